This design comes from an exercise in tuning for small area on the open sky130 flow, not from production work.
Only simulation tests tie the RTL to the original design; equivalence was not proved.
Runs are listed by start time; runs that overlapped did not see each other's results, and the first one shown may already differ from the original design.
Some runs may be left out. An edit can pass the tests and still lose a function that they never use.
In runs 2 to 12 the design's own scripts or RTL, not TritonCTS, make the clock network.
The clock port is modelled as an ideal driver, which makes a skipped or thinned clock tree look cheaper than it is; a real chip needs a root buffer or a tree.

[flow/design.v]
module mastermind(
    input clk,
    input rst,
    input enterA,
    input enterB,
    input [2:0] letterIn,            
    output reg [7:0] LEDX,
    output reg [6:0] SSD3,
    output reg [6:0] SSD2,
    output reg [6:0] SSD1,
    output reg [6:0] SSD0 
);
    parameter [4:0] START = 5'd0;
    parameter [4:0] SHOW_SCORE = 5'd1;
    parameter [4:0] SHOW_ACTIVE_PLAYER = 5'd2;
    parameter [4:0] CODE_MAKER_INPUT_1 = 5'd3;
    parameter [4:0] CODE_MAKER_INPUT_2 = 5'd4;
    parameter [4:0] CODE_MAKER_INPUT_3 = 5'd5;
    parameter [4:0] CODE_MAKER_INPUT_4 = 5'd6;
    parameter [4:0] SHOW_BREAKER_LIVES = 5'd7;
    parameter [4:0] CODE_BREAKER_INPUT_1 = 5'd8;
    parameter [4:0] CODE_BREAKER_INPUT_2 = 5'd9;
    parameter [4:0] CODE_BREAKER_INPUT_3 = 5'd10;
    parameter [4:0] CODE_BREAKER_INPUT_4 = 5'd11;
    parameter [4:0] CHECK_CODE = 5'd12;
    parameter [4:0] SHOW_CORRECT = 5'd13;
    parameter [4:0] WAIT_NEXT = 5'd14;
    parameter [4:0] END_ROUND = 5'd15;
    parameter [4:0] SHOW_ACTIVE_BREAKER = 5'd16;
    reg [4:0] cState;
    reg [4:0] nState;
    reg [2:0] code [3:0];
    reg [2:0] guess [3:0];
    reg [3:0] scoreA;
    reg [3:0] scoreB;
    reg [2:0] lives;         
    reg codeMaker;
    reg [7:0] waitCounter;
    always @(posedge clk or negedge rst) 
    begin
        if (!rst) begin
            cState <= START;
            scoreA <= 4'd0;
            scoreB <= 4'd0;
            lives <= 3'd3;
            codeMaker <= 1'b0;
            waitCounter <= 8'd0;
            code[0] <= 3'b000; code[1] <= 3'b000; code[2] <= 3'b000; code[3] <= 3'b000;
            guess[0] <= 3'b000; guess[1] <= 3'b000; guess[2] <= 3'b000; guess[3] <= 3'b000;
        end
        else 
            begin
            cState <= nState;
            if (cState == CODE_MAKER_INPUT_1 && ((codeMaker == 0 && enterA) || (codeMaker == 1 && enterB)) && letterIn != 3'b000)
                code[3] <= letterIn;
            if (cState == CODE_MAKER_INPUT_2 && ((codeMaker == 0 && enterA) || (codeMaker == 1 && enterB)) && letterIn != 3'b000)
                code[2] <= letterIn;
            if (cState == CODE_MAKER_INPUT_3 && ((codeMaker == 0 && enterA) || (codeMaker == 1 && enterB)) && letterIn != 3'b000)
                code[1] <= letterIn;
            if (cState == CODE_MAKER_INPUT_4 && ((codeMaker == 0 && enterA) || (codeMaker == 1 && enterB)) && letterIn != 3'b000)
                code[0] <= letterIn;
            if (cState == CODE_BREAKER_INPUT_1 && ((codeMaker == 1 && enterA) || (codeMaker == 0 && enterB)) && letterIn != 3'b000)
                guess[3] <= letterIn;
            if (cState == CODE_BREAKER_INPUT_2 && ((codeMaker == 1 && enterA) || (codeMaker == 0 && enterB)) && letterIn != 3'b000)
                guess[2] <= letterIn;
            if (cState == CODE_BREAKER_INPUT_3 && ((codeMaker == 1 && enterA) || (codeMaker == 0 && enterB)) && letterIn != 3'b000)
                guess[1] <= letterIn;
            if (cState == CODE_BREAKER_INPUT_4 && ((codeMaker== 1 && enterA) || (codeMaker == 0 && enterB)) && letterIn != 3'b000)
                guess[0] <= letterIn;
            if (cState == CHECK_CODE && nState == END_ROUND)
                begin
                    if(codeMaker == 1'b0)
                        scoreB <= scoreB + 1;
                    else
                        scoreA <= scoreA + 1;
                end
            if (cState == WAIT_NEXT && ((codeMaker == 1 && enterA) || (codeMaker == 0 && enterB))) 
            begin
                if(lives > 3'd1)
                    lives <= lives - 1;
                else 
                    begin
                    if(codeMaker == 1'b0)
                        scoreA <= scoreA + 1;
                    else
                        scoreB <= scoreB + 1;
                end
            end
            if (cState == END_ROUND && waitCounter >= 8'd100) begin
                if (scoreA != 4'd2 && scoreB != 4'd2) begin
                    lives <= 3'd3;
                    if (codeMaker == 1'b0)
                        codeMaker <= 1'b1;
                    else
                        codeMaker <= 1'b0;
                end
            end
            if (cState == START && (enterA || enterB)) 
            begin
                scoreA <= 4'd0;
                scoreB <= 4'd0;
                lives <= 3'd3;
                if (enterA)
                    codeMaker <= 1'b0;
                else
                    codeMaker <= 1'b1;
            end
            if (cState != nState) begin
                waitCounter <= 8'd0;
            end
            else if (cState == SHOW_SCORE || 
                cState == SHOW_ACTIVE_PLAYER || 
                cState == SHOW_BREAKER_LIVES || 
                cState == SHOW_CORRECT || 
                cState == END_ROUND ||
                cState == SHOW_ACTIVE_BREAKER) begin
                waitCounter <= waitCounter + 1;
            end
            else begin
                waitCounter <= 8'd0;
            end
        end
    end
    always @(*) begin
        nState = cState;
        case(cState)
            START: begin
                if (enterA || enterB) 
                    nState = SHOW_SCORE;
            end
            SHOW_SCORE: begin
                if (waitCounter >=8'd100) 
                    nState = SHOW_ACTIVE_PLAYER;
            end
            SHOW_ACTIVE_PLAYER: begin
                if (waitCounter >= 8'd100) 
                    nState = CODE_MAKER_INPUT_1;
            end
            CODE_MAKER_INPUT_1: begin
                if (((codeMaker == 0 && enterA) || (codeMaker == 1 && enterB)) && letterIn != 3'b000)
                    nState = CODE_MAKER_INPUT_2;
            end
            CODE_MAKER_INPUT_2: begin
                if (((codeMaker == 0 && enterA) || (codeMaker == 1 && enterB)) && letterIn != 3'b000)
                    nState = CODE_MAKER_INPUT_3;
            end
            CODE_MAKER_INPUT_3: begin
                if (((codeMaker == 0 && enterA) || (codeMaker == 1 && enterB)) && letterIn != 3'b000) 
                    nState = CODE_MAKER_INPUT_4;
            end
            CODE_MAKER_INPUT_4: begin
                if (((codeMaker == 0 && enterA) || (codeMaker == 1 && enterB)) && letterIn != 3'b000) 
                    nState = SHOW_ACTIVE_BREAKER;
            end
            SHOW_ACTIVE_BREAKER: begin
                if (waitCounter >= 8'd100)
                    nState = SHOW_BREAKER_LIVES;
            end
            SHOW_BREAKER_LIVES: begin
                if (waitCounter >= 8'd100) 
                    nState = CODE_BREAKER_INPUT_1;
            end
            CODE_BREAKER_INPUT_1: begin
                if (((codeMaker == 1 && enterA) || (codeMaker == 0 && enterB)) && letterIn != 3'b000) 
                    nState=CODE_BREAKER_INPUT_2;
            end
            CODE_BREAKER_INPUT_2: begin
                if (((codeMaker == 1 && enterA) || (codeMaker == 0 && enterB)) && letterIn != 3'b000) 
                    nState=CODE_BREAKER_INPUT_3;
            end
            CODE_BREAKER_INPUT_3: begin
                if (((codeMaker == 1 && enterA) || (codeMaker == 0 && enterB)) && letterIn != 3'b000) 
                    nState=CODE_BREAKER_INPUT_4;
            end
            CODE_BREAKER_INPUT_4: begin
                if (((codeMaker == 1 && enterA) || (codeMaker == 0 && enterB)) && letterIn != 3'b000) 
                    nState=CHECK_CODE;
            end
            CHECK_CODE: begin
                if (code[0] == guess[0] && code[1] == guess[1] && code[2] == guess[2] && code[3] == guess[3]) begin
                    if ((codeMaker==0 && enterB) || (codeMaker == 1 && enterA)) begin
                        nState = END_ROUND;
                    end
                    else begin
                        nState = CHECK_CODE;
                    end
                end
                else begin
                    nState = WAIT_NEXT;
                end
            end
            WAIT_NEXT:
                if ((codeMaker == 1 && enterA) || (codeMaker == 0 && enterB))
                    if (lives == 3'd1)
                        nState = SHOW_CORRECT;
                    else
                        nState = SHOW_BREAKER_LIVES;
            SHOW_CORRECT: 
                if (waitCounter >= 8'd100) 
                    nState = END_ROUND;
            END_ROUND:
                if (waitCounter >= 8'd100)
                    if ((scoreA == 4'd2) || (scoreB == 4'd2))
                        nState = START;
                    else
                        nState = SHOW_ACTIVE_PLAYER;
            default: nState = START;
        endcase
    end
    always @(*) begin
        SSD3 = 7'b1111111;
        SSD2 = 7'b1111111;
        SSD1 = 7'b1111111;
        SSD0 = 7'b1111111;
        LEDX = 8'b00000000;
        case (cState)
            START: begin
                SSD2 = 7'b0001000;  
                SSD1 = 7'b0111111;  
                SSD0 = 7'b0000011;  
            end
            SHOW_SCORE: begin
                SSD1 = 7'b0111111;  
                if (scoreA == 0) SSD2 = 7'b1000000;
                else if (scoreA == 1) SSD2 = 7'b1111001;
                else SSD2 = 7'b0100100;
                if (scoreB == 0) SSD0 = 7'b1000000;
                else if (scoreB == 1) SSD0 = 7'b1111001;
                else SSD0 = 7'b0100100;
            end
            SHOW_ACTIVE_PLAYER: begin
                SSD2 = 7'b0001100;  
                SSD1 = 7'b0111111;  
                if (codeMaker == 0) SSD0 = 7'b0001000;  
                else SSD0 = 7'b0000011;  
            end
            SHOW_ACTIVE_BREAKER: begin
                SSD2 = 7'b0001100;  
                SSD1 = 7'b0111111;  
                if (codeMaker == 0) SSD0 = 7'b0000011;  
                else SSD0 = 7'b0001000;  
            end
            CODE_MAKER_INPUT_1: begin
                if (letterIn == 3'b001) 
                    SSD3 = 7'b0001000;
                else if (letterIn == 3'b010) 
                    SSD3 = 7'b1000110;
                else if (letterIn == 3'b011) 
                    SSD3 = 7'b0000110;
                else if (letterIn == 3'b100) 
                    SSD3 = 7'b0001110;
                else if (letterIn == 3'b101) 
                    SSD3 = 7'b0001001;
                else if (letterIn == 3'b110) 
                    SSD3 = 7'b1000111;
                else if (letterIn == 3'b111) 
                    SSD3 = 7'b1000001;
            end
            CODE_MAKER_INPUT_2: begin
                SSD3 = 7'b0111111;
                if (letterIn == 3'b001) 
                    SSD2 = 7'b0001000;
                else if (letterIn == 3'b010) 
                    SSD2 = 7'b1000110;
                else if (letterIn == 3'b011) 
                    SSD2 = 7'b0000110;
                else if (letterIn == 3'b100) 
                    SSD2 = 7'b0001110;
                else if (letterIn == 3'b101) 
                    SSD2 = 7'b0001001;
                else if (letterIn == 3'b110) 
                    SSD2 = 7'b1000111;
                else if (letterIn == 3'b111) 
                    SSD2 = 7'b1000001;
            end
            CODE_MAKER_INPUT_3: begin
                SSD3 = 7'b0111111;
                SSD2 = 7'b0111111;
                if (letterIn == 3'b001) 
                    SSD1 = 7'b0001000;
                else if (letterIn == 3'b010) 
                    SSD1 = 7'b1000110;
                else if (letterIn == 3'b011) 
                    SSD1 = 7'b0000110;
                else if (letterIn == 3'b100) 
                    SSD1 = 7'b0001110;
                else if (letterIn == 3'b101) 
                    SSD1 = 7'b0001001;
                else if (letterIn == 3'b110) 
                    SSD1 = 7'b1000111;
                else if (letterIn == 3'b111) 
                    SSD1 = 7'b1000001;
            end
            CODE_MAKER_INPUT_4: begin
                SSD3 = 7'b0111111;
                SSD2 = 7'b0111111;
                SSD1 = 7'b0111111;
                if (letterIn == 3'b001) 
                    SSD0 = 7'b0001000;
                else if (letterIn == 3'b010) 
                    SSD0 = 7'b1000110;
                else if (letterIn == 3'b011) 
                    SSD0 = 7'b0000110;
                else if (letterIn == 3'b100) 
                    SSD0 = 7'b0001110;
                else if (letterIn == 3'b101) 
                    SSD0 = 7'b0001001;
                else if (letterIn == 3'b110) 
                    SSD0 = 7'b1000111;
                else if (letterIn == 3'b111) 
                    SSD0 = 7'b1000001;
            end
            SHOW_BREAKER_LIVES: begin
                if (waitCounter<8'd100) begin
                    SSD2 = 7'b1000111;  
                    SSD1 = 7'b0111111;  
                    if (lives == 3) SSD0 = 7'b0110000;
                    else if (lives == 2) SSD0 = 7'b0100100;
                    else SSD0 = 7'b1111001;
                end
            end
            CODE_BREAKER_INPUT_1: begin
                if (letterIn == 3'b001) 
                    SSD3 = 7'b0001000;
                else if (letterIn == 3'b010) 
                    SSD3 = 7'b1000110;
                else if (letterIn == 3'b011) 
                    SSD3 = 7'b0000110;
                else if (letterIn == 3'b100) 
                    SSD3 = 7'b0001110;
                else if (letterIn == 3'b101) 
                    SSD3 = 7'b0001001;
                else if (letterIn == 3'b110) 
                    SSD3 = 7'b1000111;
                else if (letterIn == 3'b111) 
                    SSD3 = 7'b1000001;
            end
            CODE_BREAKER_INPUT_2: begin
                case (guess[3])
                    3'b001: SSD3 = 7'b0001000;
                    3'b010: SSD3 = 7'b1000110;
                    3'b011: SSD3 = 7'b0000110;
                    3'b100: SSD3 = 7'b0001110;
                    3'b101: SSD3 = 7'b0001001;
                    3'b110: SSD3 = 7'b1000111;
                    3'b111: SSD3 = 7'b1000001;
                endcase
                if (letterIn == 3'b001) 
                    SSD2 = 7'b0001000;
                else if (letterIn == 3'b010) 
                    SSD2 = 7'b1000110;
                else if (letterIn == 3'b011) 
                    SSD2 = 7'b0000110;
                else if (letterIn == 3'b100) 
                    SSD2 = 7'b0001110;
                else if (letterIn == 3'b101) 
                    SSD2 = 7'b0001001;
                else if (letterIn == 3'b110) 
                    SSD2 = 7'b1000111;
                else if (letterIn == 3'b111) 
                    SSD2 = 7'b1000001;
            end
            CODE_BREAKER_INPUT_3: begin
                case (guess[3])
                    3'b001: SSD3 = 7'b0001000;
                    3'b010: SSD3 = 7'b1000110;
                    3'b011: SSD3 = 7'b0000110;
                    3'b100: SSD3 = 7'b0001110;
                    3'b101: SSD3 = 7'b0001001;
                    3'b110: SSD3 = 7'b1000111;
                    3'b111: SSD3 = 7'b1000001;
                endcase
                case (guess[2])
                    3'b001: SSD2 = 7'b0001000;
                    3'b010: SSD2 = 7'b1000110;
                    3'b011: SSD2 = 7'b0000110;
                    3'b100: SSD2 = 7'b0001110;
                    3'b101: SSD2 = 7'b0001001;
                    3'b110: SSD2 = 7'b1000111;
                    3'b111: SSD2 = 7'b1000001;
                endcase
                if (letterIn == 3'b001) 
                    SSD1 = 7'b0001000;
                else if (letterIn == 3'b010) 
                    SSD1 = 7'b1000110;
                else if (letterIn == 3'b011) 
                    SSD1 = 7'b0000110;
                else if (letterIn == 3'b100) 
                    SSD1 = 7'b0001110;
                else if (letterIn == 3'b101) 
                    SSD1 = 7'b0001001;
                else if (letterIn == 3'b110) 
                    SSD1 = 7'b1000111;
                else if (letterIn == 3'b111) 
                    SSD1 = 7'b1000001;
            end
            CODE_BREAKER_INPUT_4: begin
                case (guess[3])
                    3'b001: SSD3 = 7'b0001000;
                    3'b010: SSD3 = 7'b1000110;
                    3'b011: SSD3 = 7'b0000110;
                    3'b100: SSD3 = 7'b0001110;
                    3'b101: SSD3 = 7'b0001001;
                    3'b110: SSD3 = 7'b1000111;
                    3'b111: SSD3 = 7'b1000001;
                endcase
                case (guess[2])
                    3'b001: SSD2 = 7'b0001000;
                    3'b010: SSD2 = 7'b1000110;
                    3'b011: SSD2 = 7'b0000110;
                    3'b100: SSD2 = 7'b0001110;
                    3'b101: SSD2 = 7'b0001001;
                    3'b110: SSD2 = 7'b1000111;
                    3'b111: SSD2 = 7'b1000001;
                endcase
                case (guess[1])
                    3'b001: SSD1 = 7'b0001000;
                    3'b010: SSD1 = 7'b1000110;
                    3'b011: SSD1 = 7'b0000110;
                    3'b100: SSD1 = 7'b0001110;
                    3'b101: SSD1 = 7'b0001001;
                    3'b110: SSD1 = 7'b1000111;
                    3'b111: SSD1 = 7'b1000001;
                endcase
                if (letterIn == 3'b001) 
                    SSD0 = 7'b0001000;
                else if (letterIn == 3'b010) 
                    SSD0 = 7'b1000110;
                else if (letterIn == 3'b011) 
                    SSD0 = 7'b0000110;
                else if (letterIn == 3'b100) 
                    SSD0 = 7'b0001110;
                else if (letterIn == 3'b101) 
                    SSD0 = 7'b0001001;
                else if (letterIn == 3'b110) 
                    SSD0 = 7'b1000111;
                else if (letterIn == 3'b111) 
                    SSD0 = 7'b1000001;
            end
            CHECK_CODE,
            WAIT_NEXT: begin
                if (guess[3] == code[3]) begin
                    LEDX[7:6] = 2'b11;
                end
                else if (guess[3] == code[2] || guess[3] == code[1] || guess[3] == code[0]) begin
                    LEDX[7:6] = 2'b01;
                end
                else begin
                    LEDX[7:6] = 2'b00;
                end
                if (guess[2] == code[2]) begin
                    LEDX[5:4] = 2'b11;
                end
                else if (guess[2] == code[3] || guess[2] == code[1] || guess[2] == code[0]) begin
                    LEDX[5:4] = 2'b01;
                end
                else begin
                    LEDX[5:4] = 2'b00;
                end
                if (guess[1] == code[1]) begin
                    LEDX[3:2] = 2'b11;
                end
                else if (guess[1] == code[3] || guess[1] == code[2] || guess[1] == code[0]) begin
                    LEDX[3:2] = 2'b01;
                end
                else begin
                    LEDX[3:2] = 2'b00;
                end
                if (guess[0] == code[0]) begin
                    LEDX[1:0] = 2'b11;
                end
                else if (guess[0] == code[3] || guess[0] == code[2] || guess[0] == code[1]) begin
                    LEDX[1:0] = 2'b01;
                end
                else begin
                    LEDX[1:0] = 2'b00;
                end
            end
            SHOW_CORRECT: begin
                if (code[3] == 3'b001) 
                    SSD3 = 7'b0001000;
                else if (code[3] == 3'b010) 
                    SSD3 = 7'b1000110;
                else if (code[3] == 3'b011) 
                    SSD3 = 7'b0000110;
                else if (code[3] == 3'b100) 
                    SSD3 = 7'b0001110;
                else if (code[3] == 3'b101) 
                    SSD3 = 7'b0001001;
                else if (code[3] == 3'b110) 
                    SSD3 = 7'b1000111;
                else 
                    SSD3 = 7'b1000001;
                if (code[2] == 3'b001) 
                    SSD2 = 7'b0001000;
                else if (code[2] == 3'b010) 
                    SSD2 = 7'b1000110;
                else if (code[2] == 3'b011) 
                    SSD2 = 7'b0000110;
                else if (code[2] == 3'b100) 
                    SSD2 = 7'b0001110;
                else if (code[2] == 3'b101) 
                    SSD2 = 7'b0001001;
                else if (code[2] == 3'b110) 
                    SSD2 = 7'b1000111;
                else SSD2 = 7'b1000001;
                if (code[1] == 3'b001) 
                    SSD1 = 7'b0001000;
                else if (code[1] == 3'b010) 
                    SSD1 = 7'b1000110;
                else if (code[1] == 3'b011) 
                    SSD1 = 7'b0000110;
                else if (code[1] == 3'b100) 
                    SSD1 = 7'b0001110;
                else if (code[1] == 3'b101) 
                    SSD1 = 7'b0001001;
                else if (code[1] == 3'b110) 
                    SSD1 = 7'b1000111;
                else 
                    SSD1 = 7'b1000001;
                if (code[0] == 3'b001) SSD0 = 7'b0001000;
                else if (code[0] == 3'b010) SSD0 = 7'b1000110;
                else if (code[0] == 3'b011) SSD0 = 7'b0000110;
                else if (code[0] == 3'b100) SSD0 = 7'b0001110;
                else if (code[0] == 3'b101) SSD0 = 7'b0001001;
                else if (code[0] == 3'b110) SSD0 = 7'b1000111;
                else SSD0 = 7'b1000001;
            end
            END_ROUND: begin
                if (waitCounter<8'd100) begin
                    SSD1 = 7'b0111111;  
                    if (scoreA == 0) SSD2 = 7'b1000000;
                    else if (scoreA == 1) SSD2 = 7'b1111001;
                    else SSD2 = 7'b0100100;
                    if (scoreB == 0) 
                        SSD0 = 7'b1000000;
                    else if (scoreB == 1) 
                        SSD0 = 7'b1111001;
                    else 
                        SSD0 = 7'b0100100;
                end
                if ((scoreA == 4'd2) || (scoreB == 4'd2)) 
                begin
                    if (waitCounter[3])
                        LEDX = 8'b11111111;
                    else
                        LEDX = 8'b00000000;
                end
                else begin
                    LEDX = 8'b00000000;
                end
            end
        endcase
    end
endmodule
[flow/run.sh]
#!/bin/bash
# synth_recipe.tcl (not shown) runs the flow's synth.tcl, then flattens the netlist and writes it again
# the make line also repeats each setting of config.mk as NAME=value (left out here)
make -C /OpenROAD-flow-scripts/flow DESIGN_CONFIG=/design/flow/config.mk WORK_HOME=/design/flow/orfs CLKGATE_MAP_FILE= SYNTH_SCRIPT=/design/flow/synth_recipe.tcl finish
[flow/config.mk]
export PLATFORM = sky130hd
export DESIGN_NAME = mastermind
export DESIGN_NICKNAME = mastermind
export VERILOG_FILES = /design/flow/design.v
export SDC_FILE = /design/flow/constraint.sdc
export NUM_CORES = 4
export LEC_CHECK = 0
export CAP_MARGIN = 20
export CORE_MARGIN = 2
export CORE_UTILIZATION = 40
export SLEW_MARGIN = 20
[flow/constraint.sdc]
create_clock -name core_clock -period 10.0 [get_ports {clk}]
set_input_delay 2.0000 -clock core_clock [delete_from_list [all_inputs] [get_ports {clk}]]
set_output_delay 2.0000 -clock core_clock [all_outputs]
set_load 0.01 [all_outputs]
==> results.cfg, run 1 <==
[detailed_routing]
route.detailed.drc = 0
ant_nets = 0
routed_wl_um = 15100
routed.top_layer = met4
vias = 4638
drt-vias-per-instance = 6.17
dr_wl_met2_um = 6990
wl_met3_um = 1060
routedWlPerCell_um = 20.1
met1Wirelength_um = 6280
drt_first_pass_iters = 8
drt_iter0_drc = 641

[synthesis]
avgSynthCellArea_um2 = 7.70
ys_types = 65
synth_top_area_share_pct = 25.1
synth_edf_count = 0
synth_seq_area_share_pct = 26.2
netlist_area_um2 = 4690
post-synth-top-count-cell = nor2_1
yosysTopAreaCell = dfrtp_1
synth_seq_cells = 49
yosys-top-cells-area = dfrtp_1 (25%), xnor2_1 (8.2%), nor2_1 (5.4%)
yosys_warnings = 3
synth_nets = 631
synthFlopType = dfrtp_1
synthCells = 610
ys_top_cells_by_count = nor2_1 (67), nand2_1 (53), dfrtp_1 (47)
synthArstFlopShare_pct = 100

[sta]
worstMarginPinSlew_ps = 1080
finalClockSkew_ps = 4.62
fin_crit_sh_pct = 68.7
slew_violations = 0
period_minus_slack_ps = 6870
final.setup.tns_ps = 0
slew-limit-headroom_pct = 27.7
rsz0062_at_grt = no
clock.fmax_mhz = 146
setup_violations = 0
hold_violations = 0

[die]
start_util_pct = 41.1
die_area_um2 = 12600
rows = 39
core_area_um2 = 11400
ioPinCount = 43
die_w_um = 112
die_h_um = 112

[clock_tree]
cts_resized = 0
cts-root-buf = clkbuf_16
cts_tree = yes
htreeDepth = 2
post-cts-setup-buffers = 0
cts_buffer_depth = 2
path_clk_slew_ps = 60
clock-sinks = 49
clock_latency_ps = 290
cts_made_buffers = 5
hold_buffers = 0

[flow_run]
maxCapViolCount = 0

[layout]
diodes = 0
nets = 629
utilization_pct = 45.8
fin_cells = 752
layout-drive-gt1-share_pct = 6.73
area_growth_pct = 11.5
fillers = 1152

[min_path]
min_path_cells = 1
min_from = waitCounter[0]
hold_path_class = reg2reg

[run_status]
status = no timing/DRC/antenna violations

[setup_path]
reg2reg_from = cState[3]
critical_path.startpoint = letterIn[1]
reg2reg_slack_ps = 6520
cp_slowest_cell = a21boi_0
cp.arrival_ps = 4870
crit_path_end_kind = output port
worst-setup-path-type = in2out
critPathLaunchType = primary input
critical_path.max_stage_delay_ps = 970
cpMostUsedCell = clkdlybuf4s50_1
worst-path-max-fanout = 17
cp_cell_sequence = clkdlybuf4s50_1 > a21boi_0 > o2111ai_1 > a211o_1 > clkdlybuf4s50_1
rr_worst_depth = 7
critPathRequiredTime_ps = 8000

[grt]
antenna_found_initial = 0
grt_max_degree = 50
grt_first_pass_wirelength_um = 23600
gr-total-overflow = 0
grt_pass1_vias = 4292
grt.total_usage_pct = 23.5

[place]
place_inst = 744
io_buffers = 42
globalplace.congestion = 1.02
hpwl_um = 11200
==> path summary, 6_finish.rpt <==
kind	end
max in group asynchronous	waitCounter[6]
hold / removal	waitCounter[0]
setup / recovery	SSD2[2]
min in group asynchronous	code[3][0]
hold reg to reg	waitCounter[0]
setup reg to reg	waitCounter[5]
==> kinds of logic (layout without fill, tap and decap cells) <==
logic type                 after synthesis  in the layout  synth area share, %
adders and majority gates               14             14                 3.73
and+or+nand+nor                        218            218                 22.0
AOI/OAI and AO/OA                      157            157                 22.5
other                                    1              1               0.0799
DFF                                     49             49                 26.2
buffers and inverters                   76             75                 6.48
muxes                                   30             30                 6.93
xor gates and xnor gates                65             65                 12.1
==> worst max-delay path: cells and delay by family <==
family / cells / cell delay, ps
AO/OA/AOI/OAI: 3 / 1630
buffers and inverters: 2 / 1220
==> placed cells by master, fill, tap and decap left out, types with 3 or more instances in the layout <==
cell type and count:
o21bai_1 3, a211o_1 7, nor4_1 7, o22ai_1 5
and3_1 6, o21ai_0 35, o221ai_1 4, o21ai_1 4
o31ai_1 3, nand2b_1 10, o211ai_1 12, clkbuf_16 5
nor2b_1 3, ha_1 14, o2111ai_1 8, a211oi_1 6
mux2i_1 10, o41ai_1 3, mux2_2 20, a2111oi_0 3
clkdlybuf4s50_1 41, or3_1 8, dfrtp_1 47, inv_1 20
xor2_1 21, nor2_1 67, nand2_1 53, nand3_1 25
nand4_1 4, a21oi_1 31, o21a_1 3, nor3_1 19
xnor2_1 44, buf_4 4, a21boi_0 4, a31oi_1 9
==> metrics by stage <==
stage          setup WS [ps]  hold WS, ps  cell area, um2
5_1_grt                 3090          517            5230
3_5_place_dp            3210          495            5090
3_3_place_gp            3240          475            5090
6_report                3130          498            5230
2_1_floorplan           4770          455            4690
4_1_cts                 3210          504            5230
==> metal layers <==
| layer | GRT usage [%] | vias up |
|---|---|---|
| met3 | 3.51 | 57 |
| met1 | 29.9 | 2181 |
| li1 | - | 2155 |
| met4 | 12.8 | 0 |
| met2 | 38.5 | 245 |
| met5 | 0 | - |
==> final cells by class <==
cell class                      count  area [um2]  share of cell area, %
Multi-Input combinational cell    485        3160                   60.4
Sequential cell                    49        1230                   23.5
Timing Repair Buffer               46         445                   8.51
Tap cell                          143         179                   3.42
Clock buffer                        7         133                   2.53
Inverter                           21        78.8                   1.51
Clock inverter                      1        7.51                  0.143
==> sequential cells by signal, indices dropped and copies added, names as in the netlist <==
register,flops
guess,12
codeMaker,1
cState,5
scoreB,4
lives,3
code,12
scoreA,4
waitCounter,8
Power of run 1 is not shown: the default activity estimate is doubtful for this run.
==> run 2, diff against run 1 <==
==> flow/design.v (replaced) <==
module mastermind(
    input clk,
    input rst,
    input enterA,
    input enterB,
    input [2:0] letterIn,
    output [7:0] LEDX,
    output [6:0] SSD3,
    output [6:0] SSD2,
    output [6:0] SSD1,
    output [6:0] SSD0
);
    localparam [4:0] START = 5'b00000, SS = 5'b00001, SAP = 5'b00010, SBL = 5'b00011,
                     ER = 5'b00101, SAB = 5'b00110,
                     CHK = 5'b01000, WN = 5'b01001, SC = 5'b01100,
                     MI1 = 5'b10000, BI1 = 5'b11000;
    reg [4:0] s, ns;
    reg cm;                     
    reg [2:0] c3, c2, c1, c0;   
    reg [2:0] g3, g2, g1;       
    reg [2:0] xm, pm;           
    reg a1, a0, b1, b0;         
    reg l1, l0;                 
    wire E  = s[4];             
    wire Bk = s[4] & s[3];      
    wire Mk = s[4] & ~s[3];     
    wire I  = ~s[4] & ~s[3];    
    wire X  = ~s[4] & s[3];     
    wire [1:0] p = s[1:0];
    wire SCs = X & s[2];
    wire FB  = X & ~s[2];       
    wire [6:0] cnt = {g1[2], g2, g3};
    wire tc = cnt[6] & cnt[5] & cnt[2];           
    wire disp = (I & (s[2] | s[1] | s[0])) | SCs;
    wire pA = enterA, pB = enterB;
    wire rp = (s[3] ^ cm) ? pB : pA;              
    wire bp = cm ? pA : pB;                       
    wire lnz = |letterIn;
    wire allm = xm[2] & xm[1] & xm[0] & g1[1];
    wire go = a1 | b1;
    wire last = ~l0;
    wire e3 = letterIn == c3;
    wire e2 = letterIn == c2;
    wire e1 = letterIn == c1;
    wire e0 = letterIn == c0;
    wire pres = e3 | e2 | e1 | e0;
    always @(*) begin
        ns = s;
        if (E) begin
            if (rp & lnz) begin
                if (p == 2'd3) ns = s[3] ? CHK : SAB;
                else ns = {s[4:2], p + 2'd1};
            end
        end else if (I) begin
            case (s[2:0])
                3'b000: if (pA | pB) ns = SS;
                3'b001: if (tc) ns = SAP;
                3'b010: if (tc) ns = MI1;
                3'b110: if (tc) ns = SBL;
                3'b011: if (tc) ns = BI1;
                3'b101: if (tc) ns = go ? START : SAP;
                default: ns = START;
            endcase
        end else begin
            case (s[2:0])
                3'b000: if (!allm) ns = WN; else if (bp) ns = ER;
                3'b001: if (bp) ns = last ? SC : SBL;
                3'b100: if (tc) ns = ER;
                default: ns = START;
            endcase
        end
    end
    always @(posedge clk or negedge rst)
        if (!rst) s <= START;
        else s <= ns;
    wire [6:0] cnt_n = tc ? 7'd0 : cnt + 7'd1;
    always @(posedge clk) begin
        if (s == START) cm <= ~pA;
        else if (s == ER && tc && !go) cm <= ~cm;
        if (Mk && p == 2'd0) c3 <= letterIn;
        if (Mk && p == 2'd1) c2 <= letterIn;
        if (Mk && p == 2'd2) c1 <= letterIn;
        if (Mk && p == 2'd3) c0 <= letterIn;
        if (disp) {g1[2], g2, g3} <= cnt_n;
        else if (Bk) begin
            if (p == 2'd0) g3 <= letterIn;
            if (p == 2'd1) g2 <= letterIn;
            if (p == 2'd2) g1[2] <= letterIn[2];
        end
        else {g1[2], g2, g3} <= 7'd0;
        if (Bk && p == 2'd2) g1[1:0] <= letterIn[1:0];
        if (Bk && p == 2'd3 && rp && lnz) g1[1:0] <= {e0, pres};
        if (Bk && p == 2'd0) begin xm[2] <= e3; pm[2] <= pres; end
        if (Bk && p == 2'd1) begin xm[1] <= e2; pm[1] <= pres; end
        if (Bk && p == 2'd2) begin xm[0] <= e1; pm[0] <= pres; end
        if (s == START) begin a1 <= 1'b0; a0 <= 1'b0; b1 <= 1'b0; b0 <= 1'b0; end
        else if ((s == CHK && allm && bp && !cm) || (s == WN && bp && last && cm)) begin
            b1 <= b0; b0 <= 1'b1;
        end
        else if ((s == CHK && allm && bp && cm) || (s == WN && bp && last && !cm)) begin
            a1 <= a0; a0 <= 1'b1;
        end
        if (Bk || s == SBL || FB) begin
            if (s == WN && bp) begin l1 <= 1'b0; l0 <= l1; end
        end
        else begin l1 <= 1'b1; l0 <= 1'b1; end
    end
    function [6:0] let7;
        input [2:0] l;
        case (l)
            3'd1: let7 = 7'b0001000;  
            3'd2: let7 = 7'b1000110;  
            3'd3: let7 = 7'b0000110;  
            3'd4: let7 = 7'b0001110;  
            3'd5: let7 = 7'b0001001;  
            3'd6: let7 = 7'b1000111;  
            3'd7: let7 = 7'b1000001;  
            default: let7 = 7'b1111111;
        endcase
    endfunction
    function [6:0] dig7;
        input one, two;
        dig7 = two ? 7'b0100100 : one ? 7'b1111001 : 7'b1000000;
    endfunction
    wire blankI = tc & s[0] & (s[1] | s[2]);      
    wire [2:0] src3 = ({3{E & p == 2'd0}} & letterIn) | ({3{Bk & p != 2'd0}} & g3) | ({3{SCs}} & c3);
    wire [2:0] src2 = ({3{E & p == 2'd1}} & letterIn) | ({3{Bk & p[1]}} & g2) | ({3{SCs}} & c2);
    wire [2:0] src1 = ({3{E & p == 2'd2}} & letterIn) | ({3{Bk & p == 2'd3}} & g1) | ({3{SCs}} & c1);
    wire [2:0] src0 = ({3{E & p == 2'd3}} & letterIn) | ({3{SCs}} & c0);
    wire [6:0] l3 = let7(src3), l2 = let7(src2), l1d = let7(src1), l0d = let7(src0);
    reg [6:0] i2, i0;
    always @(*) begin
        case (s[2:0])
            3'b000:  begin i2 = 7'b0001000; i0 = 7'b0000011; end              
            3'b010:  begin i2 = 7'b0001100; i0 = cm ? 7'b0000011 : 7'b0001000; end   
            3'b110:  begin i2 = 7'b0001100; i0 = cm ? 7'b0001000 : 7'b0000011; end   
            3'b011:  begin i2 = 7'b1000111;                                   
                           i0 = l1 ? 7'b0110000 : l0 ? 7'b0100100 : 7'b1111001; end
            default: begin i2 = dig7(a0, a1); i0 = dig7(b0, b1); end          
        endcase
    end
    wire dash3 = Mk & p != 2'd0;
    wire dash2 = Mk & p[1];
    wire dash1 = (Mk & p == 2'd3) | (I & ~blankI);
    assign SSD3 = {l3[6] & ~dash3, l3[5:0]};
    assign SSD2 = (I & ~blankI) ? i2 : {l2[6] & ~dash2, l2[5:0]};
    assign SSD1 = {l1d[6] & ~dash1, l1d[5:0]};
    assign SSD0 = (I & ~blankI) ? i0 : l0d;
    wire blink = I & s[0] & ~s[1] & go & cnt[3];
    assign LEDX = ({8{FB}} & {xm[2], pm[2], xm[1], pm[1], xm[0], pm[0], g1[1], g1[0]}) | {8{blink}};
endmodule
==> flow/flow/run.sh (new file) <==
#!/bin/bash
# Own layout flow: the standard flow (standard.sh) with
#  - synthesis through flow/synth.tcl (the same registers; a deeper, area-oriented ABC
#    script maps the logic),
#  - port buffers made with the smallest buffer cell (sky130_fd_sc_hd__buf_1),
#  - a flat clock tree: the clock port drives four clock buffers, each at the centre of
#    a cluster of registers (flow/pre_cts.tcl), instead of TritonCTS's H-tree.
# make's output (every tool's) goes to make.log here; ORFS's per-step logs are in orfs/logs/.
set -euo pipefail
HERE=$(pwd)
bash standard.sh SYNTH_SCRIPT=$HERE/flow/synth.tcl \
  "BUFFER_PORTS_ARGS=-buffer_cell sky130_fd_sc_hd__buf_1" \
  PRE_CTS_TCL=$HERE/flow/pre_cts.tcl CLK_BUF_CELL=sky130_fd_sc_hd__clkbuf_4 CLK_CLUSTERS=4 \
  finish > $HERE/make.log 2>&1
==> flow/flow/abc.script (new file) <==
strash; &get -n; &deepsyn -T 60; &put; &get -n; &dch -f; &nf -R 1000; &put
==> flow/flow/pre_cts.tcl (new file) <==
# Clock tree: the design has few registers, so the clock port drives a few clock
# buffers directly (at most CLK_CLUSTERS, each at the centre of a cluster of
# registers) and TritonCTS, which builds a deeper H-tree, is skipped.
set cts_cell $::env(CLK_BUF_CELL)
set k $::env(CLK_CLUSTERS)
set blk [ord::get_db_block]
set dbu [$blk getDefUnits]
set clk_net [$blk findNet clk]
set pts {}
foreach it [$clk_net getITerms] {
  set bb [[$it getInst] getBBox]
  lappend pts [list [expr {([$bb xMin] + [$bb xMax]) / 2.0 / $dbu}] \
                    [expr {([$bb yMin] + [$bb yMax]) / 2.0 / $dbu}] \
                    "[[$it getInst] getName]/[[$it getMTerm] getName]"]
}
# k-means, seeded along the x then y extent
set sorted [lsort -real -index 0 $pts]
set n [llength $sorted]
set cents {}
for {set c 0} {$c < $k} {incr c} {
  set p [lindex $sorted [expr {int(($c + 0.5) * $n / $k)}]]
  lappend cents [list [lindex $p 0] [lindex $p 1]]
}
for {set iter 0} {$iter < 50} {incr iter} {
  set sums {}
  for {set c 0} {$c < $k} {incr c} { lappend sums [list 0.0 0.0 0] }
  set assign {}
  foreach p $pts {
    set best 0; set bd 1e30
    for {set c 0} {$c < $k} {incr c} {
      set d [expr {abs([lindex $p 0] - [lindex $cents $c 0]) + abs([lindex $p 1] - [lindex $cents $c 1])}]
      if {$d < $bd} { set bd $d; set best $c }
    }
    lappend assign $best
    set s [lindex $sums $best]
    lset sums $best [list [expr {[lindex $s 0] + [lindex $p 0]}] [expr {[lindex $s 1] + [lindex $p 1]}] [expr {[lindex $s 2] + 1}]]
  }
  for {set c 0} {$c < $k} {incr c} {
    set s [lindex $sums $c]
    if {[lindex $s 2] > 0} { lset cents $c [list [expr {[lindex $s 0] / [lindex $s 2]}] [expr {[lindex $s 1] / [lindex $s 2]}]] }
  }
}
for {set c 0} {$c < $k} {incr c} {
  set loads {}
  foreach p $pts a $assign { if {$a == $c} { lappend loads [get_pins [lindex $p 2]] } }
  if {[llength $loads] == 0} continue
  puts "clock buffer $c: $cts_cell, [llength $loads] registers, at [lindex $cents $c]"
  insert_buffer -buffer_cell $cts_cell -net clk -load_pins $loads -location [lindex $cents $c] \
    -buffer_name clkbuf_leaf_$c -net_name clk_leaf_$c
}
foreach it [$clk_net getITerms] {
  set cnet [[[$it getInst] findITerm X] getNet]
  $cnet setSigType CLOCK
  puts "[[$it getInst] getName] drives [expr {[llength [$cnet getITerms]] - 1}] pins"
}
rename clock_tree_synthesis __orfs_clock_tree_synthesis
proc clock_tree_synthesis {args} { puts "clock_tree_synthesis skipped: clock buffers inserted before" }
==> flow/flow/synth.tcl (new file) <==
# The standard flow's synthesis (synth_recipe.tcl) with one change: the combinational logic is
# mapped by ABC with the script in abc.script (deeper, area-oriented) instead of
# ORFS's abc_speed/abc_area script. Registers are mapped exactly as in the standard
# synthesis (dfflibmap runs before abc and abc never touches flip-flops).
set my_abc_script [file join [file dirname [file normalize [info script]]] abc.script]
proc synth {args} { yosys synth -nofsm -noshare {*}$args }
proc abc {args} {
  global my_abc_script
  set i [lsearch -exact $args -script]
  if { $i >= 0 } { lset args [expr {$i + 1}] $my_abc_script }
  puts "custom abc: $args"
  yosys abc {*}$args
}
source $::env(SCRIPTS_DIR)/synth.tcl
# left out here: clear keep_hierarchy, flatten, clean up, hide names made inside functions, write 1_2_yosys.v
==> flow/standard.sh (new file) <==
#!/bin/bash
# synth_recipe.tcl (not shown) runs the flow's synth.tcl, then flattens the netlist and writes it again
# the make line also repeats each setting of config.mk as NAME=value (left out here)
make -C /OpenROAD-flow-scripts/flow DESIGN_CONFIG=/design/flow/config.mk WORK_HOME=/design/flow/orfs CLKGATE_MAP_FILE= SYNTH_SCRIPT=/design/flow/synth_recipe.tcl "${@:-finish}"
--- a/flow/config.mk
+++ b/flow/config.mk
@@ -7,5 +7,5 @@
 export LEC_CHECK = 0
 export CAP_MARGIN = 20
 export CORE_MARGIN = 2
-export CORE_UTILIZATION = 40
+export CORE_UTILIZATION = 60
 export SLEW_MARGIN = 20
removed: flow/run.sh
==> run 2 against run 1 <==
  * Core utilization is 24 points higher
  * Maximum frequency is 23% higher
  * Global-route usage is 3.1 points higher
  * Sequential share of layout area is 15 points higher
  * Wire length is 56% lower
  * Clock skew is 24 ps higher
  * Register-to-register slack better by 600 ps
  * Die area is 61% lower
  * Sequential cell count is 10 lower
  * Setup slack better by 1300 ps
  * Critical path depth is 2 higher
  * Via count is 46% lower
==> results.cfg, run 2 <==
[synthesis]
synth_seq_cells = 39
synth_nets = 308
synth_edf_count = 28
yosys_warnings = 1
ys_types = 43
yosysTopAreaCell = edfxtp_1
ys_top_cells_by_count = nand2_1 (37), nor2_1 (33), edfxtp_1 (28)
post-synth-top-count-cell = nand2_1
synth_top_area_share_pct = 32.2
synth_seq_area_share_pct = 41.6
synthCells = 295
netlist_area_um2 = 2610
synthArstFlopShare_pct = 12.8
yosys-top-cells-area = edfxtp_1 (32%), nand2_1 (5.3%), dfrtp_1 (4.8%)
avgSynthCellArea_um2 = 8.85
synthFlopType = edfxtp_1

[sta]
worstMarginPinSlew_ps = 908
rsz0062_at_grt = no
finalClockSkew_ps = 28.6
period_minus_slack_ps = 5600
setup_violations = 0
fin_crit_sh_pct = 56.0
slew_violations = 0
final.setup.tns_ps = 0
slew-limit-headroom_pct = 39.5
clock.fmax_mhz = 179
hold_violations = 0

[min_path]
min_to = l1
min_path_cells = 2
hold_path_class = reg2reg
min_from = l1

[place]
globalplace.congestion = 0.943
hpwl_um = 5000
place_inst = 385
io_buffers = 42

[layout]
final_cell_mix = buf_1 (42), nand2_1 (37), nor2_1 (33), edfxtp_1 (28), o21ai_0 (25)
nets = 354
fin_cells = 389
utilization_pct = 69.7
regMostFlops = s
layout-drive-gt1-share_pct = 1.77
layout_commonest_cell = buf_1
diodes = 0
largest_register_ffs = 5
area_growth_pct = 9.01

[die]
die_w_um = 70.0
rows = 23
die_h_um = 70.0
core_area_um2 = 4090
ioPinCount = 43
die_area_um2 = 4900
start_util_pct = 63.9

[grt]
grt_max_degree = 30
grt_pass1_vias = 2285
grt_first_pass_wirelength_um = 10900
grt.total_usage_pct = 26.6
antenna_found_initial = 0
gr-total-overflow = 0

[setup_path]
critPathLaunchType = primary input
worst-path-max-fanout = 16
worst-setup-path-type = in2out
cp.arrival_ps = 3600
rr_worst_depth = 8
reg2reg_from = s[4]
critPathRequiredTime_ps = 8000
crit_path_end_kind = output port
reg2reg_slack_ps = 7120
rr_endpoint = a1

[run_status]
status = no timing/DRC/antenna violations

[clock_tree]
hold_buffers = 0
post-cts-setup-buffers = 0
cts_resized = 0
clock_latency_ps = 180
path_clk_slew_ps = 80

[flow_run]
maxCapViolCount = 0

[detailed_routing]
route.detailed.drc = 0
vias = 2496
drt-vias-per-instance = 6.42
routedWlPerCell_um = 17.1
drt_iter0_drc = 289
ant_nets = 0
routed_wl_um = 6670
drt_first_pass_iters = 4
[run 2: per-layer routing]
metal / global-route usage (%) / vias up / wire length [um]
li1: - / 1209 / -
met1: 39.1 / 1164 / 2980
met2: 44.2 / 115 / 3110
met3: 2.02 / 8 / 487
met4: 4.06 / 0 / 89
met5: 0 / - / 0
[run 2: cells by family after synthesis]
group                      Yosys count  synth area share, %
and+or+nand+nor                    125                 22.9
AOI/OAI and AO/OA                   94                 24.0
DFF                                 39                 41.6
xor gates and xnor gates            14                 4.70
buffers and inverters               13                 2.44
adders and majority gates            6                 2.87
muxes                                4                 1.58
[run 2: worst max-delay path, stage by stage]
cell and delay (ps):
buf_1 340, a32o_1 390, a21oi_1 220, clkinv_1 150, nor3_1 220, nand2b_1 140, buf_1 140
[run 2: final cells by class, without the clock buffers]
| type | instances | area (um2) |
|---|---|---|
| multi-input cells | 243 | 1460 |
| fillers | 363 | 1240 |
| flip-flops and latches | 39 | 1090 |
| repair buffers | 44 | 173 |
| well taps | 50 | 62.6 |
| inverters | 9 | 33.8 |
[run 2: how the worst max path moves through the flow]
stage                     depth (start not counted)      end  slack (ps)        start
final                                             7  SSD1[0]        4400  letterIn[1]
after detailed placement                          7  SSD1[0]        4420  letterIn[1]
after global routing                              7  SSD1[0]        4230  letterIn[1]
after CTS                                         7  SSD1[0]        4420  letterIn[1]
after floorplan                                   5  SSD1[0]        4770  letterIn[1]
after global placement                            7  SSD1[0]        4510  letterIn[1]
[run 2: stage by stage]
stage | setup WS [ps] | hold WS [ps] | area, um2
finish | 4400 | 515 | 2850
global route | 4230 | 563 | 2850
CTS | 4420 | 502 | 2850
detailed placement | 4420 | 501 | 2820
global placement | 4510 | 498 | 2820
floorplan | 4770 | 462 | 2610
Power of run 2 is not shown: the default activity estimate is doubtful for this run.
==> run 3, diff against run 2 <==
--- a/flow/design.v
+++ b/flow/design.v
@@ -19,7 +19,7 @@
     reg [2:0] c3, c2, c1, c0;   
     reg [2:0] g3, g2, g1;       
     reg [2:0] xm, pm;           
-    reg a1, a0, b1, b0;         
+    reg sa, sb;                 
     reg l1, l0;                 
     wire E  = s[4];             
     wire Bk = s[4] & s[3];      
@@ -37,8 +37,9 @@
     wire bp = cm ? pA : pB;                       
     wire lnz = |letterIn;
     wire allm = xm[2] & xm[1] & xm[0] & g1[1];
-    wire go = a1 | b1;
+    wire go = l1 | l0;                            
     wire last = ~l0;
+    wire winA = cm ^ s[0];                        
     wire e3 = letterIn == c3;
     wire e2 = letterIn == c2;
     wire e1 = letterIn == c1;
@@ -93,59 +94,63 @@
         if (Bk && p == 2'd0) begin xm[2] <= e3; pm[2] <= pres; end
         if (Bk && p == 2'd1) begin xm[1] <= e2; pm[1] <= pres; end
         if (Bk && p == 2'd2) begin xm[0] <= e1; pm[0] <= pres; end
-        if (s == START) begin a1 <= 1'b0; a0 <= 1'b0; b1 <= 1'b0; b0 <= 1'b0; end
-        else if ((s == CHK && allm && bp && !cm) || (s == WN && bp && last && cm)) begin
-            b1 <= b0; b0 <= 1'b1;
+        if ((s == CHK && allm && bp) || (s == WN && bp && last)) begin
+            l1 <= winA & sa;  sa <= sa | winA;
+            l0 <= ~winA & sb; sb <= sb | ~winA;
         end
-        else if ((s == CHK && allm && bp && cm) || (s == WN && bp && last && !cm)) begin
-            a1 <= a0; a0 <= 1'b1;
-        end
-        if (Bk || s == SBL || FB) begin
-            if (s == WN && bp) begin l1 <= 1'b0; l0 <= l1; end
-        end
-        else begin l1 <= 1'b1; l0 <= 1'b1; end
+        else if (s == WN && bp) begin l1 <= 1'b0; l0 <= l1; end
+        else if (s == START) begin sa <= 1'b0; sb <= 1'b0; l1 <= 1'b0; l0 <= 1'b0; end
+        else if (s == SAP || s == SAB || Mk) begin l1 <= 1'b1; l0 <= 1'b1; end
     end
     function [6:0] let7;
         input [2:0] l;
-        case (l)
-            3'd1: let7 = 7'b0001000;  
-            3'd2: let7 = 7'b1000110;  
-            3'd3: let7 = 7'b0000110;  
-            3'd4: let7 = 7'b0001110;  
-            3'd5: let7 = 7'b0001001;  
-            3'd6: let7 = 7'b1000111;  
-            3'd7: let7 = 7'b1000001;  
-            default: let7 = 7'b1111111;
-        endcase
+        reg z;
+        begin
+            z = ~(l[2] | l[1] | l[0]);
+            let7[6] = z | (l[1] & ~l[0]) | (l[2] & l[1]);
+            let7[5] = z;
+            let7[4] = z;
+            let7[3] = ~l[1];
+            let7[2] = ~l[0] | (~l[2] & l[1]);
+            let7[1] = ~l[0] | (~l[2] & l[1]);
+            let7[0] = z | (l[2] & (l[1] | l[0]));
+        end
     endfunction
-    function [6:0] dig7;
-        input one, two;
-        dig7 = two ? 7'b0100100 : one ? 7'b1111001 : 7'b1000000;
-    endfunction
-    wire blankI = tc & s[0] & (s[1] | s[2]);      
-    wire [2:0] src3 = ({3{E & p == 2'd0}} & letterIn) | ({3{Bk & p != 2'd0}} & g3) | ({3{SCs}} & c3);
-    wire [2:0] src2 = ({3{E & p == 2'd1}} & letterIn) | ({3{Bk & p[1]}} & g2) | ({3{SCs}} & c2);
-    wire [2:0] src1 = ({3{E & p == 2'd2}} & letterIn) | ({3{Bk & p == 2'd3}} & g1) | ({3{SCs}} & c1);
-    wire [2:0] src0 = ({3{E & p == 2'd3}} & letterIn) | ({3{SCs}} & c0);
+    wire info = I & ~(tc & s[0] & (s[1] | s[2]));    
+    wire p0 = p == 2'd0, p1 = p == 2'd1, p2 = p == 2'd2, p3 = p == 2'd3;
+    wire [2:0] src3 = ({3{E & p0}} & letterIn) | ({3{Bk & ~p0}} & g3) | ({3{SCs}} & c3);
+    wire [2:0] src2 = ({3{E & p1}} & letterIn) | ({3{Bk & p[1]}} & g2) | ({3{SCs}} & c2);
+    wire [2:0] src1 = ({3{E & p2}} & letterIn) | ({3{Bk & p3}} & g1) | ({3{SCs}} & c1);
+    wire [2:0] src0 = ({3{E & p3}} & letterIn) | ({3{SCs}} & c0);
     wire [6:0] l3 = let7(src3), l2 = let7(src2), l1d = let7(src1), l0d = let7(src0);
-    reg [6:0] i2, i0;
+    wire iSc = s[0] & ~s[1];                 
+    wire iP  = s[1] & ~s[0];                 
+    wire iL  = s[1] & s[0];                  
+    wire iSt = ~s[2] & ~s[1] & ~s[0];        
+    wire one_a = sa & ~l1;
+    wire [6:0] i2 = {iSc ? ~l1 : iL,
+                     iSc & sa,
+                     iSc & one_a,
+                     iSc ? one_a : ~iL,
+                     iSc ? l1 : ~iSt,
+                     iL,
+                     iSc ? one_a : iL};
+    wire showA0 = iP & (cm ^ ~s[2]);         
+    wire one_b = sb & ~l0;
+    reg [6:0] i0;
     always @(*) begin
-        case (s[2:0])
-            3'b000:  begin i2 = 7'b0001000; i0 = 7'b0000011; end              
-            3'b010:  begin i2 = 7'b0001100; i0 = cm ? 7'b0000011 : 7'b0001000; end   
-            3'b110:  begin i2 = 7'b0001100; i0 = cm ? 7'b0001000 : 7'b0000011; end   
-            3'b011:  begin i2 = 7'b1000111;                                   
-                           i0 = l1 ? 7'b0110000 : l0 ? 7'b0100100 : 7'b1111001; end
-            default: begin i2 = dig7(a0, a1); i0 = dig7(b0, b1); end          
-        endcase
+        if (iSc)       i0 = {~l0, sb, one_b, one_b, l0, 1'b0, one_b};
+        else if (iL)   i0 = {~l0, 1'b1, l1 | ~l0, ~l0, l0 & ~l1, 1'b0, ~l0};
+        else if (showA0) i0 = 7'b0001000;
+        else           i0 = 7'b0000011;
     end
-    wire dash3 = Mk & p != 2'd0;
+    wire dash3 = Mk & ~p0;
     wire dash2 = Mk & p[1];
-    wire dash1 = (Mk & p == 2'd3) | (I & ~blankI);
+    wire dash1 = (Mk & p3) | info;
     assign SSD3 = {l3[6] & ~dash3, l3[5:0]};
-    assign SSD2 = (I & ~blankI) ? i2 : {l2[6] & ~dash2, l2[5:0]};
+    assign SSD2 = info ? i2 : {l2[6] & ~dash2, l2[5:0]};
     assign SSD1 = {l1d[6] & ~dash1, l1d[5:0]};
-    assign SSD0 = (I & ~blankI) ? i0 : l0d;
-    wire blink = I & s[0] & ~s[1] & go & cnt[3];
+    assign SSD0 = info ? i0 : l0d;
+    wire blink = I & s[2] & s[0] & go & cnt[3];    
     assign LEDX = ({8{FB}} & {xm[2], pm[2], xm[1], pm[1], xm[0], pm[0], g1[1], g1[0]}) | {8{blink}};
 endmodule
==> flow/flow/run.sh (replaced) <==
#!/bin/bash
# Own layout flow: the standard flow (standard.sh) with
#  - synthesis through flow/synth.tcl: the same registers as the standard synthesis;
#    the logic is mapped by a deeper, area-oriented ABC script (flow/abc.script), and
#    adders are left to ABC (no ADDER_MAP_FILE),
#  - port buffers made with the smallest buffer cell (sky130_fd_sc_hd__buf_1),
#  - a flat clock tree: the clock port drives three clock buffers, each at the centre
#    of a cluster of registers (flow/pre_cts.tcl), instead of TritonCTS's H-tree.
# make's output (every tool's) goes to make.log here; ORFS's per-step logs are in orfs/logs/.
set -euo pipefail
HERE=$(pwd)
bash standard.sh SYNTH_SCRIPT=$HERE/flow/synth.tcl ADDER_MAP_FILE= \
  "BUFFER_PORTS_ARGS=-buffer_cell sky130_fd_sc_hd__buf_1" \
  PRE_CTS_TCL=$HERE/flow/pre_cts.tcl CLK_BUF_CELL=sky130_fd_sc_hd__clkbuf_8 CLK_CLUSTERS=3 \
  finish > $HERE/make.log 2>&1
--- a/flow/config.mk
+++ b/flow/config.mk
@@ -7,5 +7,5 @@
 export LEC_CHECK = 0
 export CAP_MARGIN = 20
 export CORE_MARGIN = 2
-export CORE_UTILIZATION = 60
+export CORE_UTILIZATION = 70
 export SLEW_MARGIN = 20
==> run 3 against run 2 <==
  * Final cell count decreased by 6.9%
  * Maximum frequency is 11% lower
  * Final area fell by 6.8%
  * Critical endpoint is now SSD2[0]
  * Core utilization up 9.9 points
  * Critical path type unchanged
  * Area after synthesis down 7.0%
  * First-iteration DRC count is 30% lower
  * Highest routed layer unchanged
  * Synthesized cell count is 6.8% lower
  * Sequential cell count decreased by 2
  * Register-to-register slack worse by 80 ps
==> results.cfg, run 3 <==
[sta]
worstMarginPinSlew_ps = 788
rsz0062_at_grt = no
final.setup.tns_ps = 0
finalClockSkew_ps = 28.5
period_minus_slack_ps = 6280
slew_violations = 0
setup_violations = 0
slew-limit-headroom_pct = 47.2
hold_violations = 0
clock.fmax_mhz = 159
fin_crit_sh_pct = 62.8

[die]
core_area_um2 = 3340
rows = 21
die_h_um = 62.9
ioPinCount = 43
start_util_pct = 72.7
die_area_um2 = 3950
die_w_um = 62.9

[flow_run]
maxCapViolCount = 0

[synthesis]
ys_top_cells_by_count = nor2_1 (37), nand2_1 (36), edfxtp_1 (32)
yosys_warnings = 1
synthArstFlopShare_pct = 13.5
synth_edf_count = 32
synth_seq_area_share_pct = 44.7
yosysTopAreaCell = edfxtp_1
synthFlopType = edfxtp_1
yosys-top-cells-area = edfxtp_1 (40%), nor2_1 (5.7%), nand2_1 (5.6%)
synthCells = 275
netlist_area_um2 = 2430
synth_nets = 282
avgSynthCellArea_um2 = 8.83
post-synth-top-count-cell = nor2_1
ys_types = 39
synth_top_area_share_pct = 39.6
synth_seq_cells = 37

[layout]
fillers = 247
utilization_pct = 79.5
nets = 325
final_cell_mix = buf_1 (42), nor2_1 (37), nand2_1 (36), edfxtp_1 (32), o21ai_0 (27)
layout-drive-gt1-share_pct = 0.949
largest_register_ffs = 5
regMostFlops = s
area_growth_pct = 9.33
layout_commonest_cell = buf_1
diodes = 0

[grt]
grt_pass1_vias = 2122
grt_max_degree = 18
antenna_found_initial = 0
gr-total-overflow = 0
grt_first_pass_wirelength_um = 9850
grt.total_usage_pct = 30.7

[clock_tree]
path_clk_slew_ps = 90
post-cts-setup-buffers = 0
clock_latency_ps = 150
hold_buffers = 0
cts_resized = 0

[place]
globalplace.congestion = 0.911
io_buffers = 42
hpwl_um = 4480

[run_status]
status = no timing/DRC/antenna violations

[min_path]
hold_path_class = reg2reg

[detailed_routing]
routedWlPerCell_um = 16.1
drt-vias-per-instance = 6.32
routed_wl_um = 5830
drt_first_pass_iters = 5
vias = 2289
drt_iter0_drc = 201
route.detailed.drc = 0
ant_nets = 0

[setup_path]
worst-setup-path-type = in2out
crit_path_end_kind = output port
critPathLaunchType = primary input
critPathRequiredTime_ps = 8000
worst-path-max-fanout = 12
cp.arrival_ps = 4280
==> run 3: final timing paths <==
path	start	endpoint	slack, ps	cells after the start
hold reg to reg	sa	sa	670	2
max in group asynchronous	rst	s[0]	8140	1
setup / recovery	letterIn[1]	SSD2[0]	3720	9
min in group asynchronous	rst	s[1]	1670	1
hold / removal	sa	sa	670	2
setup reg to reg	s[0]	s[1]	7040	10
==> run 3: area by class of cell, without the clock buffers <==
class	count	area, um2	share of cell area [%]
multi-input combinational	223	1270	47.9
sequential	37	1090	40.9
timing repair buffer	42	158	5.94
tap	46	57.6	2.17
inverter	11	41.3	1.56
==> run 3: through the flow <==
stage | setup slack, ps | cells | hold WS (ps) | area [um2]
2_1_floorplan | 4550 | 275 | 563 | 2430
3_3_place_gp | 3880 | 359 | 644 | 2610
3_5_place_dp | 3760 | 359 | 657 | 2610
4_1_cts | 3770 | 362 | 657 | 2650
5_1_grt | 3420 | 362 | 708 | 2650
6_report | 3720 | 362 | 670 | 2650
==> run 3: cells by family (layout without fill, tap and decap cells) <==
group | after synthesis | count (layout) | synth area share, %
buf+inv | 15 | 56 | 2.94
mux | 5 | 5 | 2.16
xor+xnor | 16 | 16 | 5.77
flops | 37 | 37 | 44.7
compound gates | 84 | 84 | 21.9
simple gates | 118 | 118 | 22.5
==> run 3: metal layers <==
layer,track usage [%],share of wire (%)
met5,0,0
met4,6.67,2.2
met1,44.6,42
met2,49.7,47
met3,3.96,8.6
==> run 3: worst max-delay path, cell delays in order <==
cell      delay (ps)
buf_1            440
nand2_1          220
o21ai_0          550
clkinv_1         120
o21ai_0          180
nand2_1           90
o21a_1           130
o311ai_0         350
buf_1            190
Power of run 3 is not shown: the default activity estimate is doubtful for this run.
==> run 4, diff against run 3 <==
==> flow/design.v (replaced) <==
module mastermind(
    input clk,
    input rst,
    input enterA,
    input enterB,
    input [2:0] letterIn,
    output [7:0] LEDX,
    output [6:0] SSD3,
    output [6:0] SSD2,
    output [6:0] SSD1,
    output [6:0] SSD0
);
    localparam [3:0] START = 4'b0000, SS = 4'b0001, SAP = 4'b0010, SBL = 4'b0011,
                     ER = 4'b0101, SAB = 4'b0110,
                     MI = 4'b1000, BI = 4'b1100, SC = 4'b1001, CHK = 4'b1110, WN = 4'b1111;
    reg [3:0] s, ns;
    reg cm;                     
    reg [2:0] c3, c2, c1, c0;   
    reg [2:0] g3, g2, g1;       
    reg [2:0] xm, pm;           
    reg sa, sb;                 
    reg l1, l0;                 
    wire I   = ~s[3];                       
    wire E   = s[3] & ~s[1] & ~s[0];        
    wire Bk  = E & s[2];
    wire Mk  = E & ~s[2];
    wire SCs = s[3] & ~s[1] & s[0];
    wire FB  = s[3] & s[1];                 
    wire [6:0] cnt = {g1[2], g2, g3};
    wire tc = cnt[6] & cnt[5] & cnt[2];           
    wire disp = (I & (s[2] | s[1] | s[0])) | SCs;
    wire nz3 = |g3, nz2 = |g2, nz1 = |g1;
    wire q0 = ~nz3, q1 = nz3 & ~nz2, q2 = nz2 & ~nz1, q3 = nz1;    
    wire pA = enterA, pB = enterB;
    wire rp = (s[2] ^ cm) ? pB : pA;              
    wire bp = cm ? pA : pB;                       
    wire lnz = |letterIn;
    wire allm = xm[2] & xm[1] & xm[0] & g1[1];
    wire go = l1 | l0;                            
    wire last = ~l0;
    wire winA = cm ^ s[0];                        
    wire e3 = letterIn == c3;
    wire e2 = letterIn == c2;
    wire e1 = letterIn == c1;
    wire e0 = letterIn == c0;
    wire pres = e3 | e2 | e1 | e0;
    always @(*) begin
        ns = s;
        case (s)
            START: if (pA | pB) ns = SS;
            SS:    if (tc) ns = SAP;
            SAP:   if (tc) ns = MI;
            SAB:   if (tc) ns = SBL;
            SBL:   if (tc) ns = BI;
            ER:    if (tc) ns = go ? START : SAP;
            MI:    if (rp & lnz & q3) ns = SAB;
            BI:    if (rp & lnz & q3) ns = CHK;
            CHK:   if (!allm) ns = WN; else if (bp) ns = ER;
            WN:    if (bp) ns = last ? SC : SBL;
            SC:    if (tc) ns = ER;
            default: ns = START;
        endcase
    end
    always @(posedge clk or negedge rst)
        if (!rst) s <= START;
        else s <= ns;
    wire [6:0] cnt_n = tc ? 7'd0 : cnt + 7'd1;
    wire [2:0] lin = letterIn & {3{rp}};          
    always @(posedge clk) begin
        if (s == START) cm <= ~pA;
        else if (s == ER && tc && !go) cm <= ~cm;
        if (Mk && q0) c3 <= letterIn;
        if (Mk && q1) c2 <= letterIn;
        if (Mk && q2) c1 <= letterIn;
        if (Mk && q3) c0 <= letterIn;
        if (disp) {g1[2], g2, g3} <= cnt_n;
        else if (E) begin
            if (q0) g3 <= lin;
            if (q1) g2 <= lin;
            if (q2) g1[2] <= lin[2];
            if (q3 && rp && lnz) {g1[2], g2, g3} <= 7'd0;
        end
        else {g1[2], g2, g3} <= 7'd0;
        if (disp) g1[1:0] <= 2'd0;
        else if (E && q2) g1[1:0] <= lin[1:0];
        else if (Bk && q3 && rp && lnz) g1[1:0] <= {e0, pres};
        if (Bk && q0) begin xm[2] <= e3; pm[2] <= pres; end
        if (Bk && q1) begin xm[1] <= e2; pm[1] <= pres; end
        if (Bk && q2) begin xm[0] <= e1; pm[0] <= pres; end
        if ((s == CHK && allm && bp) || (s == WN && bp && last)) begin
            l1 <= winA & sa;  sa <= sa | winA;
            l0 <= ~winA & sb; sb <= sb | ~winA;
        end
        else if (s == WN && bp) begin l1 <= 1'b0; l0 <= l1; end
        else if (s == START) begin sa <= 1'b0; sb <= 1'b0; l1 <= 1'b0; l0 <= 1'b0; end
        else if (s == SAP || s == SAB || Mk) begin l1 <= 1'b1; l0 <= 1'b1; end
    end
    function [6:0] let7;
        input [2:0] l;
        reg z;
        begin
            z = ~(l[2] | l[1] | l[0]);
            let7[6] = z | (l[1] & ~l[0]) | (l[2] & l[1]);
            let7[5] = z;
            let7[4] = z;
            let7[3] = ~l[1];
            let7[2] = ~l[0] | (~l[2] & l[1]);
            let7[1] = ~l[0] | (~l[2] & l[1]);
            let7[0] = z | (l[2] & (l[1] | l[0]));
        end
    endfunction
    wire info = I & ~(tc & s[0] & (s[1] | s[2]));    
    wire [2:0] src3 = ({3{E & q0}} & letterIn) | ({3{Bk & nz3}} & g3) | ({3{SCs}} & c3);
    wire [2:0] src2 = ({3{E & q1}} & letterIn) | ({3{Bk & nz2}} & g2) | ({3{SCs}} & c2);
    wire [2:0] src1 = ({3{E & q2}} & letterIn) | ({3{Bk & nz1}} & g1) | ({3{SCs}} & c1);
    wire [2:0] src0 = ({3{E & q3}} & letterIn) | ({3{SCs}} & c0);
    wire [6:0] l3 = let7(src3), l2 = let7(src2), l1d = let7(src1), l0d = let7(src0);
    wire iSc = s[0] & ~s[1];                 
    wire iP  = s[1] & ~s[0];                 
    wire iL  = s[1] & s[0];                  
    wire iSt = ~s[2] & ~s[1] & ~s[0];        
    wire one_a = sa & ~l1;
    wire [6:0] i2 = {iSc ? ~l1 : iL,
                     iSc & sa,
                     iSc & one_a,
                     iSc ? one_a : ~iL,
                     iSc ? l1 : ~iSt,
                     iL,
                     iSc ? one_a : iL};
    wire showA0 = iP & (cm ^ ~s[2]);         
    wire one_b = sb & ~l0;
    reg [6:0] i0;
    always @(*) begin
        if (iSc)         i0 = {~l0, sb, one_b, one_b, l0, 1'b0, one_b};
        else if (iL)     i0 = {~l0, 1'b1, l1 | ~l0, ~l0, l0 & ~l1, 1'b0, ~l0};
        else if (showA0) i0 = 7'b0001000;
        else             i0 = 7'b0000011;
    end
    wire dash3 = Mk & nz3;
    wire dash2 = Mk & nz2;
    wire dash1 = (Mk & nz1) | info;
    assign SSD3 = {l3[6] & ~dash3, l3[5:0]};
    assign SSD2 = info ? i2 : {l2[6] & ~dash2, l2[5:0]};
    assign SSD1 = {l1d[6] & ~dash1, l1d[5:0]};
    assign SSD0 = info ? i0 : l0d;
    wire blink = I & s[2] & s[0] & go & cnt[3];    
    assign LEDX = ({8{FB}} & {xm[2], pm[2], xm[1], pm[1], xm[0], pm[0], g1[1], g1[0]}) | {8{blink}};
endmodule
==> flow/flow/abc.script (replaced) <==
strash; &get -n; &deepsyn -T 60; &put; &get -n; &dch -f; &nf -R 1000 -E 100 -C 32 -F 10; &put
==> run 4 against run 3 <==
  * Still clean
  * Final area decreased by 4.5%
  * Area after synthesis decreased by 5.1%
  * Critical path depth decreased by 1
  * Critical path type unchanged
  * Critical endpoint unchanged
==> results.cfg, run 4 <==
[run_status]
status = no timing/DRC/antenna violations

[min_path]
hold_path_class = reg2reg
min_path_cells = 2

[sta]
slew_violations = 0
finalClockSkew_ps = 9.42
rsz0062_at_grt = no
worstMarginPinSlew_ps = 887
slew-limit-headroom_pct = 40.7
clock.fmax_mhz = 166
period_minus_slack_ps = 6020
final.setup.tns_ps = 0
fin_crit_sh_pct = 60.2
hold_violations = 0
setup_violations = 0

[synthesis]
synthFlopType = edfxtp_1
avgSynthCellArea_um2 = 9.29
synth_nets = 255
post-synth-top-count-cell = edfxtp_1
yosys-top-cells-area = edfxtp_1 (39%), xor2_1 (5.3%), dfrtp_1 (4.3%)
ys_types = 42
synth_top_area_share_pct = 39.1
synthArstFlopShare_pct = 11.1
yosys_warnings = 1
ys_top_cells_by_count = edfxtp_1 (30), nor2_1 (26), nand2_1 (24)
synth_seq_cells = 36
synth_edf_count = 30
netlist_area_um2 = 2300
yosysTopAreaCell = edfxtp_1
synthCells = 248
synth_seq_area_share_pct = 45.2

[layout]
utilization_pct = 81.7
diodes = 0
final_cell_mix = buf_1 (42), edfxtp_1 (30), nor2_1 (26), nand2_1 (24), a21oi_1 (19)
regMostFlops = s
fin_cells = 334
nets = 299
area_growth_pct = 10.0
largest_register_ffs = 4
layout-drive-gt1-share_pct = 1.38
layout_commonest_cell = buf_1

[setup_path]
cp_slowest_cell = a222oi_1
critical_path.max_stage_delay_ps = 750
critPathLaunchType = primary input
rr_worst_depth = 7
worst-setup-path-type = in2out
cp.arrival_ps = 4020
critPathRequiredTime_ps = 8000
crit_path_end_kind = output port
cp_cell_sequence = buf_1 > a222oi_1 > a21oi_1 > o32ai_1 > a21oi_1 > nor2_1 > nand2_1 > buf_1
worst-path-max-fanout = 14

[detailed_routing]
drt_iter0_drc = 293
vias = 2220
drt-vias-per-instance = 6.65
drt_first_pass_iters = 5
routedWlPerCell_um = 17.1
routed_wl_um = 5700
route.detailed.drc = 0
ant_nets = 0

[flow_run]
maxCapViolCount = 0

[clock_tree]
path_clk_slew_ps = 80
post-cts-setup-buffers = 0
cts_resized = 0
hold_buffers = 0
clock_latency_ps = 140

[grt]
grt_pass1_vias = 1843
antenna_found_initial = 0
gr-total-overflow = 0
grt.total_usage_pct = 29.6
grt_max_degree = 23
grt_first_pass_wirelength_um = 8470

[die]
rows = 20
die_area_um2 = 3770
core_area_um2 = 3100
die_w_um = 61.4
ioPinCount = 43
start_util_pct = 74.2
die_h_um = 61.4

[place]
place_inst = 331
hpwl_um = 4190
io_buffers = 42
globalplace.congestion = 0.947
[run 4: cell count changes after synthesis, moves of 5 or more]
| cell | change |
|---|---|
| a222oi_1 | +8 |
| nor3_1 | +8 |
| o21a_1 | +6 |
| nor2_1 | -11 |
| o21ai_0 | -14 |
| xnor2_1 | -5 |
| nand2b_1 | -6 |
| nand2_1 | -12 |
| nor2b_1 | -5 |
[run 4: final timing paths]
| kind | startpoint | slack (ps) | to |
|---|---|---|---|
| max | letterIn[2] | 3980 | SSD2[0] |
| min | g1[0] | 590 | g1[0] |
| max reg2reg | s[1] | 6880 | s[3] |
| min reg2reg | g1[0] | 590 | g1[0] |
| max in group asynchronous | rst | 8130 | s[3] |
| min in group asynchronous | rst | 1680 | s[1] |
[run 4: layer usage]
| layer | global-route usage, % | share of wire [%] |
|---|---|---|
| met5 | 0 | 0 |
| met1 | 41.3 | 42 |
| met4 | 5.17 | 1.9 |
| met2 | 51.2 | 48 |
| met3 | 3.15 | 8.5 |
[run 4: kinds of logic (layout without fill, tap and decap cells)]
group | after synthesis | count (layout) | synth area share (%)
muxes | 3 | 3 | 1.30
and+or+nand+nor | 101 | 101 | 20.9
buffers and inverters | 12 | 54 | 2.61
AOI/OAI and AO/OA | 81 | 81 | 24.3
DFF | 36 | 36 | 45.2
xor gates and xnor gates | 15 | 15 | 5.70
[run 4: critical path: cells and delay by family]
kind                   cells  cell delay [ps]
buffers and inverters      2              400
and+or+nand+nor            2              170
AOI/OAI and AO/OA          4             1440
[run 4: cell type report, without the clock buffers]
type	count	area [um2]
inverters	8	30.0
well taps	44	55.1
flip-flops and latches	36	1040
multi-input cells	200	1200
fillers	227	568
repair buffers	43	165
[run 4: stage by stage]
step	setup WS (ps)	hold slack, ps	instance area [um2]
floorplan	4530	479	2300
global placement	4150	552	2490
detailed placement	4020	558	2490
CTS	4020	557	2530
global route	3750	628	2530
finish	3980	590	2530
Power of run 4 is not shown: the default activity estimate is doubtful for this run.
==> run 5, diff against run 4 <==
--- a/flow/design.v
+++ b/flow/design.v
@@ -10,9 +10,8 @@
     output [6:0] SSD1,
     output [6:0] SSD0
 );
-    localparam [3:0] START = 4'b0000, SS = 4'b0001, SAP = 4'b0010, SBL = 4'b0011,
-                     ER = 4'b0101, SAB = 4'b0110,
-                     MI = 4'b1000, BI = 4'b1100, SC = 4'b1001, CHK = 4'b1110, WN = 4'b1111;
+    localparam [3:0] START = 4'd0, SS = 4'd1, SAP = 4'd2, SBL = 4'd14, ER = 4'd13, SAB = 4'd15,
+                     MI = 4'd11, BI = 4'd10, SC = 4'd6, CHK = 4'd3, WN = 4'd12;
     reg [3:0] s, ns;
     reg cm;                     
     reg [2:0] c3, c2, c1, c0;   
@@ -20,25 +19,27 @@
     reg [2:0] xm, pm;           
     reg sa, sb;                 
     reg l1, l0;                 
-    wire I   = ~s[3];                       
-    wire E   = s[3] & ~s[1] & ~s[0];        
-    wire Bk  = E & s[2];
-    wire Mk  = E & ~s[2];
-    wire SCs = s[3] & ~s[1] & s[0];
-    wire FB  = s[3] & s[1];                 
+    wire I   = (~s[0] & ~s[2] & ~s[3]) | (s[0] & ~s[1]) | (s[1] & s[2] & s[3]);    
+    wire E   = (~s[2] & s[3]);    
+    wire Bk  = (~s[0] & ~s[2] & s[3]);
+    wire Mk  = (s[0] & ~s[2] & s[3]);
+    wire SCs = (s[2] & ~s[3]);
+    wire FB  = (~s[0] & ~s[1] & s[2]) | (s[0] & s[1] & ~s[3]);    
     wire [6:0] cnt = {g1[2], g2, g3};
     wire tc = cnt[6] & cnt[5] & cnt[2];           
-    wire disp = (I & (s[2] | s[1] | s[0])) | SCs;
+    wire disp = (~s[0] & s[1] & ~s[3]) | (s[0] & ~s[1]) | (s[1] & s[2]);
     wire nz3 = |g3, nz2 = |g2, nz1 = |g1;
     wire q0 = ~nz3, q1 = nz3 & ~nz2, q2 = nz2 & ~nz1, q3 = nz1;    
+    wire bE = (~s[0]);
+    wire sSTART = (~s[0] & ~s[1] & ~s[2]), sERg = (s[0] & ~s[1] & s[2]), sCHK = (s[0] & s[1] & ~s[3]), sWNg = (~s[0] & ~s[1] & s[2]), lset = (~s[0] & s[1] & ~s[2] & ~s[3]) | (s[0] & s[1] & s[3]);
     wire pA = enterA, pB = enterB;
-    wire rp = (s[2] ^ cm) ? pB : pA;              
+    wire rp = (bE ^ cm) ? pB : pA;              
     wire bp = cm ? pA : pB;                       
     wire lnz = |letterIn;
     wire allm = xm[2] & xm[1] & xm[0] & g1[1];
     wire go = l1 | l0;                            
     wire last = ~l0;
-    wire winA = cm ^ s[0];                        
+    wire winA = cm ^ ((~s[0]));                        
     wire e3 = letterIn == c3;
     wire e2 = letterIn == c2;
     wire e1 = letterIn == c1;
@@ -67,8 +68,8 @@
     wire [6:0] cnt_n = tc ? 7'd0 : cnt + 7'd1;
     wire [2:0] lin = letterIn & {3{rp}};          
     always @(posedge clk) begin
-        if (s == START) cm <= ~pA;
-        else if (s == ER && tc && !go) cm <= ~cm;
+        if (sSTART) cm <= ~pA;
+        else if (sERg && tc && !go) cm <= ~cm;
         if (Mk && q0) c3 <= letterIn;
         if (Mk && q1) c2 <= letterIn;
         if (Mk && q2) c1 <= letterIn;
@@ -87,13 +88,13 @@
         if (Bk && q0) begin xm[2] <= e3; pm[2] <= pres; end
         if (Bk && q1) begin xm[1] <= e2; pm[1] <= pres; end
         if (Bk && q2) begin xm[0] <= e1; pm[0] <= pres; end
-        if ((s == CHK && allm && bp) || (s == WN && bp && last)) begin
+        if ((sCHK && allm && bp) || (sWNg && bp && last)) begin
             l1 <= winA & sa;  sa <= sa | winA;
             l0 <= ~winA & sb; sb <= sb | ~winA;
         end
-        else if (s == WN && bp) begin l1 <= 1'b0; l0 <= l1; end
-        else if (s == START) begin sa <= 1'b0; sb <= 1'b0; l1 <= 1'b0; l0 <= 1'b0; end
-        else if (s == SAP || s == SAB || Mk) begin l1 <= 1'b1; l0 <= 1'b1; end
+        else if (sWNg && bp) begin l1 <= 1'b0; l0 <= l1; end
+        else if (sSTART) begin sa <= 1'b0; sb <= 1'b0; l1 <= 1'b0; l0 <= 1'b0; end
+        else if (lset) begin l1 <= 1'b1; l0 <= 1'b1; end
     end
     function [6:0] let7;
         input [2:0] l;
@@ -109,16 +110,16 @@
             let7[0] = z | (l[2] & (l[1] | l[0]));
         end
     endfunction
-    wire info = I & ~(tc & s[0] & (s[1] | s[2]));    
+    wire info = I & ~(tc & ((~s[0] & s[2]) | (~s[1] & s[2])));    
     wire [2:0] src3 = ({3{E & q0}} & letterIn) | ({3{Bk & nz3}} & g3) | ({3{SCs}} & c3);
     wire [2:0] src2 = ({3{E & q1}} & letterIn) | ({3{Bk & nz2}} & g2) | ({3{SCs}} & c2);
     wire [2:0] src1 = ({3{E & q2}} & letterIn) | ({3{Bk & nz1}} & g1) | ({3{SCs}} & c1);
     wire [2:0] src0 = ({3{E & q3}} & letterIn) | ({3{SCs}} & c0);
     wire [6:0] l3 = let7(src3), l2 = let7(src2), l1d = let7(src1), l0d = let7(src0);
-    wire iSc = s[0] & ~s[1];                 
-    wire iP  = s[1] & ~s[0];                 
-    wire iL  = s[1] & s[0];                  
-    wire iSt = ~s[2] & ~s[1] & ~s[0];        
+    wire iSc = (s[0] & ~s[1]);    
+    wire iP  = (s[0] & s[1]) | (s[1] & ~s[2]);    
+    wire iL  = (~s[0] & s[2]);    
+    wire iSt = (~s[0] & ~s[1]);    
     wire one_a = sa & ~l1;
     wire [6:0] i2 = {iSc ? ~l1 : iL,
                      iSc & sa,
@@ -127,7 +128,7 @@
                      iSc ? l1 : ~iSt,
                      iL,
                      iSc ? one_a : iL};
-    wire showA0 = iP & (cm ^ ~s[2]);         
+    wire showA0 = iP & (cm ^ ~((s[0])));    
     wire one_b = sb & ~l0;
     reg [6:0] i0;
     always @(*) begin
@@ -143,6 +144,6 @@
     assign SSD2 = info ? i2 : {l2[6] & ~dash2, l2[5:0]};
     assign SSD1 = {l1d[6] & ~dash1, l1d[5:0]};
     assign SSD0 = info ? i0 : l0d;
-    wire blink = I & s[2] & s[0] & go & cnt[3];    
+    wire blink = I & ((~s[1] & s[2])) & go & cnt[3];    
     assign LEDX = ({8{FB}} & {xm[2], pm[2], xm[1], pm[1], xm[0], pm[0], g1[1], g1[0]}) | {8{blink}};
 endmodule
==> run 5 against run 4 <==
  * Critical path depth is the same
  * Sequential share of layout area shrank 0.66 points
  * Hold slack lost 4.7 ps
  * First-iteration DRC count grew 11%
  * Sequential cell count is the same
  * Final area grew 1.6%
  * Critical path type unchanged
  * Die area grew 1.9%
==> results.cfg, run 5 <==
[detailed_routing]
drt_first_pass_iters = 6
routed_wl_um = 5800
drt-vias-per-instance = 6.39
routedWlPerCell_um = 16.2
drt_iter0_drc = 325
vias = 2286
ant_nets = 0
route.detailed.drc = 0

[layout]
layout-drive-gt1-share_pct = 0.962
layout_commonest_cell = nand2_1
regMostFlops = s
largest_register_ffs = 4
area_growth_pct = 9.64
diodes = 0
final_cell_mix = nand2_1 (52), buf_1 (42), edfxtp_1 (30), nor2_1 (28), o21ai_0 (23)
nets = 321

[synthesis]
synth_seq_area_share_pct = 44.3
synthArstFlopShare_pct = 11.1
synth_top_area_share_pct = 38.3
synth_edf_count = 30
synthCells = 271
synth_seq_cells = 36
yosys-top-cells-area = edfxtp_1 (38%), nand2_1 (8.3%), o21ai_0 (4.9%)
synth_nets = 278
post-synth-top-count-cell = nand2_1
netlist_area_um2 = 2350
yosysTopAreaCell = edfxtp_1
synthFlopType = edfxtp_1
avgSynthCellArea_um2 = 8.67
ys_types = 44
ys_top_cells_by_count = nand2_1 (52), edfxtp_1 (30), nor2_1 (28)
yosys_warnings = 1

[die]
rows = 21
ioPinCount = 43
die_h_um = 61.9
die_w_um = 61.9
die_area_um2 = 3840
core_area_um2 = 3280
start_util_pct = 71.5

[setup_path]
rr_worst_depth = 12
cp.arrival_ps = 3800
critPathRequiredTime_ps = 8000
crit_path_end_kind = output port
reg2reg_slack_ps = 6430
worst-setup-path-type = in2out
worst-path-max-fanout = 13
rr_endpoint = s[1]
critPathLaunchType = primary input
reg2reg_from = s[0]
critical_path.startpoint = letterIn[1]
crit_end = SSD2[0]

[place]
io_buffers = 42
globalplace.congestion = 0.878
hpwl_um = 4390
dp_worst_setup_slack_ps = 4250

[run_status]
status = no timing/DRC/antenna violations

[clock_tree]
post-cts-setup-buffers = 0
clock_latency_ps = 140
path_clk_slew_ps = 80
hold_buffers = 0
cts_resized = 0

[grt]
grt_pass1_vias = 1835
grt_first_pass_wirelength_um = 8850
gr-total-overflow = 0
grt_max_degree = 17
antenna_found_initial = 0
grt.total_usage_pct = 30.6

[sta]
period_minus_slack_ps = 5800
slew_violations = 0
fin_ws_ps = 4200
finalClockSkew_ps = 14.9
hold_violations = 0
final.setup.tns_ps = 0
rsz0062_at_grt = no
slew-limit-headroom_pct = 39.9
clock.fmax_mhz = 172
fin_crit_sh_pct = 58.0
setup_violations = 0
worstMarginPinSlew_ps = 890

[min_path]
min_path_cells = 2
hold_path_class = reg2reg

[flow_run]
maxCapViolCount = 0
[run 5: cell count changes in the layout (fill, tap and decap cells not counted), sizes merged, moves of 5 or more]
| cell | delta |
|---|---|
| nand2 | +28 |
| o21a | -6 |
| a21o | -7 |
| o21ai | +10 |
| nor3 | -5 |
| nor2b | +5 |
| a222oi | -5 |
[run 5: cell type report, without the clock buffers]
type	count	area [um2]
fill	252	708
inverter	8	30.0
multi-input combinational	223	1250
sequential	36	1040
tap	46	57.6
timing repair buffer	42	158
[run 5: worst min-delay path by stage]
stage,startpoint,slack [ps],to
global placement,g1[0],550,g1[0]
floorplan,g1[0],500,g1[0]
global route,g1[0],640,g1[0]
CTS,g1[0],560,g1[0]
detailed placement,g1[0],560,g1[0]
finish,g1[0],590,g1[0]
[run 5: cell families after synthesis]
kind of cell | after synthesis | share of synthesized area, %
muxes | 4 | 1.76
DFF | 36 | 44.3
and+or+nand+nor | 131 | 25.6
AOI/OAI and AO/OA | 73 | 20.2
buffers and inverters | 12 | 2.56
xor gates and xnor gates | 15 | 5.59
[run 5: through the flow]
| stage | std cells | area [um2] | util [%] | hold slack (ps) |
|---|---|---|---|---|
| final | 358 | 2580 | 78.4 | 585 |
| after global routing | 358 | 2580 | 78.4 | 640 |
| after CTS | 358 | 2580 | 78.4 | 560 |
| after detailed placement | 355 | 2530 | 77.2 | 555 |
| after global placement | 355 | 2530 | 77.2 | 549 |
| after floorplan | 271 | 2350 | - | 502 |
[run 5: layer usage]
| metal | vias to the layer above | GRT usage, % | wire (um) |
|---|---|---|---|
| met5 | - | 0 | 0 |
| met4 | 0 | 7.29 | 133 |
| met3 | 18 | 4.14 | 536 |
| met2 | 155 | 46.8 | 2580 |
| met1 | 1027 | 46.3 | 2550 |
| li1 | 1086 | - | - |
[run 5: critical path, stage by stage]
cell and delay, ps:
buf_1 270, a222oi_1 670, nor2_1 150, a21o_1 200, nand3_1 100, o21ai_0 110
o21bai_1 170, buf_1 140
Power of run 5 is not shown: the default activity estimate is doubtful for this run.
==> run 6, diff against run 5 <==
--- a/flow/flow/run.sh
+++ b/flow/flow/run.sh
@@ -9,7 +9,7 @@
 # make's output (every tool's) goes to make.log here; ORFS's per-step logs are in orfs/logs/.
 set -euo pipefail
 HERE=$(pwd)
-bash standard.sh SYNTH_SCRIPT=$HERE/flow/synth.tcl ADDER_MAP_FILE= \
+bash standard.sh SYNTH_SCRIPT=$HERE/flow/synth.tcl ADDER_MAP_FILE= SYNTH_INSBUF=0 \
   "BUFFER_PORTS_ARGS=-buffer_cell sky130_fd_sc_hd__buf_1" \
   PRE_CTS_TCL=$HERE/flow/pre_cts.tcl CLK_BUF_CELL=sky130_fd_sc_hd__clkbuf_8 CLK_CLUSTERS=3 \
   finish > $HERE/make.log 2>&1
--- a/flow/config.mk
+++ b/flow/config.mk
@@ -8,4 +8,5 @@
 export CAP_MARGIN = 20
 export CORE_MARGIN = 2
 export CORE_UTILIZATION = 70
+export GPL_TIMING_DRIVEN = 0
 export SLEW_MARGIN = 20
==> run 6 against run 5 <==
  * Still clean on timing, DRC and antenna
  * Synthesized cell count is 1.5% lower
  * Setup slack worse by 110 ps
  * Final area about the same
  * Critical path depth is 5 higher
  * Register-to-register slack better by 20 ps
  * Wire length rose by 6.4%
  * First-iteration DRC count is 13% lower
  * Sequential cell count stayed put
  * Global-route usage rose by 3.5 points
  * Area after synthesis decreased by 1.3%
  * Maximum frequency fell by 1.9%
==> results.cfg, run 6 <==
[run_status]
status = no timing/DRC/antenna violations

[synthesis]
yosysTopAreaCell = edfxtp_1
ys_top_cells_by_count = nand2_1 (52), edfxtp_1 (30), nor2_1 (28)
synth_seq_area_share_pct = 44.9
synthCells = 267
post-synth-top-count-cell = nand2_1
ys_types = 43
synthFlopType = edfxtp_1
synth_seq_cells = 36
synthArstFlopShare_pct = 11.1
avgSynthCellArea_um2 = 8.69
yosys-top-cells-area = edfxtp_1 (39%), nand2_1 (8.4%), o21ai_0 (5.0%)
yosys_warnings = 1
synth_edf_count = 30
synth_top_area_share_pct = 38.8
synth_nets = 274
netlist_area_um2 = 2320

[grt]
grt_max_degree = 17
grt.total_usage_pct = 34.0
grt_first_pass_wirelength_um = 9620
gr-total-overflow = 0
antenna_found_initial = 0
grt_pass1_vias = 2048

[place]
hpwl_um = 4500
dp_worst_setup_slack_ps = 4200
io_buffers = 42
globalplace.congestion = 0.859

[detailed_routing]
vias = 2341
route.detailed.drc = 0
drt-vias-per-instance = 6.58
routedWlPerCell_um = 17.3
drt_first_pass_iters = 5
ant_nets = 0
routed_wl_um = 6170
drt_iter0_drc = 282

[min_path]
hold_path_class = reg2reg

[layout]
final_cell_mix = nand2_1 (52), buf_1 (42), edfxtp_1 (30), nor2_1 (28), o21ai_0 (23)
regMostFlops = s
regArea_um2 = 1040
largest_register_ffs = 4
multiInputGateArea_um2 = 1250
nets = 321
diodes = 0
area_growth_pct = 10.9
fillers = 217
layout-drive-gt1-share_pct = 0.962
layout_commonest_cell = nand2_1

[clock_tree]
hold_buffers = 0
post-cts-setup-buffers = 0
clock_latency_ps = 140
cts_resized = 0
path_clk_slew_ps = 80

[setup_path]
reg2reg_from = s[0]
reg2reg_slack_ps = 6450
cpMostUsedCell = clkinv_1
critical_path.max_stage_delay_ps = 570
rr_endpoint = s[1]
rr_worst_depth = 12
crit_path_end_kind = output port
cp_slowest_cell = dfrtp_1
cp_cell_sequence = nor2b_1 > clkinv_1 > nand4_1 > or2_0 > a31o_1 > nand2b_1 > clkinv_1 > a21oi_1 > and2_0 > nand3_1 > o21ai_0 > o21bai_1 > buf_1
crit_end = SSD2[0]
critPathRequiredTime_ps = 8000
worst-path-max-fanout = 16
cp.arrival_ps = 3910
critical_path.startpoint = s[0]
worst-setup-path-type = reg2out
critPathLaunchType = flop

[die]
die_h_um = 61.6
ioPinCount = 43
core_area_um2 = 3100
start_util_pct = 74.8
die_w_um = 61.6
rows = 20
die_area_um2 = 3790

[sta]
fin_ws_ps = 4090
slew-limit-headroom_pct = 35.0
slew_violations = 0
final.setup.tns_ps = 0
setup_violations = 0
fin_hold_ws_ps = 604
worstMarginPinSlew_ps = 972
finalClockSkew_ps = 12.2
hold_violations = 0
fin_crit_sh_pct = 59.1
clock.fmax_mhz = 169
rsz0062_at_grt = no
period_minus_slack_ps = 5910

[flow_run]
maxCapViolCount = 0
==> run 6: cell families (layout without fill, tap and decap cells) <==
kind of cell	Yosys count	count (layout)	synth area share, %
AO/OA/AOI/OAI	73	73	20.5
XOR/XNOR	15	15	5.66
buffers and inverters	8	53	1.29
flip-flops	36	36	44.9
multiplexers	4	4	1.78
AND/OR/NAND/NOR	131	131	25.9
==> run 6: how the worst min path moves through the flow <==
stage / start / to / slack [ps] / depth (start not counted)
final: g1[1] / g1[1] / 600 / 2
after floorplan: g1[0] / g1[0] / 500 / 2
after global placement: g1[0] / g1[0] / 550 / 2
after CTS: g1[0] / g1[0] / 580 / 2
after global routing: g1[0] / g1[0] / 640 / 2
after detailed placement: g1[0] / g1[0] / 580 / 2
==> run 6: metrics by stage <==
step                      instances  area (um2)  utilization, %
final                           356        2570            82.9
after global routing            356        2570            82.9
after CTS                       356        2570            82.9
after detailed placement        353        2530            81.6
after global placement          353        2530            81.6
after floorplan                 267        2320               -
==> run 6: routing by layer <==
layer	share of wire [%]	vias to the layer above	track usage, %
li1	-	1085	-
met1	37	1057	48.4
met2	48	175	56.1
met3	11	24	2.52
met4	2.9	0	10.0
met5	0	-	0
==> run 6: worst max-delay path, delay by kind of cell (launching register included) <==
kind                   cells  cell delay (ps)
and+or+nand+nor            6             1800
AOI/OAI and AO/OA          4              770
DFF                        1              570
buffers and inverters      3              610
==> run 6: layout make-up, without the clock buffers <==
cell class                      count  area share, %
Multi-Input combinational cell    223           48.5
Sequential cell                    36           40.4
Timing Repair Buffer               42           6.13
Tap cell                           44           2.14
Inverter                            8           1.17
Power of run 6 is not shown: the default activity estimate is doubtful for this run.
==> run 7, diff against run 6 <==
==> flow/design.v (replaced) <==
module mastermind(
    input clk,
    input rst,
    input enterA,
    input enterB,
    input [2:0] letterIn,
    output [7:0] LEDX,
    output [6:0] SSD3,
    output [6:0] SSD2,
    output [6:0] SSD1,
    output [6:0] SSD0
);
    localparam [3:0] START = 4'b0000, SS = 4'b0001, SAP = 4'b0010, SBL = 4'b0011,
                     ER = 4'b0101, SAB = 4'b0110,
                     MI = 4'b1000, BI = 4'b1100, SC = 4'b1001, CHK = 4'b1110, WN = 4'b1111;
    reg [3:0] s, ns;
    reg cm;                     
    reg [2:0] c3, c2, c1, c0;   
    reg [2:0] g3, g2, g1;       
    reg [2:0] xm, pm;           
    reg sa, sb;                 
    reg l1, l0;                 
    wire I   = ~s[3];                       
    wire E   = s[3] & ~s[1] & ~s[0];        
    wire Bk  = E & s[2];
    wire Mk  = E & ~s[2];
    wire SCs = s[3] & ~s[1] & s[0];
    wire FB  = s[3] & s[1];                 
    wire [6:0] cnt = {g1[2], g2, g3};
    wire tc = cnt[6] & cnt[5] & cnt[2];           
    wire disp = (I & (s[2] | s[1] | s[0])) | SCs;
    wire nz3 = |g3, nz2 = |g2, nz1 = |g1;
    wire q0 = ~nz3, q1 = nz3 & ~nz2, q2 = nz2 & ~nz1, q3 = nz1;    
    wire pA = enterA, pB = enterB;
    wire rp = (s[2] ^ cm) ? pB : pA;              
    wire bp = cm ? pA : pB;                       
    wire lnz = |letterIn;
    wire allm = xm[2] & xm[1] & xm[0] & g1[1];
    wire go = l1 | l0;                            
    wire last = ~l0;
    wire winA = cm ^ s[0];                        
    wire e3 = letterIn == c3;
    wire e2 = letterIn == c2;
    wire e1 = letterIn == c1;
    wire e0 = letterIn == c0;
    wire pres = e3 | e2 | e1 | e0;
    always @(*) begin
        ns = s;
        case (s)
            START: if (pA | pB) ns = SS;
            SS:    if (tc) ns = SAP;
            SAP:   if (tc) ns = MI;
            SAB:   if (tc) ns = SBL;
            SBL:   if (tc) ns = BI;
            ER:    if (tc) ns = go ? START : SAP;
            MI:    if (rp & lnz & q3) ns = SAB;
            BI:    if (rp & lnz & q3) ns = CHK;
            CHK:   if (!allm) ns = WN; else if (bp) ns = ER;
            WN:    if (bp) ns = last ? SC : SBL;
            SC:    if (tc) ns = ER;
            default: ns = START;
        endcase
    end
    always @(posedge clk or negedge rst)
        if (!rst) s <= START;
        else s <= ns;
    wire [6:0] cnt_n = tc ? 7'd0 : cnt + 7'd1;
    wire [2:0] lin = letterIn & {3{rp}};          
    wire sSTART = s == START, sER = s == ER, sCHK = s == CHK, sWN = s == WN;
    wire lset = (s == SAP) | (s == SAB) | Mk;                       
    wire ev = (sCHK & allm & bp) | (sWN & bp & last);               
    wire wsh = sWN & bp & ~last;                                    
    wire vexit = E & q3 & rp & lnz;                                 
    wire [2:0] ld3 = {3{E & q0}}, ld2 = {3{E & q1}};
    wire ld1 = E & q2;
    wire [6:0] cld = {ld1, ld2, ld3};                               
    wire [6:0] clin = {lin[2], lin, lin};
    wire [6:0] cnt_d = ({7{disp}} & cnt_n) |
                       ({7{E}} & ((cld & clin) | (~cld & {7{~vexit}} & cnt)));
    wire fb0 = Bk & q3 & rp & lnz;
    wire [1:0] g10_d = {2{~disp}} & (({2{ld1}} & lin[1:0]) | ({2{fb0}} & {e0, pres}) |
                                     ({2{~ld1 & ~fb0}} & g1[1:0]));
    always @(posedge clk) begin
        cm <= (sSTART & ~pA) | (~sSTART & (cm ^ (sER & tc & ~go)));
        if (Mk && q0) c3 <= letterIn;
        if (Mk && q1) c2 <= letterIn;
        if (Mk && q2) c1 <= letterIn;
        if (Mk && q3) c0 <= letterIn;
        {g1[2], g2, g3} <= cnt_d;
        g1[1:0] <= g10_d;
        if (Bk && q0) begin xm[2] <= e3; pm[2] <= pres; end
        if (Bk && q1) begin xm[1] <= e2; pm[1] <= pres; end
        if (Bk && q2) begin xm[0] <= e1; pm[0] <= pres; end
        sa <= ~sSTART & (sa | (ev & winA));
        sb <= ~sSTART & (sb | (ev & ~winA));
        l1 <= (ev & winA & sa) | lset | (l1 & ~ev & ~wsh & ~sSTART);
        l0 <= (ev & ~winA & sb) | lset | (wsh & l1) | (l0 & ~ev & ~wsh & ~sSTART);
    end
    function [6:0] let7;
        input [2:0] l;
        reg z;
        begin
            z = ~(l[2] | l[1] | l[0]);
            let7[6] = z | (l[1] & ~l[0]) | (l[2] & l[1]);
            let7[5] = z;
            let7[4] = z;
            let7[3] = ~l[1];
            let7[2] = ~l[0] | (~l[2] & l[1]);
            let7[1] = ~l[0] | (~l[2] & l[1]);
            let7[0] = z | (l[2] & (l[1] | l[0]));
        end
    endfunction
    wire info = I & ~(tc & s[0] & (s[1] | s[2]));    
    wire [2:0] src3 = ({3{E & q0}} & letterIn) | ({3{Bk & nz3}} & g3) | ({3{SCs}} & c3);
    wire [2:0] src2 = ({3{E & q1}} & letterIn) | ({3{Bk & nz2}} & g2) | ({3{SCs}} & c2);
    wire [2:0] src1 = ({3{E & q2}} & letterIn) | ({3{Bk & nz1}} & g1) | ({3{SCs}} & c1);
    wire [2:0] src0 = ({3{E & q3}} & letterIn) | ({3{SCs}} & c0);
    wire [6:0] l3 = let7(src3), l2 = let7(src2), l1d = let7(src1), l0d = let7(src0);
    wire iSc = s[0] & ~s[1];                 
    wire iP  = s[1] & ~s[0];                 
    wire iL  = s[1] & s[0];                  
    wire iSt = ~s[2] & ~s[1] & ~s[0];        
    wire one_a = sa & ~l1;
    wire [6:0] i2 = {iSc ? ~l1 : iL,
                     iSc & sa,
                     iSc & one_a,
                     iSc ? one_a : ~iL,
                     iSc ? l1 : ~iSt,
                     iL,
                     iSc ? one_a : iL};
    wire showA0 = iP & (cm ^ ~s[2]);         
    wire one_b = sb & ~l0;
    reg [6:0] i0;
    always @(*) begin
        if (iSc)         i0 = {~l0, sb, one_b, one_b, l0, 1'b0, one_b};
        else if (iL)     i0 = {~l0, 1'b1, l1 | ~l0, ~l0, l0 & ~l1, 1'b0, ~l0};
        else if (showA0) i0 = 7'b0001000;
        else             i0 = 7'b0000011;
    end
    wire dash3 = Mk & nz3;
    wire dash2 = Mk & nz2;
    wire dash1 = (Mk & nz1) | info;
    assign SSD3 = {l3[6] & ~dash3, l3[5:0]};
    assign SSD2 = info ? i2 : {l2[6] & ~dash2, l2[5:0]};
    assign SSD1 = {l1d[6] & ~dash1, l1d[5:0]};
    assign SSD0 = info ? i0 : l0d;
    wire blink = I & s[2] & s[0] & go & cnt[3];    
    assign LEDX = ({8{FB}} & {xm[2], pm[2], xm[1], pm[1], xm[0], pm[0], g1[1], g1[0]}) | {8{blink}};
endmodule
--- a/flow/flow/run.sh
+++ b/flow/flow/run.sh
@@ -3,6 +3,8 @@
 #  - synthesis through flow/synth.tcl: the same registers as the standard synthesis;
 #    the logic is mapped by a deeper, area-oriented ABC script (flow/abc.script), and
 #    adders are left to ABC (no ADDER_MAP_FILE),
+#  - no pass-through buffers in synthesis (SYNTH_INSBUF=0): every port gets its own
+#    buffer in placement anyway,
 #  - port buffers made with the smallest buffer cell (sky130_fd_sc_hd__buf_1),
 #  - a flat clock tree: the clock port drives three clock buffers, each at the centre
 #    of a cluster of registers (flow/pre_cts.tcl), instead of TritonCTS's H-tree.
==> run 7 against run 6 <==
  * Setup slack gained 12 ps
  * Hold slack worse by 110 ps
  * Clock skew rose by 8.1 ps
  * Still clean
  * Sequential share of layout area fell by 3.5 points
  * Die area decreased by 3.4%
  * Critical endpoint is now SSD2[6]
  * Register-to-register slack improved by 230 ps
  * Highest routed layer unchanged
  * Area after synthesis fell by 3.6%
==> results.cfg, run 7 <==
[setup_path]
cp.arrival_ps = 3900
cp_slowest_cell = a222oi_1
critPathRequiredTime_ps = 8000
cp_cell_sequence = buf_1 > a222oi_1 > o21ai_0 > o21bai_1 > nand2b_1 > a21oi_1 > buf_1
critical_path.max_stage_delay_ps = 570
reg2reg_slack_ps = 6680
critPathLaunchType = primary input
crit_path_end_kind = output port
worst-setup-path-type = in2out
worst-path-max-fanout = 17
cpMostUsedCell = buf_1

[sta]
clock.fmax_mhz = 169
setup_violations = 0
slew-limit-headroom_pct = 28.7
final.setup.tns_ps = 0
rsz0062_at_grt = no
slew_violations = 0
period_minus_slack_ps = 5900
fin_crit_sh_pct = 59.0
hold_violations = 0
finalClockSkew_ps = 20.3
worstMarginPinSlew_ps = 1050

[place]
io_buffers = 42
place_inst = 351
globalplace.congestion = 0.894
hpwl_um = 3990

[clock_tree]
post-cts-setup-buffers = 0
clock_latency_ps = 150
path_clk_slew_ps = 70
hold_buffers = 0
cts_resized = 0

[die]
core_area_um2 = 3050
die_w_um = 60.5
start_util_pct = 73.2
ioPinCount = 43
rows = 20
die_h_um = 60.5
die_area_um2 = 3660

[synthesis]
synth_edf_count = 18
ys_types = 41
netlist_area_um2 = 2240
avgSynthCellArea_um2 = 8.47
post-synth-top-count-cell = nand2_1
synth_seq_cells = 36
yosys-top-cells-area = edfxtp_1 (24%), dfxtp_1 (13%), nand2_1 (7.7%)
synthFlopType = edfxtp_1
yosysTopAreaCell = edfxtp_1
yosys_warnings = 1
synth_top_area_share_pct = 24.2
ys_top_cells_by_count = nand2_1 (46), nor2_1 (26), edfxtp_1 (18)
synth_seq_area_share_pct = 41.2
synthArstFlopShare_pct = 11.1
synth_nets = 271
synthCells = 264

[detailed_routing]
vias = 2311
met1Wirelength_um = 2370
routedWlPerCell_um = 15.9
ant_nets = 0
routed_wl_um = 5610
dr_wl_met2_um = 2620
route.detailed.drc = 0
drt_iter0_drc = 276
routed.top_layer = met4
drt-vias-per-instance = 6.53
drt_first_pass_iters = 8
wl_met3_um = 507

[grt]
grt.total_usage_pct = 30.9
antenna_found_initial = 0
grt_max_degree = 23
grt_pass1_vias = 1886
grt_first_pass_wirelength_um = 8730
gr-total-overflow = 0

[layout]
largest_register_ffs = 4
final_cell_mix = nand2_1 (46), buf_1 (42), nor2_1 (26), edfxtp_1 (18)
nets = 319
layout-drive-gt1-share_pct = 1.29
fillers = 238
layout_commonest_cell = nand2_1
utilization_pct = 81.7
fin_cells = 354
regMostFlops = s
area_growth_pct = 11.6
diodes = 0

[flow_run]
maxCapViolCount = 0

[run_status]
status = no timing/DRC/antenna violations

[min_path]
hold_path_class = reg2reg
==> run 7: cell count changes after synthesis, moves of 3 or more <==
cell,change
a222oi_1,+4
a22oi_1,+4
clkinv_1,+3
dfxtp_1,+12
edfxtp_1,-12
nand2_1,-6
nand3_1,+3
nor3_1,-3
nor4_1,+3
o21ai_0,-10
o221ai_1,+5
o31ai_1,+3
or2_0,-4
==> run 7: final timing paths <==
| kind | depth (start not counted) | to | startpoint |
|---|---|---|---|
| worst min-delay path | 2 | sa | sa |
| min in group asynchronous | 1 | s[2] | rst |
| worst min register to register | 2 | sa | sa |
| max in group asynchronous | 1 | s[1] | rst |
| worst max register to register | 7 | s[3] | s[2] |
| worst max-delay path | 7 | SSD2[6] | letterIn[2] |
==> run 7: final cells by class, without the clock buffers <==
cell class / instances / area [um2] / area share, %
tap: 44 / 55.1 / 2.21
sequential: 36 / 921 / 36.9
multi-input combinational: 217 / 1270 / 51.1
timing repair buffer: 43 / 163 / 6.52
inverter: 11 / 41.3 / 1.65
==> run 7: cell families (layout without fill, tap and decap cells) <==
family | Yosys count | count (layout) | synth area share, %
AOI/OAI and AO/OA | 74 | 74 | 23.1
xor gates and xnor gates | 16 | 16 | 6.27
buffers and inverters | 11 | 57 | 1.85
DFF | 36 | 36 | 41.2
muxes | 4 | 4 | 1.79
and+or+nand+nor | 123 | 123 | 25.8
==> run 7: routing by layer <==
metal,vias to the layer above,global-route usage [%]
met4,0,6.83
met5,-,0
met2,135,52.3
met3,16,2.35
li1,1102,-
met1,1058,43.9
==> run 7: critical path, delay by kind of cell <==
family | cells | cell delay [ps]
compound gates | 4 | 1210
buf+inv | 2 | 500
simple gates | 1 | 190
==> run 7: per-stage QoR <==
stage	setup slack, ps	hold WS, ps	instance area, um2
3_5_place_dp	4150	477	2450
4_1_cts	4130	483	2490
3_3_place_gp	4160	480	2450
6_report	4100	496	2490
5_1_grt	3850	514	2490
2_1_floorplan	4800	441	2240
Power of run 7 is not shown: the default activity estimate is doubtful for this run.
==> run 8, diff against run 7 <==
--- a/flow/design.v
+++ b/flow/design.v
@@ -82,10 +82,7 @@
                                      ({2{~ld1 & ~fb0}} & g1[1:0]));
     always @(posedge clk) begin
         cm <= (sSTART & ~pA) | (~sSTART & (cm ^ (sER & tc & ~go)));
-        if (Mk && q0) c3 <= letterIn;
-        if (Mk && q1) c2 <= letterIn;
-        if (Mk && q2) c1 <= letterIn;
-        if (Mk && q3) c0 <= letterIn;
+        if (Mk && rp && lnz) {c3, c2, c1, c0} <= {c2, c1, c0, letterIn};
         {g1[2], g2, g3} <= cnt_d;
         g1[1:0] <= g10_d;
         if (Bk && q0) begin xm[2] <= e3; pm[2] <= pres; end
==> run 8 against run 7 <==
  * Still clean on timing, DRC and antenna
  * Hold slack gained 6.6 ps
  * Sequential cell count is the same
  * Sequential share of layout area shrank 0.17 points
  * Die area is essentially flat
  * Area after synthesis is essentially flat
  * Global-route usage shrank 0.089 points
  * First-iteration DRC count shrank 16%
  * Final cell count shrank 0.85%
  * Core utilization grew 0.37 points
  * Via count shrank 0.74%
  * Highest routed layer unchanged
==> results.cfg, run 8 <==
[run_status]
status = no timing/DRC/antenna violations

[die]
die_w_um = 60.5
start_util_pct = 73.2
die_h_um = 60.5
rows = 20
die_area_um2 = 3660
ioPinCount = 43
core_area_um2 = 3050

[min_path]
min_path_cells = 2
hold_path_class = reg2reg

[grt]
grt_max_degree = 22
antenna_found_initial = 0
gr-total-overflow = 0
grt.total_usage_pct = 30.8
grt_first_pass_wirelength_um = 8760
grt_pass1_vias = 1937

[sta]
clock.fmax_mhz = 168
finalClockSkew_ps = 17.8
slew_violations = 0
worstMarginPinSlew_ps = 1040
slew-limit-headroom_pct = 29.9
hold_violations = 0
final.setup.tns_ps = 0
fin_crit_sh_pct = 59.6
period_minus_slack_ps = 5960
rsz0062_at_grt = no
setup_violations = 0

[place]
io_buffers = 42
hpwl_um = 3920
globalplace.congestion = 0.932

[detailed_routing]
route.detailed.drc = 0
drt_first_pass_iters = 8
ant_nets = 0
vias = 2294
routed_wl_um = 5530
drt-vias-per-instance = 6.54
routedWlPerCell_um = 15.8
drt_iter0_drc = 233

[synthesis]
synth_top_area_share_pct = 24.2
synth_seq_cells = 36
yosys-top-cells-area = edfxtp_1 (24%), dfxtp_1 (13%), nand2_1 (7.4%)
avgSynthCellArea_um2 = 8.53
yosys_warnings = 1
synthFlopType = edfxtp_1
synth_edf_count = 18
synth_nets = 269
netlist_area_um2 = 2230
synthArstFlopShare_pct = 11.1
synth_seq_area_share_pct = 41.2
post-synth-top-count-cell = nand2_1
ys_types = 44
ys_top_cells_by_count = nand2_1 (44), o21ai_0 (21), nor2_1 (20)
yosysTopAreaCell = edfxtp_1
synthCells = 262

[setup_path]
rr_worst_depth = 9
cp_cell_sequence = buf_1 > a222oi_1 > nand3_1 > a211oi_1 > a21boi_0 > a221o_1 > buf_1
cpMostUsedCell = buf_1
crit_path_end_kind = output port
worst-setup-path-type = in2out
critPathRequiredTime_ps = 8000
critPathLaunchType = primary input
cp.arrival_ps = 3960
cp_slowest_cell = a222oi_1
worst-path-max-fanout = 13
critical_path.max_stage_delay_ps = 590

[flow_run]
maxCapViolCount = 0

[layout]
layout_commonest_cell = nand2_1
diodes = 0
layout-drive-gt1-share_pct = 1.95
multiInputGateArea_um2 = 1310
regMostFlops = s
regArea_um2 = 921
largest_register_ffs = 4
area_growth_pct = 12.1
nets = 316
fillers = 229
utilization_pct = 82.1
final_cell_mix = nand2_1 (44), buf_1 (42), o21ai_0 (21), nor2_1 (20), edfxtp_1 (18)

[clock_tree]
post-cts-setup-buffers = 0
clock_latency_ps = 150
path_clk_slew_ps = 70
cts_resized = 0
hold_buffers = 0
==> run 8: layer usage <==
layer	track usage, %	vias to the layer above	part of all wire, %
met2	52.0	123	48
met4	5.28	0	1.3
met1	44.8	1070	42
li1	-	1090	-
met3	1.92	11	9.3
met5	0	-	0
==> run 8: worst paths after layout <==
check,endpoint,slack [ps],start
min reg2reg,sb,500,sb
max reg2reg,s[3],7080,s[2]
min,sb,500,sb
max in group asynchronous,s[3],8180,rst
min in group asynchronous,s[2],1650,rst
max,SSD2[0],4040,letterIn[0]
==> run 8: stage by stage <==
| step | setup slack [ps] | instances | hold WS [ps] | area (um2) |
|---|---|---|---|---|
| 3_3_place_gp | 4150 | 348 | 483 | 2450 |
| 2_1_floorplan | 4450 | 262 | 464 | 2230 |
| 6_report | 4040 | 351 | 503 | 2510 |
| 3_5_place_dp | 4050 | 348 | 496 | 2450 |
| 5_1_grt | 3900 | 351 | 510 | 2510 |
| 4_1_cts | 4060 | 351 | 498 | 2490 |
==> run 8: cell families after synthesis <==
family,after synthesis,share of synthesized area (%)
AND/OR/NAND/NOR,125,27.0
buffers and inverters,7,1.18
multiplexers,2,0.952
flip-flops,36,41.2
XOR/XNOR,17,6.66
AO/OA/AOI/OAI,75,23.0
==> run 8: final cells by class, without the clock buffers <==
class                   count  area share [%]
multi-input cells         219            52.1
well taps                  44            2.20
flip-flops and latches     36            36.7
inverters                   7            1.05
repair buffers             42            6.29
==> run 8: critical path: cells and delay by family <==
kind                   cells  cell delay (ps)
AO/OA/AOI/OAI              4             1340
buffers and inverters      2              450
AND/OR/NAND/NOR            1              170
Power of run 8 is not shown: the default activity estimate is doubtful for this run.
==> run 9, diff against run 8 <==
--- a/flow/flow/run.sh
+++ b/flow/flow/run.sh
@@ -6,12 +6,12 @@
 #  - no pass-through buffers in synthesis (SYNTH_INSBUF=0): every port gets its own
 #    buffer in placement anyway,
 #  - port buffers made with the smallest buffer cell (sky130_fd_sc_hd__buf_1),
-#  - a flat clock tree: the clock port drives three clock buffers, each at the centre
+#  - a flat clock tree: the clock port drives three buffers (buf_6), each at the centre
 #    of a cluster of registers (flow/pre_cts.tcl), instead of TritonCTS's H-tree.
 # make's output (every tool's) goes to make.log here; ORFS's per-step logs are in orfs/logs/.
 set -euo pipefail
 HERE=$(pwd)
 bash standard.sh SYNTH_SCRIPT=$HERE/flow/synth.tcl ADDER_MAP_FILE= SYNTH_INSBUF=0 \
   "BUFFER_PORTS_ARGS=-buffer_cell sky130_fd_sc_hd__buf_1" \
-  PRE_CTS_TCL=$HERE/flow/pre_cts.tcl CLK_BUF_CELL=sky130_fd_sc_hd__clkbuf_8 CLK_CLUSTERS=3 \
+  PRE_CTS_TCL=$HERE/flow/pre_cts.tcl CLK_BUF_CELL=sky130_fd_sc_hd__buf_6 CLK_CLUSTERS=3 \
   finish > $HERE/make.log 2>&1
==> run 9 against run 8 <==
  * Still clean
  * Hold slack is essentially flat
  * Global-route usage is essentially flat
  * Sequential cell count is the same
  * Final cell count is the same
  * Final area shrank 0.30%
  * Register-to-register slack lost 60 ps
  * Via count shrank 0.78%
  * Setup slack gained 2.0 ps
  * Die area is the same
==> results.cfg, run 9 <==
[run_status]
status = no timing/DRC/antenna violations

[die]
die_h_um = 60.5
die_area_um2 = 3660
ioPinCount = 43
die_w_um = 60.5
core_area_um2 = 3050
start_util_pct = 73.2
rows = 20

[grt]
grt_max_degree = 22
grt_first_pass_wirelength_um = 8760
grt_pass1_vias = 1934
grt.total_usage_pct = 30.8
gr-total-overflow = 0
antenna_found_initial = 0

[clock_tree]
cts_resized = 0
post-cts-setup-buffers = 0
clock_latency_ps = 120
path_clk_slew_ps = 70
hold_buffers = 0

[setup_path]
rr_endpoint = s[3]
rr_worst_depth = 9
worst-path-max-fanout = 13
reg2reg_slack_ps = 7020
cp.arrival_ps = 3960
critPathLaunchType = primary input
worst-setup-path-type = in2out
reg2reg_from = s[2]
critPathRequiredTime_ps = 8000
crit_path_end_kind = output port

[sta]
final.setup.tns_ps = 0
slew_violations = 0
hold_violations = 0
clock.fmax_mhz = 168
setup_violations = 0
rsz0062_at_grt = no
period_minus_slack_ps = 5960
slew-limit-headroom_pct = 27.4
worstMarginPinSlew_ps = 1080
fin_crit_sh_pct = 59.6
fin_ws_ps = 4040
finalClockSkew_ps = 17.5

[synthesis]
ys_top_cells_by_count = nand2_1 (44), o21ai_0 (21), nor2_1 (20)
yosys-top-cells-area = edfxtp_1 (24%), dfxtp_1 (13%), nand2_1 (7.4%)
netlist_area_um2 = 2230
synth_edf_count = 18
yosys_warnings = 1
synth_seq_area_share_pct = 41.2
synthFlopType = edfxtp_1
yosysTopAreaCell = edfxtp_1
synthCells = 262
synthArstFlopShare_pct = 11.1
synth_nets = 269
avgSynthCellArea_um2 = 8.53
post-synth-top-count-cell = nand2_1
ys_types = 44
synth_seq_cells = 36
synth_top_area_share_pct = 24.2

[place]
place_inst = 348
globalplace.congestion = 0.932
dp_worst_setup_slack_ps = 4050
hpwl_um = 3920
io_buffers = 42

[min_path]
min_to = sb
min_path_cells = 2
hold_path_class = reg2reg
min_from = sb

[detailed_routing]
vias = 2276
drt-vias-per-instance = 6.48
drt_first_pass_iters = 6
met1Wirelength_um = 2280
ant_nets = 0
routed.top_layer = met4
routedWlPerCell_um = 15.7
dr_wl_met2_um = 2630
route.detailed.drc = 0
drt_iter0_drc = 262
routed_wl_um = 5520
wl_met3_um = 546

[layout]
utilization_pct = 81.8
layout_commonest_cell = nand2_1
nets = 316
largest_register_ffs = 4
final_cell_mix = nand2_1 (44), buf_1 (42), o21ai_0 (21), nor2_1 (20), edfxtp_1 (18)
fin_cells = 351
area_growth_pct = 11.8
layout-drive-gt1-share_pct = 1.95
regMostFlops = s
diodes = 0

[flow_run]
maxCapViolCount = 0
==> run 9: cells by family (layout without fill, tap and decap cells) <==
logic type / count (synthesis) / after routing / synth area share (%)
AO/OA/AOI/OAI: 75 / 75 / 23.0
XOR/XNOR: 17 / 17 / 6.66
buffers and inverters: 7 / 52 / 1.18
flip-flops: 36 / 36 / 41.2
multiplexers: 2 / 2 / 0.952
AND/OR/NAND/NOR: 125 / 125 / 27.0
==> run 9: area by class of cell, without the clock buffers <==
cell class,count,area (um2)
well taps,44,55.1
repair buffers,42,158
inverters,7,26.3
multi-input cells,219,1310
flip-flops and latches,36,921
fillers,229,554
==> run 9: stage by stage <==
| stage | hold slack (ps) | cell area (um2) |
|---|---|---|
| after detailed placement | 496 | 2450 |
| after floorplan | 464 | 2230 |
| after global placement | 483 | 2450 |
| after CTS | 498 | 2490 |
| after global routing | 509 | 2500 |
| final | 503 | 2500 |
==> run 9: how the worst max path moves through the flow <==
stage                     start  endpoint  depth (start not counted)
floorplan           letterIn[0]   SSD2[0]                          5
global placement    letterIn[0]   SSD2[0]                          7
detailed placement  letterIn[0]   SSD2[0]                          7
CTS                 letterIn[0]   SSD2[0]                          7
global route        letterIn[0]   SSD2[0]                          7
finish              letterIn[0]   SSD2[0]                          7
==> run 9: critical path, cell delays in order <==
cell and delay [ps]:
buf_1 300, a222oi_1 590, nand3_1 170, a211oi_1 280, a21boi_0 300, a221o_1 170
buf_1 150
==> run 9: metal layers <==
metal  vias to the layer above  global-route usage [%]
met5                         -                       0
met4                         0                    5.28
met3                         7                    2.56
met2                       132                    51.7
met1                      1049                    44.8
li1                       1088                       -
Power of run 9 is not shown: the default activity estimate is doubtful for this run.
==> run 10, diff against run 9 <==
==> flow/flow/abc.script (replaced) <==
strash; &get -n; &deepsyn -T 300; &put; &get -n; &dch -f; &nf -R 1000 -E 100 -C 32 -F 10; &put
==> run 10 against run 9 <==
  * Register-to-register slack worse by 340 ps
  * Sequential share of layout area rose by 0.30 points
  * Highest routed layer unchanged
  * First-iteration DRC count decreased by 16%
  * Global-route usage fell by 1.5 points
  * Clock skew about the same
  * Core utilization hardly changed
  * Maximum frequency grew 0.32%
  * Setup slack gained 19 ps
  * Critical path type unchanged
  * Area after synthesis is 0.34% lower
  * Die area fell by 0.31%
  * Largest cell class unchanged
  * Final cell count unchanged
  * Hold slack got worse by 14 ps
==> results.cfg, run 10 <==
[min_path]
hold_path_class = reg2reg
min_path_cells = 2
min_from = sb
min_to = l0

[setup_path]
worst-path-max-fanout = 12
crit_family = compound AO/OA/AOI/OAI gates
cp_cell_sequence = buf_1 > a222oi_1 > nand3_1 > a211oi_1 > a21boi_0 > a221o_1 > buf_1
critPathLaunchType = primary input
rr_endpoint = g3[2]
rr_worst_depth = 8
critPathRequiredTime_ps = 8000
cpMostUsedCell = buf_1
cp.arrival_ps = 3940
cp_slowest_cell = a222oi_1
critical_path.max_stage_delay_ps = 600
reg2reg_from = s[2]
crit_buf_inv = 2
crit_path_end_kind = output port
worst-setup-path-type = in2out
reg2reg_slack_ps = 6680

[layout]
fillers = 219
multiInputGateArea_um2 = 1260
layout-drive-gt1-share_pct = 1.30
largest_register_ffs = 4
diodes = 0
final_cell_mix = nand2_1 (49), buf_1 (42), nor2_1 (21), edfxtp_1 (18)
regMostFlops = s
layout_commonest_cell = nand2_1
nets = 316
regArea_um2 = 921
area_growth_pct = 11.3

[synthesis]
synthMuxAreaShare_pct = 1.35
synth_edf_count = 18
synthCells = 262
netlist_area_um2 = 2230
yosys-top-cells-area = edfxtp_1 (24%), dfxtp_1 (13%), nand2_1 (8.3%)
synth_top_area_share_pct = 24.3
synth_top_family_by_area = compound AO/OA/AOI/OAI gates
yosysTopAreaCell = edfxtp_1
yosys.area_share.adder_pct = 0
ys_types = 43
synth_seq_cells = 36
synth_seq_area_share_pct = 41.3
synth-simple-area-share_pct = 24.6
synthArstFlopShare_pct = 11.1
synth_nets = 269
synth_compound_area_share_pct = 24.7
yosys.area_share.xor_xnor_pct = 5.90
synthFlopType = edfxtp_1
yosys_warnings = 1
ys_top_cells_by_count = nand2_1 (49), nor2_1 (21), edfxtp_1 (18)
avgSynthCellArea_um2 = 8.50
post-synth-top-count-cell = nand2_1

[run_status]
status = no timing/DRC/antenna violations

[sta]
hold_violations = 0
finalClockSkew_ps = 17.5
setup_violations = 0
slew_violations = 0
clock.fmax_mhz = 168
slew-limit-headroom_pct = 28.9
rsz0062_at_grt = no
final.setup.tns_ps = 0
period_minus_slack_ps = 5940
fin_crit_sh_pct = 59.4
worstMarginPinSlew_ps = 1060

[clock_tree]
clock_latency_ps = 120
cts_resized = 0
post-cts-setup-buffers = 0
path_clk_slew_ps = 90
hold_buffers = 0

[grt]
grtUsageMet1_pct = 43.2
antenna_found_initial = 0
grt_first_pass_wirelength_um = 8290
gr-total-overflow = 0
grt_max_degree = 21
grt.total_usage_pct = 29.3
gr-usage-met2_pct = 48.8
grtUsageMet3_pct = 1.28
grt_pass1_vias = 1845
busiest_layer = met2

[die]
die_area_um2 = 3650
core_area_um2 = 3030
ioPinCount = 43
die_w_um = 60.4
rows = 20
start_util_pct = 73.6
die_h_um = 60.4

[detailed_routing]
drt_iter0_drc = 219
ant_nets = 0
vias = 2250
routed_wl_um = 5440
drt_first_pass_iters = 6
route.detailed.drc = 0
routedWlPerCell_um = 15.5
drt-vias-per-instance = 6.41

[place]
hpwl_um = 3980
io_buffers = 42
globalplace.congestion = 0.872

[flow_run]
maxCapViolCount = 0
==> run 10: how the worst max path moves through the flow <==
stage	start	to	cells after the start
floorplan	letterIn[0]	SSD2[0]	5
global placement	letterIn[0]	SSD2[0]	7
detailed placement	letterIn[0]	SSD2[0]	7
CTS	letterIn[0]	SSD2[0]	7
global route	letterIn[0]	SSD2[0]	7
finish	letterIn[0]	SSD2[0]	7
==> run 10: cell families after synthesis <==
logic type | Yosys count
buf+inv | 13
simple gates | 118
mux | 3
flops | 36
xor+xnor | 15
compound gates | 77
==> run 10: layout make-up, without the clock buffers <==
type / count / area share (%)
inverters: 13 / 1.97
multi-input cells: 213 / 50.9
flip-flops and latches: 36 / 37.2
well taps: 44 / 2.22
repair buffers: 42 / 6.36
==> run 10: worst reg2reg max path: cells and delay by family, from the launching register on <==
kind                   cells  cell delay [ps]
AND/OR/NAND/NOR            1              210
XOR/XNOR                   1              290
flip-flops                 1              770
multiplexers               1              550
buffers and inverters      1              280
AO/OA/AOI/OAI              4             1160
==> run 10: through the flow <==
stage               setup slack [ps]  std cells  util (%)  hold slack (ps)  instance area (um2)
CTS                             4120        351      81.9              474                 2480
detailed placement              4120        348      80.7              473                 2440
finish                          4060        351      81.9              489                 2480
global placement                4120        348      80.6              470                 2440
floorplan                       4450        262         -              450                 2230
global route                    3900        351      81.9              502                 2480
==> run 10: metal layers <==
layer  wire length, um  part of all wire, %
met1              2350                   43
met2              2500                   46
met3               520                  9.6
met4                73                  1.3
met5                 0                    0
Power of run 10 is not shown: the default activity estimate is doubtful for this run.
==> run 11, diff against run 10 <==
==> flow/flow/abc.script (replaced) <==
strash; &get -n; &deepsyn -T 600; &put; &get -n; &dch -f; &nf -R 1000 -E 100 -C 32 -F 10; &put
==> run 11 against run 10 <==
  * Register-to-register slack about the same
  * Area after synthesis unchanged
  * Die area did not move
  * Final cell count stayed put
  * Final area unchanged
  * Highest routed layer unchanged
==> results.cfg, run 11 <==
[setup_path]
cp.arrival_ps = 3940
critical_path.max_stage_delay_ps = 600
critPathLaunchType = primary input
worst-path-max-fanout = 12
worst-setup-path-type = in2out
cp_cell_sequence = buf_1 > a222oi_1 > nand3_1 > a211oi_1 > a21boi_0 > a221o_1 > buf_1
cpMostUsedCell = buf_1
critPathRequiredTime_ps = 8000
cp_slowest_cell = a222oi_1
rr_worst_depth = 8
crit_path_end_kind = output port

[place]
hpwl_um = 3980
globalplace.congestion = 0.872
io_buffers = 42

[layout]
diodes = 0
multiInputGateArea_um2 = 1260
regMostFlops = s
area_growth_pct = 11.3
layout-drive-gt1-share_pct = 1.30
utilization_pct = 81.9
regArea_um2 = 921
layout_commonest_cell = nand2_1
nets = 316
final_cell_mix = nand2_1 (49), buf_1 (42), nor2_1 (21), edfxtp_1 (18)
fillers = 219
largest_register_ffs = 4

[detailed_routing]
vias = 2250
routedWlPerCell_um = 15.5
routed_wl_um = 5440
drt_first_pass_iters = 6
drt-vias-per-instance = 6.41
route.detailed.drc = 0
drt_iter0_drc = 219
ant_nets = 0

[synthesis]
synth_nets = 269
synth_edf_count = 18
synth_seq_area_share_pct = 41.3
synth_top_family_by_area = compound AO/OA/AOI/OAI gates
synthFlopType = edfxtp_1
synthArstFlopShare_pct = 11.1
yosys_warnings = 1
avgSynthCellArea_um2 = 8.50
yosysTopAreaCell = edfxtp_1
synth_top_area_share_pct = 24.3
ys_top_cells_by_count = nand2_1 (49), nor2_1 (21), edfxtp_1 (18)
yosys.area_share.adder_pct = 0
yosys.area_share.xor_xnor_pct = 5.90
synthCells = 262
synth-simple-area-share_pct = 24.6
synthMuxAreaShare_pct = 1.35
synth_compound_area_share_pct = 24.7
ys_types = 43
yosys-top-cells-area = edfxtp_1 (24%), dfxtp_1 (13%), nand2_1 (8.3%)
post-synth-top-count-cell = nand2_1
synth_seq_cells = 36
netlist_area_um2 = 2230

[die]
die_w_um = 60.4
ioPinCount = 43
die_h_um = 60.4
start_util_pct = 73.6
core_area_um2 = 3030
rows = 20
die_area_um2 = 3650

[sta]
period_minus_slack_ps = 5940
slew-limit-headroom_pct = 28.9
finalClockSkew_ps = 17.5
final.setup.tns_ps = 0
clock.fmax_mhz = 168
setup_violations = 0
worstMarginPinSlew_ps = 1060
slew_violations = 0
fin_crit_sh_pct = 59.4
hold_violations = 0
rsz0062_at_grt = no

[clock_tree]
path_clk_slew_ps = 90
cts_resized = 0
clock_latency_ps = 120
post-cts-setup-buffers = 0
hold_buffers = 0

[min_path]
hold_path_class = reg2reg
min_path_cells = 2

[grt]
grt.total_usage_pct = 29.3
grt_pass1_vias = 1845
antenna_found_initial = 0
grt_max_degree = 21
grt_first_pass_wirelength_um = 8290
gr-total-overflow = 0

[run_status]
status = no timing/DRC/antenna violations

[flow_run]
maxCapViolCount = 0
==> run 11: cell counts in the layout (fill, tap and decap cells not counted) <==
Identical to the previous run, type by type.
==> run 11: cell type report, without the clock buffers <==
class	instances	area share, %
sequential	36	37.2
multi-input combinational	213	50.9
tap	44	2.22
inverter	13	1.97
timing repair buffer	42	6.36
==> run 11: cell families (layout without fill, tap and decap cells) <==
group	Yosys count	after routing
xor gates and xnor gates	15	15
buffers and inverters	13	58
DFF	36	36
and+or+nand+nor	118	118
muxes	3	3
AOI/OAI and AO/OA	77	77
==> run 11: critical path, delay by kind of cell <==
kind | cells | cell delay (ps)
AO/OA/AOI/OAI | 4 | 1340
AND/OR/NAND/NOR | 1 | 180
buffers and inverters | 2 | 420
==> run 11: path summary, 6_finish.rpt <==
kind | slack, ps | end | from
worst max register to register | 6680 | g3[2] | s[2]
worst max-delay path | 4060 | SSD2[0] | letterIn[0]
worst min-delay path | 490 | l0 | sb
max in group asynchronous | 8150 | s[1] | rst
min in group asynchronous | 1680 | s[2] | rst
worst min register to register | 490 | l0 | sb
==> run 11: metrics by stage <==
| step | cell area (um2) | setup WS (ps) | hold WS [ps] | cells |
|---|---|---|---|---|
| 2_1_floorplan | 2230 | 4450 | 450 | 262 |
| 3_3_place_gp | 2440 | 4120 | 470 | 348 |
| 3_5_place_dp | 2440 | 4120 | 473 | 348 |
| 4_1_cts | 2480 | 4120 | 474 | 351 |
| 5_1_grt | 2480 | 3900 | 502 | 351 |
| 6_report | 2480 | 4060 | 489 | 351 |
==> run 11: routing by layer <==
layer / GRT usage [%] / share of wire [%] / up-vias
met5: 0 / 0 / -
met4: 5.71 / 1.3 / 0
met3: 1.28 / 9.6 / 8
met2: 48.8 / 46 / 119
met1: 43.2 / 43 / 1036
li1: - / - / 1087
Power of run 11 is not shown: the default activity estimate is doubtful for this run.
==> run 12, diff against run 11 <==
--- a/flow/design.v
+++ b/flow/design.v
@@ -82,7 +82,10 @@
                                      ({2{~ld1 & ~fb0}} & g1[1:0]));
     always @(posedge clk) begin
         cm <= (sSTART & ~pA) | (~sSTART & (cm ^ (sER & tc & ~go)));
-        if (Mk && rp && lnz) {c3, c2, c1, c0} <= {c2, c1, c0, letterIn};
+        if (Mk && q0) c3 <= letterIn;
+        if (Mk && q1) c2 <= letterIn;
+        if (Mk && q2) c1 <= letterIn;
+        if (Mk && q3) c0 <= letterIn;
         {g1[2], g2, g3} <= cnt_d;
         g1[1:0] <= g10_d;
         if (Bk && q0) begin xm[2] <= e3; pm[2] <= pres; end
==> flow/flow/abc.script (replaced) <==
strash; &get -n; &deepsyn -T 300; &put; &get -n; &dch -f; &nf -R 1000 -E 100 -C 32 -F 10; &put
==> run 12 against run 11 <==
  * Via count grew 3.7%
  * Still clean
  * Critical path depth is the same
  * Hold slack lost 15 ps
  * Final cell count grew 0.28%
  * Synthesized cell count grew 0.38%
  * First-iteration DRC count grew 40%
  * Wire length grew 5.9%
  * Setup slack gained 140 ps
  * Maximum frequency grew 2.5%
  * Sequential share of layout area grew 0.23 points
  * Sequential cell count is the same
  * Core utilization shrank 0.50 points
==> results.cfg, run 12 <==
[min_path]
min_to = l1
min_from = sa
min_path_cells = 2
hold_path_class = reg2reg

[grt]
grt_pass1_vias = 1936
grt_first_pass_wirelength_um = 9180
grt_max_degree = 18
gr-total-overflow = 0
grt.total_usage_pct = 32.8
antenna_found_initial = 0

[layout]
largest_register_ffs = 4
regMostFlops = s
nets = 317
diodes = 0
final_cell_mix = nand2_1 (57), buf_1 (42), nor2_1 (26), edfxtp_1 (18), dfxtp_1 (14)
area_growth_pct = 11.4
layout_commonest_cell = nand2_1
layout-drive-gt1-share_pct = 1.30

[setup_path]
cp.arrival_ps = 3800
cpMostUsedCell = buf_1
crit_path_end_kind = output port
critPathLaunchType = primary input
critical_path.startpoint = letterIn[2]
critical_path.max_stage_delay_ps = 530
cp_slowest_cell = a222oi_1
rr_endpoint = s[0]
worst-setup-path-type = in2out
cp_cell_sequence = buf_1 > a222oi_1 > o21ai_0 > o21bai_1 > a21oi_1 > o22a_1 > buf_1
reg2reg_slack_ps = 6620
reg2reg_from = s[2]
critPathRequiredTime_ps = 8000
rr_worst_depth = 7
worst-path-max-fanout = 17

[synthesis]
synth_nets = 270
synth_top_area_share_pct = 24.4
ys_top_cells_by_count = nand2_1 (57), nor2_1 (26), edfxtp_1 (18)
post-synth-top-count-cell = nand2_1
yosys_warnings = 1
synth_edf_count = 18
synth_seq_cells = 36
synthFlopType = edfxtp_1
synthArstFlopShare_pct = 11.1
ys_types = 45
yosysTopAreaCell = edfxtp_1
synth_seq_area_share_pct = 41.7
yosys-top-cells-area = edfxtp_1 (24%), dfxtp_1 (13%), nand2_1 (9.7%)
synthCells = 263
netlist_area_um2 = 2210
avgSynthCellArea_um2 = 8.41

[detailed_routing]
ant_nets = 0
vias = 2333
drt-vias-per-instance = 6.63
route.detailed.drc = 0
drt_iter0_drc = 307
routed_wl_um = 5760
drt_first_pass_iters = 8
routedWlPerCell_um = 16.4

[die]
ioPinCount = 43
core_area_um2 = 3030
die_w_um = 60.2
start_util_pct = 73.0
die_area_um2 = 3620
rows = 20
die_h_um = 60.2

[place]
io_buffers = 42
hpwl_um = 4200
globalplace.congestion = 0.916

[sta]
slew-limit-headroom_pct = 23.2
setup_violations = 0
fin_crit_sh_pct = 58.0
period_minus_slack_ps = 5800
rsz0062_at_grt = no
hold_violations = 0
finalClockSkew_ps = 26.2
clock.fmax_mhz = 173
final.setup.tns_ps = 0
worstMarginPinSlew_ps = 1120
slew_violations = 0

[flow_run]
maxCapViolCount = 0

[clock_tree]
post-cts-setup-buffers = 0
hold_buffers = 0
clock_latency_ps = 120
path_clk_slew_ps = 100
cts_resized = 0

[run_status]
status = no timing/DRC/antenna violations
-- run 12: cell count changes after synthesis, sizes merged, moves of 4 or more --
| cell | previous run | this run |
|---|---|---|
| nor2 | 21 | 26 |
| a32o | 4 | 0 |
| clkinv | 13 | 5 |
| nand2 | 49 | 57 |
| a211oi | 5 | 1 |
| and3 | 4 | 8 |
-- run 12: final cells by class, without the clock buffers --
type | count | area, um2
Inverter | 5 | 18.8
Timing Repair Buffer | 42 | 158
Tap cell | 44 | 55.1
Multi-Input combinational cell | 222 | 1280
Fill cell | 199 | 564
Sequential cell | 36 | 921
-- run 12: critical path: cells and delay by family --
kind,cells,cell delay [ps]
buf+inv,2,470
compound gates,5,1320
-- run 12: cell families (layout without fill, tap and decap cells) --
group	count (synthesis)	count (layout)	synth area share [%]
AOI/OAI and AO/OA	73	73	23.3
muxes	2	2	0.906
buffers and inverters	5	50	0.849
and+or+nand+nor	130	130	26.5
DFF	36	36	41.7
xor gates and xnor gates	17	17	6.73
-- run 12: metrics by stage --
stage,hold WS (ps),cell area (um2),utilization (%),setup slack [ps],instances
2_1_floorplan,457,2210,-,4780,263
3_3_place_gp,484,2420,80.0,4280,349
3_5_place_dp,500,2420,80.0,4230,349
4_1_cts,502,2460,81.2,4230,352
5_1_grt,489,2460,81.4,4040,352
6_report,474,2460,81.4,4200,352
-- run 12: how the worst max path moves through the flow --
stage | to
global route | SSD2[6]
global placement | SSD2[4]
floorplan | SSD2[4]
detailed placement | SSD2[6]
CTS | SSD2[6]
finish | SSD2[6]
-- run 12: per-layer routing --
layer	share of wire, %	up-vias	global-route usage, %
met5	0	-	0
met3	10	21	3.90
li1	-	1084	-
met4	1.9	0	4.76
met2	49	163	56.1
met1	39	1065	45.5
Power of run 12 is not shown: the default activity estimate is doubtful for this run.

==> static timing again, ports no longer ideal <==
The flow's constraints put no driver on any port. The routed layouts listed below were extracted and timed again, unchanged, in two steps.
Step 1 sets driving cells, clkbuf_16 on the clock port and buf_2 on the other inputs (assumed; they add their load-dependent delay and slew).
Step 2 also shifts input and output timing later by t, the mid clock arrival at the registers, as if the neighbouring blocks saw the same clock.
Slacks: no drivers / after step 1 / after step 2; pairs: no drivers / after step 1.
| run | t (ns) | setup slack, ns | latest minus earliest clock arrival (ns) |
|---|---|---|---|
| run 1 | 0.326 | 3.131 / 3.108 / 3.108 | 0.005 / 0.005 |
| run 2 | 0.210 | 4.405 / 4.382 / 4.382 | 0.029 / 0.029 |
| run 3 | 0.189 | 3.717 / 3.691 / 3.691 | 0.030 / 0.029 |
| run 4 | 0.182 | 3.984 / 3.963 / 3.963 | 0.009 / 0.009 |
| run 5 | 0.188 | 4.197 / 4.174 / 4.174 | 0.015 / 0.015 |
| run 6 | 0.189 | 4.087 / 4.034 / 4.172 | 0.012 / 0.012 |
| run 7 | 0.182 | 4.099 / 4.078 / 4.078 | 0.020 / 0.021 |
| run 8 | 0.186 | 4.040 / 4.019 / 4.019 | 0.018 / 0.018 |
| run 9 | 0.166 | 4.042 / 4.021 / 4.021 | 0.017 / 0.018 |
| run 10 | 0.164 | 4.061 / 4.041 / 4.041 | 0.018 / 0.018 |
| run 11 | 0.164 | 4.061 / 4.041 / 4.041 | 0.018 / 0.018 |
| run 12 | 0.158 | 4.203 / 4.183 / 4.183 | 0.026 / 0.026 |
After both steps every run listed still meets setup and hold. For run 3, which loses most, drivers alone change the setup slack by -0.026 ns; drivers and shift together by -0.026 ns.
